Context: an optimization exercise on an open-source flow, tuned for small area and a short achievable clock period. The choices shown serve that exercise and are no tape-out recipe.
Only simulation tests tie the RTL to the original design; equivalence was not proved.
Runs are listed by start time; runs that overlapped did not see each other's results, and the first one shown may already differ from the original design.
Some runs may be left out. An edit can pass the tests and still lose a function that they never use.

==> flow/design.v <==
`timescale 1ns / 1ps
module PC(
    input CLK,
    input Reset, 
    input PCWre, 
    input [31:0] PCData,
    output reg [31:0] Addr
);
    always@(posedge CLK or negedge Reset) begin
        if(Reset == 0)
            Addr <= 0;
        else begin 
            if (PCWre == 0)
                Addr <= Addr;
            else 
                Addr <= PCData;
        end
    end
endmodule
`timescale 1ns / 1ps
module Extend(
    input ExtSel,
    input [15:0] DataIn,
    output [31:0] DataOut
);
    wire [15:0] ext_bit;
    assign ext_bit =(DataIn[15] == 0)?16'b0000_0000_0000_0000:16'b1111_1111_1111_1111;
    assign DataOut = (ExtSel == 0)?{16'b0000_0000_0000_0000, DataIn}:{ext_bit, DataIn};
endmodule
`timescale 1ns / 1ps
module mux2to1_32(
    input sel,
    input [31:0] DataIn1,
    input [31:0] DataIn2,
    output reg [31:0] DataOut
);
    always@(*) begin
    case(sel)
        1'b0: DataOut = DataIn1;
        1'b1: DataOut = DataIn2;
    endcase
end 
endmodule
`timescale 1ns / 1ps
module mux2to1_5(
    input sel,
    input [4:0] DataIn1,
    input [4:0] DataIn2,
    output reg [4:0] DataOut
);
    always@(*) begin
    case(sel)
        1'b0: DataOut = DataIn1;
        1'b1: DataOut = DataIn2;
    endcase
end 
endmodule
`timescale 1ns / 1ps
module mux4to1(
    input [1:0] sel,
    input Reset,
    input [31:0] DataIn1,
    input [31:0] DataIn2,
    input [31:0] DataIn3,
    input [31:0] DataIn4,
    output reg [31:0] DataOut
    );
    always@(*) begin
        if (Reset == 0) begin
            DataOut = 0;
        end 
        else begin
            case(sel)
                2'b00: DataOut = DataIn1;
                2'b01: DataOut = DataIn2;
                2'b10: DataOut = DataIn3;
                2'b11: DataOut = DataIn4;
            endcase
        end
    end
endmodule
`timescale 1ns / 1ps
module ALU32(
        input [2:0] ALUopcode,
        input [31:0] rega,
        input [31:0] regb,
        output reg [31:0] result,
        output sign,
        output zero
        );
    assign zero = (result == 0) ? 1 : 0;
    assign sign = result[31];
    always @(ALUopcode or rega or regb) begin
        case (ALUopcode)
            3'b000 : result = rega + regb;
            3'b001 : result = rega - regb;
            3'b010 : result = regb << rega;
            3'b011 : result = rega | regb;
            3'b100 : result = rega & regb;
            3'b101 : result = (rega < regb) ? 1 : 0;  
            3'b110 : 
                begin                            
                    if (rega < regb && ((rega[31] == 0 && regb[31] == 0) ||
                             (rega[31] == 1 && regb[31] == 1))) result = 1;
                    else if (rega[31] == 0 && regb[31] == 1) result = 0;
                    else if (rega[31] == 1 && regb[31] == 0) result = 1;
                    else result = 0;
                end 
            3'b111:
                    result = rega ^ regb;
            default : result = 32'h00000000;
        endcase
    end
endmodule
`timescale 1ns / 1ps
module Control_unit(
    input [5:0] Opcode,
    input zero,
    input sign,
    output reg Reset,
    output reg ALUSrcA,
    output reg ALUSrcB,
    output reg DBDataSrc,
    output reg PCWre,
    output reg RegWre,
    output reg InsMemRW,
    output reg nRD,  
    output reg nWR,  
    output reg RegDst,  
    output reg ExtSel,
    output reg [1:0] PCSrc,  
    output reg [2:0] ALUOp  
);
    always@(*)
    begin
        Reset <= 1;
        InsMemRW <= 1;
        PCWre <= 0;
        RegDst <= 0;
        RegWre <= 0;
        ALUSrcA <= 0;
        ALUSrcB <= 0;
        ALUOp <= 3'b000;
        DBDataSrc <= 0;
        ExtSel <= 0;
        nRD <= 1;
        nWR <= 1;
        PCSrc <= 2'b00;
        case(Opcode)
            6'b000000: begin  
                PCWre <= 1;
                RegDst <= 1;
                RegWre <= 1;
                ALUSrcA <= 0;
                ALUSrcB <= 0;
                ALUOp <= 3'b000;
                DBDataSrc <= 0;
                PCSrc <= 0;
                nRD <= 1;
                nWR <= 1;
            end
            6'b000001: begin  
                PCWre <= 1;
                RegDst <= 0;
                RegWre <= 1;
                ALUSrcA <= 0;
                ALUSrcB <= 1;
                ALUOp <= 3'b000;
                DBDataSrc <= 0;
                ExtSel <= 1;  
                nRD <= 1;
                nWR <= 1;
                PCSrc <= 0;
            end
            6'b000010: begin  
                PCWre <= 1;
                RegDst <= 1;
                RegWre <= 1;
                ALUSrcA <= 0;
                ALUSrcB <= 0;
                ALUOp <= 3'b001;
                DBDataSrc <= 0;
                nRD <= 1;
                nWR <= 1;
                PCSrc <= 0;
            end
            6'b010000: begin  
                PCWre <= 1;
                RegDst <= 0;
                RegWre <= 1;
                ALUSrcA <= 0;
                ALUSrcB <= 1;
                ALUOp <= 3'b011;
                DBDataSrc <= 0;
                ExtSel <= 0;  
                nRD <= 1;
                nWR <= 1;
                PCSrc <= 0;
            end
            6'b010001: begin  
                PCWre <= 1;
                RegDst <= 1;
                RegWre <= 1;
                ALUSrcA <= 0;
                ALUSrcB <= 0;
                ALUOp <= 3'b100;
                DBDataSrc <= 0;
                nRD <= 1;
                nWR <= 1;
                PCSrc <= 0;
            end
            6'b010010: begin   
                PCWre <= 1;
                RegDst <= 1;
                RegWre <= 1;
                ALUSrcA <= 0;
                ALUSrcB <= 0;
                ALUOp <= 3'b011;
                DBDataSrc <= 0;
                nRD <= 1;
                nWR <= 1;
                PCSrc <= 0;
            end
            6'b011000: begin  
                PCWre <= 1;
                RegDst <= 1;
                RegWre <= 1;
                ALUSrcA <= 1; 
                ALUSrcB <= 0;
                ALUOp <= 3'b010;
                DBDataSrc <= 0;
                nRD <= 1;
                nWR <= 1;
                PCSrc <= 0;
            end
            6'b011100: begin  
                PCWre <= 1;
                RegDst <= 1;
                RegWre <= 1;
                ALUSrcA <= 0; 
                ALUSrcB <= 0;
                ALUOp <= 3'b110;
                DBDataSrc <= 0;
                nRD <= 1;
                nWR <= 1;
                PCSrc <= 0;
            end
            6'b100110: begin  
                PCWre <= 1;
                RegDst <= 0;
                RegWre <= 0;
                ALUSrcA <= 0;
                ALUSrcB <= 1;
                ALUOp <= 3'b000;
                ExtSel <= 1;
                nRD <= 1;
                nWR <= 0;
                PCSrc <= 0;
            end
            6'b100111: begin  
                PCWre <= 1;
                RegDst <= 0;
                RegWre <= 1;
                ALUSrcA <= 0;
                ALUSrcB <= 1;
                ALUOp <= 3'b000;
                DBDataSrc <= 1;
                ExtSel <= 1;
                nRD <= 0;
                nWR <= 1;
                PCSrc <= 0;
            end
            6'b110000: begin  
                PCWre <= 1;
                RegDst <= 0;
                RegWre <= 0;
                ALUSrcA <= 0;
                ALUSrcB <= 0;
                ALUOp <= 3'b111;
                DBDataSrc <= 1; 
                ExtSel <= 1;
                nRD <= 1;
                nWR <= 1;
                PCSrc <= {1'b0,zero};
            end    
            6'b110001: begin  
                PCWre <= 1;
                RegDst <= 0;
                RegWre <= 0;
                ALUSrcA <= 0;
                ALUSrcB <= 0;
                ALUOp <= 3'b111;
                DBDataSrc <= 1; 
                ExtSel <= 1;
                nRD <= 1;
                nWR <= 1;
                PCSrc <= {1'b0,~zero};
            end
            6'b110010: begin  
                PCWre <= 1;
                RegDst <= 0;
                RegWre <= 0;
                ALUSrcA <= 0;
                ALUSrcB <= 0;
                ALUOp <= 3'b001;
                DBDataSrc <= 1; 
                ExtSel <= 1;
                nRD <= 1;
                nWR <= 1;
                PCSrc <= {1'b0,~(sign|zero)};
            end
            6'b111000: begin  
                PCWre <= 1;
                PCSrc <= 2'b10;
            end   
            6'b111111: begin
                PCWre <= 0;
                PCSrc <= 0;
            end
            default: PCWre <= 0;
        endcase
    end
endmodule
`timescale 1ns / 1ps
module RegFile(
    input CLK, 
    input RegWre, 
    input [4:0] ReadReg1,
    input [4:0] ReadReg2,
    input [4:0] WriteReg,  
    input [31:0] WriteData,  
    output [31:0] ReadData1,
    output [31:0] ReadData2,
    input RST  
);
    reg [31:0] regFile[1:31]; 
    integer i;
    assign   ReadData1 = (ReadReg1 == 0) ? 0 : regFile[ReadReg1];  
    assign   ReadData2 = (ReadReg2 == 0) ? 0 : regFile[ReadReg2];  
    always @ (posedge CLK or negedge RST) begin    
        if (RST==0) begin
            for(i=1;i<32;i=i+1) regFile[i] <= 0;  
        end
        else if(RegWre == 1 && WriteReg != 0)    
            regFile[WriteReg] <= WriteData;   
    end
endmodule
`timescale 1ns / 1ps
module Data_Memory(
    input CLK,
    input [31:0] DAddr,
    input [31:0] DataIn, 
    output [31:0] Dataout,
    input nRD,  
    input nWR  
);
    reg [7:0] lane0 [0:31];
    reg [7:0] lane1 [0:31];
    reg [7:0] lane2 [0:31];
    reg [7:0] lane3 [0:31];
    wire [1:0] o = DAddr[1:0];
    wire [4:0] r = DAddr[6:2];
    wire [4:0] rn = DAddr[6:2] + 5'd1;
    wire [4:0] row0 = (o != 2'd0) ? rn : r;
    wire [4:0] row1 = (o >  2'd1) ? rn : r;
    wire [4:0] row2 = (o == 2'd3) ? rn : r;
    wire [4:0] row3 = r;
    wire [7:0] b0 = DataIn[31:24], b1 = DataIn[23:16], b2 = DataIn[15:8], b3 = DataIn[7:0];
    reg [7:0] w0, w1, w2, w3;
    always @(*) begin
        case (o)
            2'd0: begin w0 = b0; w1 = b1; w2 = b2; w3 = b3; end
            2'd1: begin w0 = b3; w1 = b0; w2 = b1; w3 = b2; end
            2'd2: begin w0 = b2; w1 = b3; w2 = b0; w3 = b1; end
            default: begin w0 = b1; w1 = b2; w2 = b3; w3 = b0; end
        endcase
    end
    always @(posedge CLK) begin
        if (nWR == 0) begin
            lane0[row0] <= w0;
            lane1[row1] <= w1;
            lane2[row2] <= w2;
            lane3[row3] <= w3;
        end
    end
    wire [7:0] q0 = lane0[row0], q1 = lane1[row1], q2 = lane2[row2], q3 = lane3[row3];
    reg [31:0] rd;
    always @(*) begin
        case (o)
            2'd0: rd = {q0, q1, q2, q3};
            2'd1: rd = {q1, q2, q3, q0};
            2'd2: rd = {q2, q3, q0, q1};
            default: rd = {q3, q0, q1, q2};
        endcase
    end
    assign Dataout = rd;
endmodule
`timescale 1ns / 1ps
module CPU_single_cycle(
    input CLK,
    input Reset,  
    output [31:0] iaddr,  
    input [31:0] idata,  
    output reg tr_rf_we,  
    output reg [4:0] tr_rf_waddr,
    output reg [31:0] tr_rf_wdata,
    output reg tr_dm_we,  
    output reg [6:0] tr_dm_addr,
    output reg [31:0] tr_dm_wdata
);
    wire PCWre;
    wire ALUSrcA;
    wire ALUSrcB;
    wire DBDataSrc;
    wire RegWre;
    wire nRD;
    wire nWR;
    wire RegDst;
    wire ExtSel;
    wire [1:0] PCSrc;
    wire [2:0] ALUOp;
    wire [31:0] PCData;
    wire [31:0] Addr;
    PC mypc(
        .CLK(CLK),
        .Reset(Reset),
        .PCWre(PCWre), 
        .PCData(PCData), 
        .Addr(Addr)
    );
    wire [5:0] Op_code;
    wire [4:0] Rs_reg;
    wire [4:0] Rt_reg;
    wire [4:0] Rd_reg;
    wire [4:0] Sa_number;
    wire [15:0] Imm_number;
    assign iaddr = Addr;
    assign Op_code = idata[31:26];
    assign Rs_reg = idata[25:21];
    assign Rt_reg = idata[20:16];
    assign Rd_reg = idata[15:11];
    assign Sa_number = idata[10:6];
    assign Imm_number = idata[15:0];
    wire [4:0] Wre_reg;
    mux2to1_5 mux2to1_1(
        .sel(RegDst),
        .DataIn1(Rt_reg),
        .DataIn2(Rd_reg),
        .DataOut(Wre_reg)
    );
    wire [31:0] Re_Data_1;
    wire [31:0] Re_Data_2;
    wire [31:0] Wre_back_data;
    RegFile myregfile(
        .CLK(CLK),
        .RegWre(RegWre), 
        .ReadReg1(Rs_reg),
        .ReadReg2(Rt_reg),
        .WriteReg(Wre_reg),
        .WriteData(Wre_back_data),
        .ReadData1(Re_Data_1),
        .ReadData2(Re_Data_2),
        .RST(Reset)
    );
    wire [31:0] Ext_Sa_number = {27'b000000000000000000000000000, Sa_number};
    wire [31:0] Ext_Imm_number;
    Extend MY_Extend(
        .ExtSel(ExtSel), 
        .DataIn(Imm_number),
        .DataOut(Ext_Imm_number)
    );
    wire [31:0] ALU_a;
    wire [31:0] ALU_b;
    mux2to1_32 Select_ALU_srcA(
        .sel(ALUSrcA), 
        .DataIn1(Re_Data_1),
        .DataIn2(Ext_Sa_number),
        .DataOut(ALU_a)
    );
    mux2to1_32 Select_ALU_srcB(
        .sel(ALUSrcB),  
        .DataIn1(Re_Data_2),
        .DataIn2(Ext_Imm_number),
        .DataOut(ALU_b)
    );
    wire [31:0] ALU_result;
    wire sign;
    wire zero;
    ALU32 My_ALU32(
        .ALUopcode(ALUOp),
        .rega(ALU_a),
        .regb(ALU_b),
        .result(ALU_result),
        .sign(sign),
        .zero(zero) 
    );
    wire [31:0] Re_Mem_Data;
    Data_Memory MY_Data_Memory(
        .CLK(CLK),
        .DAddr(ALU_result),
        .DataIn(Re_Data_2),
        .nRD(nRD),
        .nWR(nWR), 
        .Dataout(Re_Mem_Data)
    );
    mux2to1_32 Select_Wre_back_data(
        .sel(DBDataSrc), 
        .DataIn1(ALU_result),
        .DataIn2(Re_Mem_Data),
        .DataOut(Wre_back_data)
    );
    wire [31:0] PC4 = Addr+4;
    wire [31:0] PC4_move = PC4+(Ext_Imm_number << 2);
    wire [31:0] PC4_jump = {PC4[31:28], Ext_Imm_number,2'b00};
    mux4to1 My_mux4to1(
        .sel(PCSrc), 
        .Reset(Reset),
        .DataIn1(PC4),
        .DataIn2(PC4_move),
        .DataIn3(PC4_jump),
        .DataIn4(32'b0),
        .DataOut(PCData)
    );
    Control_unit my_control_unit(
        .Opcode(Op_code),
        .zero(zero),
        .sign(sign),
        .PCWre(PCWre),
        .RegDst(RegDst),
        .RegWre(RegWre),
        .ALUOp(ALUOp),
        .ALUSrcA(ALUSrcA),
        .ALUSrcB(ALUSrcB),
        .ExtSel(ExtSel),
        .PCSrc(PCSrc),
        .nRD(nRD),
        .nWR(nWR),
        .DBDataSrc(DBDataSrc)
    );
    always @(posedge CLK or negedge Reset) begin
        if (Reset == 0) begin
            tr_rf_we <= 0;
            tr_rf_waddr <= 0;
            tr_rf_wdata <= 0;
            tr_dm_we <= 0;
            tr_dm_addr <= 0;
            tr_dm_wdata <= 0;
        end else begin
            tr_rf_we <= RegWre && (Wre_reg != 0);
            tr_rf_waddr <= Wre_reg;
            tr_rf_wdata <= Wre_back_data;
            tr_dm_we <= ~nWR;
            tr_dm_addr <= ALU_result[6:0];
            tr_dm_wdata <= Re_Data_2;
        end
    end
endmodule
==> flow/run.sh <==
#!/bin/bash
# synth_recipe.tcl (not shown) runs the flow's synth.tcl, then flattens the netlist and writes it again
# the make line also repeats each setting of config.mk as NAME=value (left out here)
make -C /OpenROAD-flow-scripts/flow DESIGN_CONFIG=/design/flow/config.mk WORK_HOME=/design/flow/orfs CLKGATE_MAP_FILE= SYNTH_SCRIPT=/design/flow/synth_recipe.tcl finish
==> flow/config.mk <==
export PLATFORM = sky130hd
export DESIGN_NAME = CPU_single_cycle
export DESIGN_NICKNAME = CPU_single_cycle
export VERILOG_FILES = /design/flow/design.v
export SDC_FILE = /design/flow/constraint.sdc
export NUM_CORES = 4
export LEC_CHECK = 0
export CAP_MARGIN = 20
export CORE_MARGIN = 2
export CORE_UTILIZATION = 40
export PLACE_DENSITY = 0.6
export SLEW_MARGIN = 20
==> flow/constraint.sdc <==
create_clock -name core_clock -period 12.0 [get_ports {CLK}]
set_input_delay 2.4000 -clock core_clock [delete_from_list [all_inputs] [get_ports {CLK}]]
set_output_delay 2.4000 -clock core_clock [all_outputs]
set_load 0.01 [all_outputs]
==> reports/qor.txt, run 1 <==
status: finished clean
Least-Margin Pin Slew: 1.356 ns
post_cts resized: 0
Initial Utilization: 0.4021
Starting DRT DRC Count: 15802
Inserted Clock Buffers: 231
TritonRoute pass-1 iters: 8
Worst slew margin: 0.09511
TritonCTS clock tree: yes
synth cell count leaders: dfrtp_1 (1100), edfxtp_1 (1024), nand2_1 (930)
WL/cell: 39.66 um
crit path kind: input pin to flop
Yosys top cell area share: 0.2822
f_max: 0.09002 GHz
Crit path arrival time: 11.98 ns
setup TNS: 0 ns
CTS sink cnt: 2124
Clk pin slew, worst setup/hold paths: 0.07 ns
Via density: 6.930
IO Pins: 144
H-tree lvl count: 4
root buf cell: clkbuf_16
Die Y: 525.9 um
Detail Placement HPWL: 374500 um
Top FF cell, synth: dfrtp_1
Setup crit start kind: input pin
Yosys reg bits: 2124
Final Hold Vio Count: 0
fin crit share: 0.9258
largest cells by area after synthesis: edfxtp_1 (28%), dfrtp_1 (25%), mux2_2 (4.9%), nand2_1 (3.2%), a22oi_1 (2.6%)
clock buffer depth: 4
Post-Route WL: 554600 um
most frequent CP cell: buf_4
YS warnings: 10
number of distinct library cells after synthesis: 129
Crit. End Element: flop
Finish-stage setup viols: 0
Setup Skew: 0.08734 ns
Critical Path Fanout Max: 32
Final Net Count: 10346
Hold-fix buffers, CTS: 0
most frequent cell after synthesis: dfrtp_1
Sequential Area: 0.05828 mm2
Core Footprint: 0.2710 mm2
area grow syn2layout: 16.33%
critical path's largest stage delay: 0.93 ns
proportion of layout cells with a drive suffix above 1: 0.1826
initial antenna violation count: 42
Mapped Area: 0.1090 mm2
number of synthesized flops with an enable pin: 1024
post-synthesis sequential area ratio: 0.5348
number of port buffers: 141
Final min period: 11.11 ns
unrepaired setup endpoints after global routing: false
HP Class: flop to flop
GRT Total Usage: 0.3889
Clk Latency, worst-skew pair: 0.97 ns
# fillers: 24807
Critical Path RT: 12.87 ns
area of the multi-input gates: 0.04779 mm2
GRT overflow: 0
first-pass GRT wire length: 758300 um
min-delay src: myregfile.regFile[29][15]
DRC: 0
vias in the first global route: 91438
FFs w/ async S/R, synth: 0.5179
largest net degree at the start of global routing: 157
CP Launch Point: idata[17]
Antenna Nets Post-Route: 0
Avg Cell Area, Syn: 10.93 um2
critical path's slowest cell: nor2_2
Setup Buffers After CTS: 0
area leader, netlist: edfxtp_1
Horiz. Die Dim: 525.9 um
max-cap check violation count: 0
FP Rows: 191
vias: 96914
worst r2r src: myregfile.regFile[30][1]
RePlAce Congestion: 1.061
cell count after synthesis: 9974
Slew Limit Fails: 0
Die ar.: 0.2766 mm2
## state kept, by name, indices dropped and copies added, names as in the netlist, 30 cells and up
| signal | cells |
|---|---|
| MY_Data_Memory.lane0 | 256 |
| MY_Data_Memory.lane1 | 256 |
| MY_Data_Memory.lane2 | 256 |
| tr_rf_wdata | 32 |
| myregfile.regFile | 992 |
| tr_dm_wdata | 32 |
| MY_Data_Memory.lane3 | 256 |
| mypc.Addr | 30 |
## routing by layer
metal | routed length (um) | global-route usage | vias up
met1 | 201100 | 0.4793 | 48439
met4 | 51760 | 0.2908 | 28
met2 | 235100 | 0.5696 | 7533
met3 | 66290 | 0.1227 | 2327
li1 | - | - | 38587
met5 | 366 | 0.004675 | -
## cell type report
| type | count | share of cell area |
|---|---|---|
| flip-flops and latches | 2124 | 0.4597 |
| diodes | 40 | 0.0007896 |
| multi-input cells | 6844 | 0.3770 |
| repair buffers | 802 | 0.05879 |
| clock buffers | 307 | 0.05196 |
| inverters | 175 | 0.005300 |
| clock inverters | 122 | 0.01124 |
| well taps | 3570 | 0.03524 |
## critical path: cells and delay by family
family                   cells  cell delay, ns
buffers and inverters        9            2.16
adder cells (fa/ha/maj)      1            0.52
AO/OA/AOI/OAI               10            3.01
multiplexers                 1            0.20
AND/OR/NAND/NOR              9            3.56
## layout by cell type (no fill, tap or decap), types with 48 or more instances in the layout
cell type	Yosys	final
o21ai_1	60	60
o21ai_0	462	460
mux2i_1	218	186
clkbuf_16	0	240
a21o_1	65	62
o211ai_1	78	78
clkdlybuf4s50_1	0	130
buf_12	0	87
nand2_1	930	914
a22oi_1	372	370
nor2_4	3	61
a211oi_1	72	69
a22o_1	125	125
nor2_1	694	607
ha_1	131	131
mux2_2	479	479
a2111oi_0	109	109
buf_4	39	575
nand3_1	257	256
nor4_1	52	50
nand2b_1	87	87
o31ai_1	124	124
a21oi_1	506	502
mux4_2	65	65
nor3_1	110	102
inv_1	167	167
o21bai_1	85	85
dfrtp_1	1100	1100
o22ai_1	111	110
edfxtp_1	1024	1024
a31oi_1	51	48
and3_1	372	370
nand4_1	190	190
a221oi_1	132	132
## cell families (layout without fill, tap and decap cells)
group,Yosys count,count (layout),share of synthesized area
other,1,42,0.00003441
buffers and inverters,1007,1406,0.03973
AOI/OAI and AO/OA,2836,2836,0.1826
and+or+nand+nor,3033,3033,0.1378
DFF,2124,2124,0.5348
xor gates and xnor gates,72,72,0.005925
muxes,767,767,0.08348
adders and majority gates,134,134,0.01559
## final timing paths
check | depth (start not counted) | to | slack [ns]
max | 30 | myregfile.regFile[14][6] | 0.89
max in group asynchronous | 4 | myregfile.regFile[19][4] | 7.95
min | 2 | myregfile.regFile[29][15] | 0.49
min in group asynchronous | 1 | myregfile.regFile[8][22] | 1.39
min reg2reg | 2 | myregfile.regFile[29][15] | 0.49
max reg2reg | 28 | myregfile.regFile[24][0] | 3.30
## through the flow
step           setup WS [ns]  instances  utilization  cell area (um2)  hold slack (ns)
2_1_floorplan          1.217       9975            -           109000           0.4485
3_3_place_gp          0.1901      13511       0.4375           118600           0.4672
3_5_place_dp         0.08436      13512       0.4375           118600           0.4775
4_1_cts                1.038      13941       0.4671           126600           0.4920
5_1_grt               0.6816      13949       0.4674           126700           0.5134
6_report              0.8908      13984       0.4678           126800           0.4901
Power of run 1 is not shown: the default activity estimate is doubtful for this run.
==> run 2: changes to the inputs <==
==> flow/design.v (replaced) <==
`timescale 1ns / 1ps
`timescale 1ns / 1ps
`timescale 1ns / 1ps
`timescale 1ns / 1ps
`timescale 1ns / 1ps
`timescale 1ns / 1ps
`timescale 1ns / 1ps
`timescale 1ns / 1ps
`timescale 1ns / 1ps
`timescale 1ns / 1ps
module CPU_single_cycle(
    input CLK,
    input Reset,  
    output [31:0] iaddr,  
    input [31:0] idata,  
    output reg tr_rf_we,  
    output reg [4:0] tr_rf_waddr,
    output reg [31:0] tr_rf_wdata,
    output reg tr_dm_we,  
    output reg [6:0] tr_dm_addr,
    output reg [31:0] tr_dm_wdata
);
    genvar i, L;
    wire [5:0] op = idata[31:26];
    wire [4:0] rs = idata[25:21];
    wire [4:0] rt = idata[20:16];
    wire [4:0] rd = idata[15:11];
    wire [4:0] sa = idata[10:6];
    wire [15:0] imm = idata[15:0];
    wire op_add  = (op == 6'b000000);
    wire op_addi = (op == 6'b000001);
    wire op_sub  = (op == 6'b000010);
    wire op_ori  = (op == 6'b010000);
    wire op_and  = (op == 6'b010001);
    wire op_or   = (op == 6'b010010);
    wire op_sll  = (op == 6'b011000);
    wire op_slt  = (op == 6'b011100);
    wire op_sw   = (op == 6'b100110);
    wire op_lw   = (op == 6'b100111);
    wire op_beq  = (op == 6'b110000);
    wire op_bne  = (op == 6'b110001);
    wire op_bgtz = (op == 6'b110010);
    wire op_j    = (op == 6'b111000);
    wire wr_rd = op_add | op_sub | op_and | op_or | op_sll | op_slt;
    wire wr_rt = op_addi | op_ori | op_lw;
    wire pc_en = wr_rd | wr_rt | op_sw | op_beq | op_bne | op_bgtz | op_j;
    wire [4:0] wa = wr_rd ? rd : rt;
    wire rf_we = (wr_rd | wr_rt) & (wa != 5'd0);
    wire [31:0] wdata;
    wire [31:0] rfq [0:31];
    reg  [31:1] rv;
    wire [31:0] rvw = {rv, 1'b0};
    assign rfq[0] = 32'd0;
    generate
        for (i = 1; i < 32; i = i + 1) begin : R
            reg [31:0] q;
            always @(posedge CLK)
                if (rf_we && wa == i) q <= wdata;
            assign rfq[i] = q;
        end
    endgenerate
    always @(posedge CLK or negedge Reset) begin
        if (Reset == 1'b0)
            rv <= 31'd0;
        else if (rf_we)
            rv[wa] <= 1'b1;
    end
    wire [31:0] A = rvw[rs] ? rfq[rs] : 32'd0;
    wire [31:0] B = rvw[rt] ? rfq[rt] : 32'd0;
    wire use_imm = op_addi | op_lw | op_sw;
    wire do_sub = op_sub | op_slt | op_bgtz;
    wire [31:0] simm = {{16{imm[15]}}, imm};
    wire [31:0] Bop = use_imm ? simm : (do_sub ? ~B : B);
    wire [31:0] sum = A + Bop + {31'd0, do_sub};
    wire lt = (A[31] ^ B[31]) ? A[31] : sum[31];
    wire eq = (A == B);
    wire [31:0] shl = B << sa;
    wire [6:0] ea = A[6:0] + imm[6:0];
    wire [1:0] o = ea[1:0];
    wire [7:0] wb [0:3];
    assign wb[0] = B[31:24];
    assign wb[1] = B[23:16];
    assign wb[2] = B[15:8];
    assign wb[3] = B[7:0];
    wire [7:0] q [0:3];
    generate
        for (L = 0; L < 4; L = L + 1) begin : LANE
            wire [6:0] ip = imm[6:0] + (3 - L);
            wire [6:0] ra = A[6:0] + ip;
            wire [4:0] row = ra[6:2];
            wire [1:0] k = L - o;
            wire [7:0] wbyte = wb[k];
            wire [7:0] m [0:31];
            for (i = 0; i < 32; i = i + 1) begin : ROW
                reg [7:0] b;
                always @(posedge CLK)
                    if (op_sw && row == i) b <= wbyte;
                assign m[i] = b;
            end
            assign q[L] = m[row];
        end
    endgenerate
    wire [31:0] mdata = {q[o], q[o + 2'd1], q[o + 2'd2], q[o + 2'd3]};
    assign wdata = ({32{op_add | op_addi | op_sub}} & sum)
                 | ({32{op_ori}} & (A | {16'd0, imm}))
                 | ({32{op_and}} & (A & B))
                 | ({32{op_or}}  & (A | B))
                 | ({32{op_sll}} & shl)
                 | ({32{op_slt}} & {31'd0, lt})
                 | ({32{op_lw}}  & mdata);
    reg [31:2] pc;
    wire [31:2] pc4 = pc + 30'd1;
    wire [31:2] pct = pc4 + {{14{imm[15]}}, imm};
    wire take = (op_beq & eq) | (op_bne & ~eq) | (op_bgtz & ~eq & ~sum[31]);
    wire [31:2] npc = op_j ? {14'd0, imm} : (take ? pct : pc4);
    always @(posedge CLK or negedge Reset) begin
        if (Reset == 1'b0)
            pc <= 30'd0;
        else if (pc_en)
            pc <= npc;
    end
    assign iaddr = {pc, 2'b00};
    always @(posedge CLK or negedge Reset) begin
        if (Reset == 1'b0) begin
            tr_rf_we <= 1'b0;
            tr_dm_we <= 1'b0;
        end else begin
            tr_rf_we <= rf_we;
            tr_dm_we <= op_sw;
        end
    end
    always @(posedge CLK) begin
        tr_rf_waddr <= wa;
        tr_rf_wdata <= wdata;
        tr_dm_addr <= ea;
        tr_dm_wdata <= B;
    end
endmodule
==> run 2 against run 1 <==
Effect of this change:
- the layout now fails its checks (capacitance limit, slew limit)
- count of clock-buffer cells in the layout shrank 42
- flip-flop and latch count grew 31
- register-to-register slack lost 0.07 ns
- cell area shrank 10%
- sequential share of layout area grew 10 points
- non-clock buffer count shrank 199
==> reports/qor.txt, run 2 <==
post-synthesis sequential area ratio: 0.6549 (was 0.5348)
Least-Margin Pin Slew: 1.529 ns (was 1.356 ns)
f_max: 0.08975 GHz (was 0.09002 GHz)
YS warnings: 1 (was 10)
Min-Delay Endpoint: rv[21] (was myregfile.regFile[29][15])
min-delay src: rv[21] (was myregfile.regFile[29][15])
TritonCTS clock tree: yes (unchanged)
first-pass GRT wire length: 611200 um (was 758300 um)
FP Rows: 180 (was 191)
H-tree lvl count: 4 (unchanged)
FFs w/ async S/R, synth: 0.02923 (was 0.5179)
RePlAce Congestion: 1.047 (was 1.061)
initial antenna violation count: 36 (was 42)
Clk Latency, worst-skew pair: 0.97 ns (about the same)
Crit path arrival time: 11.74 ns (was 11.98 ns)
vias in the first global route: 73616 (was 91438)
Via density: 7.083 (was 6.930)
most frequent cell after synthesis: edfxtp_1 (was dfrtp_1)
Post-Route WL: 452800 um (was 554600 um)
worst r2r src: rv[15] (was myregfile.regFile[30][1])
most common cell after layout, fill and taps aside: edfxtp_1 (was dfrtp_1)
Finish-stage setup viols: 0 (unchanged)
pre-CTS setup slack: 0.3726 ns (was 0.08436 ns)
Yosys top cell area share: 0.6230 (was 0.2822)
max-cap check violation count: 1 (was 0)
unrepaired setup endpoints after global routing: false (unchanged)
max reg flops: 1024 (was 992)
Initial Utilization: 0.4032 (was 0.4021)
Layout Check Failures: capacitance limit, slew limit
crit path kind: input pin to flop (unchanged)
area leader, netlist: edfxtp_1 (unchanged)
synth cell count leaders: edfxtp_1 (2016), a22oi_1 (739), nor2_1 (481) (was dfrtp_1 (1100), edfxtp_1 (1024), nand2_1 (930))
R2R depth: 20 (was 28)
number of distinct library cells after synthesis: 101 (was 129)
number of synthesized flops with an enable pin: 2016 (was 1024)
largest net degree at the start of global routing: 64 (was 157)
TritonRoute pass-1 iters: 10 (was 8)
GRT overflow: 0 (unchanged)
Antenna Nets Post-Route: 0 (unchanged)
post_cts resized: 0 (unchanged)
reg2reg setup slack: 3.23 ns (was 3.30 ns)
Top reg by flops: LANE.ROW.b (was myregfile.regFile)
Yosys reg bits: 2155 (was 2124)
DRC: 0 (unchanged)
largest cells by area after synthesis: edfxtp_1 (62%), a22oi_1 (5.7%), mux2i_1 (2.1%), ha_1 (2.0%), nor2_1 (1.9%) (was edfxtp_1 (28%), dfrtp_1 (25%), mux2_2 (4.9%), nand2_1 (3.2%), a22oi_1 (2.6%))
Worst Slack Setup Final: 0.8582 ns (was 0.8908 ns)
largest registers: LANE.ROW.b x1024, R.q x992
Detail Placement HPWL: 289800 um (was 374500 um)
HP Class: flop to flop (unchanged)
vias: 78195 (was 96914)
# fillers: 21074 (was 24807)
number of port buffers: 141 (unchanged)
Die ar.: 0.2469 mm2 (was 0.2766 mm2)
GRT Total Usage: 0.3545 (was 0.3889)
Final min period: 11.14 ns (was 11.11 ns)
root buf cell: clkbuf_16 (unchanged)
WL/cell: 41.01 um (was 39.66 um)
Core Footprint: 0.2410 mm2 (was 0.2710 mm2)
WHS Path Cells: 1 (was 2)
CTS sink cnt: 2155 (was 2124)
Inserted Clock Buffers: 220 (was 231)
cell count after synthesis: 7283 (was 9974)
commonest cells after routing, fill and taps aside: edfxtp_1 (2016), a22oi_1 (739), buf_4 (425) (was dfrtp_1 (1100), edfxtp_1 (1024), nand2_1 (914))
area grow syn2layout: 16.99% (was 16.33%)
Horiz. Die Dim: 496.9 um (was 525.9 um)
status: complete, but fails checks (was finished clean)
Top FF cell, synth: edfxtp_1 (was dfrtp_1)
Worst slew margin: -0.02790 (was 0.09511)
Final Net Count: 7837 (was 10346)
Hold-fix buffers, CTS: 0 (unchanged)
Avg Cell Area, Syn: 13.34 um2 (was 10.93 um2)
fin crit share: 0.9285 (was 0.9258)
worst reg2reg endpoint: R[19].q[27] (was myregfile.regFile[24][0])
Die Y: 496.9 um (was 525.9 um)
proportion of layout cells with a drive suffix above 1: 0.1423 (was 0.1826)
Starting DRT DRC Count: 15288 (was 15802)
clock buffer depth: 3 (was 4)
setup TNS: 0 ns (unchanged)
Crit. End Element: flop (unchanged)
Mapped Area: 0.09717 mm2 (was 0.1090 mm2)
Setup Skew: 0.1113 ns (was 0.08734 ns)
Slew Limit Fails: 3 (was 0)
Critical Path RT: 12.60 ns (was 12.87 ns)
Final Hold Vio Count: 0 (unchanged)
Critical Path Fanout Max: 32 (unchanged)
Clk pin slew, worst setup/hold paths: 0.06 ns (was 0.07 ns)
IO Pins: 144 (unchanged)
Setup crit start kind: input pin (unchanged)
Setup Buffers After CTS: 0 (unchanged)
[run 2: cell types whose count changed in the layout (fill, tap and decap cells not counted), sizes merged, moves of 68 or more]
cell    change
and3      -194
edfxtp    +992
nand4      -68
nand2     -527
dfxtp      +76
nor2      -217
dfrtp    -1037
a21oi     -234
mux2      -466
a22oi     +366
buf       -204
o31ai     -112
o21ai     -359
[run 2: critical path: stages]
cell             delay [ns]
clkdlybuf4s50_1        0.98
nand2b_1               0.71
nor2_4                 0.75
a22o_1                 0.25
a221oi_1               0.04
and3_1                 0.21
a41o_1                 0.40
inv_1                  0.18
ha_1                   0.19
inv_1                  0.06
fa_1                   0.66
or4b_1                 0.63
nor2_1                 0.32
nor4_1                 0.19
nor2_4                 0.65
buf_4                  0.40
o41ai_1                0.13
a2111oi_0              0.68
a31oi_1                0.42
mux2i_1                0.50
o22ai_1                0.30
or3_1                  0.43
buf_12                 0.18
[run 2: layout make-up]
cell class                      count  area [um2]  share of cell area
Sequential cell                  2155       63640              0.5598
Antenna cell                       24       60.06           0.0005283
Timing Repair Buffer              603        5408             0.04757
Inverter                          127       476.7            0.004193
Clock inverter                    147        1723             0.01516
Tap cell                         3185        3985             0.03506
Multi-Input combinational cell   4534       32610              0.2868
Clock buffer                      265        5784             0.05088
[run 2: cell families after synthesis]
| logic type | synth area share |
|---|---|
| AOI/OAI and AO/OA | 0.1613 |
| xor gates and xnor gates | 0.01271 |
| adders and majority gates | 0.02155 |
| buffers and inverters | 0.02549 |
| DFF | 0.6549 |
| muxes | 0.03097 |
| other | 0.00003859 |
| and+or+nand+nor | 0.09307 |
[run 2: worst max-delay path by stage]
stage                    from          end  slack (ns)  cells after the start
floorplan           idata[21]  R[10].q[15]        1.28                     28
global placement    idata[21]  R[26].q[15]        0.10                     22
detailed placement  idata[21]  R[28].q[27]        0.37                     23
CTS                 idata[21]  R[31].q[27]        1.24                     23
global route        idata[21]  R[20].q[12]        0.66                     25
finish              idata[21]  R[19].q[27]        0.86                     23
[run 2: layer usage]
metal	up-vias	track usage	part of all wire	wire, um
met5	-	0	0.00049	223
met4	28	0.2220	0.079	35860
met3	1970	0.1099	0.14	63180
met2	7360	0.5309	0.43	195400
met1	38694	0.4476	0.35	158200
li1	30143	-	-	-
[run 2: per-stage QoR]
step	cell area (um2)	std cells	utilization	hold WS, ns
after floorplan	97180	7284	-	0.4487
after global placement	105500	10578	0.4377	0.4762
after detailed placement	105800	10590	0.4388	0.4856
after CTS	113300	11002	0.4700	0.5026
after global routing	113600	11018	0.4715	0.5205
final	113700	11040	0.4717	0.5053
Power of run 2 is not shown: the default activity estimate is doubtful for this run.
==> run 3: changes to the inputs <==
--- a/flow/config.mk
+++ b/flow/config.mk
@@ -11,2 +11,4 @@
 export PLACE_DENSITY = 0.6
+export SETUP_SLACK_MARGIN = 5
 export SLEW_MARGIN = 20
+export TNS_END_PERCENT = 10
==> run 3 against run 2 <==
Effect of this change:
- now clean on timing, DRC and antenna
- utilization up 3.4 points
- first-iteration DRC count up 4.9%
- critical endpoint is now R[11].q[27]
- cell area up 7.1%
- count of clock-buffer cells in the layout up 14
==> reports/qor.txt, run 3 <==
Via density: 7.055 (was 7.083)
M3 GR Usage: 0.1275 (was 0.1099)
critical path's largest stage delay: 0.52 ns (was 0.98 ns)
largest registers: LANE.ROW.b x1024, R.q x992 (unchanged)
Core Footprint: 0.2410 mm2 (unchanged)
Post-Route WL: 468300 um (was 452800 um)
largest family of logic cells by synthesized area: compound AO/OA/AOI/OAI gates (unchanged)
worst path buffer plus inverter count: 12 (was 5)
Crit path arrival time: 8.92 ns (was 11.74 ns)
GRT overflow: 0 (unchanged)
GRT busiest layer: met2 (unchanged)
setup TNS: 0 ns (unchanged)
clock buffer depth: 3 (unchanged)
commonest cells after routing, fill and taps aside: edfxtp_1 (2016), a22oi_1 (719), buf_4 (673) (was edfxtp_1 (2016), a22oi_1 (739), buf_4 (425))
post-synthesis sequential area ratio: 0.6549 (unchanged)
largest net degree at the start of global routing: 64 (unchanged)
max reg flops: 1024 (unchanged)
Clk pin slew, worst setup/hold paths: 0.06 ns (about the same)
min-delay src: rv[9] (was rv[21])
mux share of post-synthesis cell area: 0.03097 (unchanged)
YS warnings: 1 (unchanged)
root buf cell: clkbuf_16 (unchanged)
most frequent CP cell: buf_12
Mapped Area: 0.09717 mm2 (unchanged)
Final Hold Vio Count: 0 (unchanged)
Final Net Count: 8267 (was 7837)
XOR/XNOR share of the synthesized area: 0.01271 (unchanged)
number of distinct library cells after synthesis: 101 (unchanged)
IO Pins: 144 (unchanged)
unrepaired setup endpoints after global routing: true (was false)
met2 usage: 0.5420 (was 0.5309)
cell count after synthesis: 7283 (unchanged)
synth cell count leaders: edfxtp_1 (2016), a22oi_1 (739), nor2_1 (481) (unchanged)
FFs w/ async S/R, synth: 0.02923 (unchanged)
Worst slew margin: 0.1607 (was -0.02790)
Clk Latency, worst-skew pair: 0.93 ns (was 0.97 ns)
Antenna Nets Post-Route: 0 (unchanged)
Critical Path Fanout Max: 12 (was 32)
most frequent cell after synthesis: edfxtp_1 (unchanged)
Detail Placement HPWL: 285500 um (was 289800 um)
TritonCTS clock tree: yes (unchanged)
DRC: 0 (unchanged)
Starting DRT DRC Count: 16032 (was 15288)
CP top delay family: buffers and inverters (was simple AND/OR/NAND/NOR gates)
vias in the first global route: 76710 (was 73616)
Avg Cell Area, Syn: 13.34 um2 (unchanged)
CP Launch Point: idata[23] (was idata[21])
WL/cell: 40.77 um (was 41.01 um)
critical path's slowest cell: or3_4 (was clkdlybuf4s50_1)
FP Rows: 180 (unchanged)
compound-cell area share of the yosys netlist: 0.1613 (unchanged)
Top reg by flops: LANE.ROW.b (unchanged)
Crit. End Element: flop (unchanged)
max-cap check violation count: 0 (was 1)
Yosys reg bits: 2155 (unchanged)
Least-Margin Pin Slew: 1.249 ns (was 1.529 ns)
first-pass GRT wire length: 630700 um (was 611200 um)
fin crit share: 0.6897 (was 0.9285)
area leader, netlist: edfxtp_1 (unchanged)
vias: 81031 (was 78195)
most common cell after layout, fill and taps aside: edfxtp_1 (unchanged)
Top FF cell, synth: edfxtp_1 (unchanged)
area grow syn2layout: 25.33% (was 16.99%)
Final min period: 8.276 ns (was 11.14 ns)
Finish-stage setup viols: 0 (unchanged)
# fillers: 20283 (was 21074)
GRT Total Usage: 0.3641 (was 0.3545)
Initial Utilization: 0.4032 (unchanged)
Yosys top cell area share: 0.6230 (unchanged)
Inserted Clock Buffers: 224 (was 220)
H-tree lvl count: 4 (unchanged)
Setup crit start kind: input pin (unchanged)
Die ar.: 0.2469 mm2 (unchanged)
Setup Skew: 0.06828 ns (was 0.1113 ns)
number of port buffers: 141 (unchanged)
largest cells by area after synthesis: edfxtp_1 (62%), a22oi_1 (5.7%), mux2i_1 (2.1%), ha_1 (2.0%), nor2_1 (1.9%) (unchanged)
Slew Limit Fails: 0 (was 3)
Sequential Area: 0.06364 mm2 (unchanged)
proportion of layout cells with a drive suffix above 1: 0.2357 (was 0.1423)
f_max: 0.1208 GHz (was 0.08975 GHz)
initial antenna violation count: 25 (was 36)
RePlAce Congestion: 1.047 (about the same)
Die Y: 496.9 um (unchanged)
CTS sink cnt: 2155 (unchanged)
TritonRoute pass-1 iters: 13 (was 10)
Hold-fix buffers, CTS: 0 (unchanged)
Horiz. Die Dim: 496.9 um (unchanged)
crit path kind: input pin to flop (unchanged)
M1 GR Usage: 0.4513 (was 0.4476)
area of the multi-input gates: 0.03564 mm2 (was 0.03261 mm2)
number of synthesized flops with an enable pin: 2016 (unchanged)
status: finished clean (was complete, but fails checks)
Critical Path RT: 12.64 ns (was 12.60 ns)
Synth Area in Adders: 0.02155 (unchanged)
Synth Area in Simple Gates: 0.09307 (unchanged)
worst r2r src: rv[31] (was rv[15])
HP Class: flop to flop (unchanged)
-- run 3: cell counts after synthesis --
No cell type changed its count.
-- run 3: final cells by class --
cell class | instances | share of cell area
sequential | 2155 | 0.5225
multi-input combinational | 4540 | 0.2927
timing repair buffer | 1023 | 0.08456
clock buffer | 279 | 0.04913
tap | 3185 | 0.03272
clock inverter | 148 | 0.01371
inverter | 127 | 0.004069
antenna | 29 | 0.0005959
-- run 3: path summary, 6_finish.rpt --
path                            slack [ns]          end  cells after the start
worst max-delay path                  3.72  R[11].q[27]                     30
worst min-delay path                  0.50        rv[9]                      1
worst max register to register        5.11  R[11].q[27]                     24
worst min register to register        0.50        rv[9]                      1
max in group asynchronous             9.71        pc[3]                      1
min in group asynchronous             1.62        rv[3]                      1
-- run 3: worst reg2reg max path, delay by kind of cell, from the launching register on --
kind                       cells  cell delay (ns)
and+or+nand+nor                5             1.79
muxes                          4             1.42
AOI/OAI and AO/OA              5             1.30
buffers and inverters          8             1.09
adders and majority gates      2             0.64
DFF                            1             0.41
-- run 3: timing repair --
action                     4_1_cts  5_1_grt
cloned                          26        8
pin swaps                      149       75
setup buffers                  320       70
resized for setup              542      256
setup endpoints to repair     3135     1817
-- run 3: through the flow --
stage	setup slack [ns]	hold slack (ns)	cells	cell area [um2]	util
2_1_floorplan	3.309	0.4487	7284	98420	-
3_3_place_gp	0.2441	0.4737	10588	105800	0.4389
3_5_place_dp	0.1896	0.4823	10596	106000	0.4398
4_1_cts	3.948	0.4998	11369	119500	0.4958
5_1_grt	3.809	0.5169	11461	121700	0.5051
6_report	3.724	0.4965	11486	121800	0.5054
-- run 3: layer usage --
layer	routed length, um	up-vias
met5	454	-
li1	-	31101
met1	161800	40005
met3	67430	2305
met4	39530	30
met2	199100	7590
-- run 3: cell families after synthesis --
group,count (synthesis)
AOI/OAI and AO/OA,2113
xor gates and xnor gates,141
adders and majority gates,162
buffers and inverters,595
DFF,2155
muxes,258
other,1
and+or+nand+nor,1858
Power of run 3 is not shown: the default activity estimate is doubtful for this run.
==> run 4: changes to the inputs <==
--- a/flow/design.v
+++ b/flow/design.v
@@ -5,6 +5,169 @@
 `timescale 1ns / 1ps
-`timescale 1ns / 1ps
-`timescale 1ns / 1ps
-`timescale 1ns / 1ps
-`timescale 1ns / 1ps
+module c_aoi22(input a, input b, input c, input d, output y);
+    assign y = ~((a & b) | (c & d));
+endmodule
+module c_nand4(input a, input b, input c, input d, output y);
+    assign y = ~(a & b & c & d);
+endmodule
+module c_nor2(input a, input b, output y);
+    assign y = ~(a | b);
+endmodule
+module c_nand2(input a, input b, output y);
+    assign y = ~(a & b);
+endmodule
+module aor8(input [7:0] s, input [7:0] d, output y);
+    assign y = |(s & d);
+endmodule
+module aor32(input [31:0] s, input [31:0] d, output y);
+    wire [3:0] o;
+    wire [1:0] n;
+    genvar i;
+    generate
+        for (i = 0; i < 4; i = i + 1) begin : P
+            aor8 u(.s(s[8*i+7:8*i]), .d(d[8*i+7:8*i]), .y(o[i]));
+        end
+    endgenerate
+    c_nor2 u0(.a(o[0]), .b(o[1]), .y(n[0]));
+    c_nor2 u1(.a(o[2]), .b(o[3]), .y(n[1]));
+    c_nand2 u2(.a(n[0]), .b(n[1]), .y(y));
+endmodule
+module aor4(input [3:0] s, input [3:0] d, output y);
+    assign y = |(s & d);
+endmodule
+module c_xor2(input a, input b, output y);
+    assign y = a ^ b;
+endmodule
+module c_and2(input a, input b, output y);
+    assign y = a & b;
+endmodule
+module c_inv(input a, output y);
+    assign y = ~a;
+endmodule
+module c_aoi21(input a1, input a2, input b1, output y);
+    assign y = ~((a1 & a2) | b1);
+endmodule
+module c_oai21(input a1, input a2, input b1, output y);
+    assign y = ~((a1 | a2) & b1);
+endmodule
+`timescale 1ns / 1ps
+module ALU32(
+    input [31:0] a,
+    input [31:0] b,
+    input cin,
+    output [31:0] s
+);
+    wire [31:0] p;
+    wire [32:0] G [0:6];
+    wire [32:0] P [0:6];
+    genvar l, k;
+    generate
+        for (k = 0; k < 32; k = k + 1) begin : PG
+            c_xor2 ux(.a(a[k]), .b(b[k]), .y(p[k]));
+            c_and2 ug(.a(a[k]), .b(b[k]), .y(G[0][k+1]));
+            assign P[0][k+1] = p[k];
+        end
+        assign G[0][0] = cin;
+        assign P[0][0] = 1'b0;
+        for (l = 0; l < 6; l = l + 1) begin : LV
+            for (k = 0; k < 33; k = k + 1) begin : B
+                if (k >= (1 << l)) begin : C
+                    if (l % 2 == 0) begin : ODD
+                        c_aoi21 ug(.a1(P[l][k]), .a2(G[l][k - (1 << l)]), .b1(G[l][k]), .y(G[l+1][k]));
+                        if (k - (1 << l) >= 1) begin : PP
+                            c_nand2 up(.a(P[l][k]), .b(P[l][k - (1 << l)]), .y(P[l+1][k]));
+                        end else begin : PZ
+                            assign P[l+1][k] = 1'b1;
+                        end
+                    end else begin : EVEN
+                        c_oai21 ug(.a1(P[l][k]), .a2(G[l][k - (1 << l)]), .b1(G[l][k]), .y(G[l+1][k]));
+                        if (k - (1 << l) >= 1) begin : PP
+                            c_nor2 up(.a(P[l][k]), .b(P[l][k - (1 << l)]), .y(P[l+1][k]));
+                        end else begin : PZ
+                            assign P[l+1][k] = 1'b0;
+                        end
+                    end
+                end else begin : N
+                    c_inv ug(.a(G[l][k]), .y(G[l+1][k]));
+                    assign P[l+1][k] = (l % 2 == 0) ? 1'b1 : 1'b0;
+                end
+            end
+        end
+        for (k = 0; k < 32; k = k + 1) begin : S
+            c_xor2 us(.a(p[k]), .b(G[6][k]), .y(s[k]));
+        end
+    endgenerate
+endmodule
+`timescale 1ns / 1ps
+`timescale 1ns / 1ps
+module RegFile(
+    input [31:0] s,
+    input [1023:0] d,
+    output [31:0] y
+);
+    genvar b, j;
+    generate
+        for (b = 0; b < 32; b = b + 1) begin : BIT
+            wire [31:0] col;
+            for (j = 0; j < 32; j = j + 1) begin : C
+                assign col[j] = d[32*j + b];
+            end
+            aor32 m(.s(s), .d(col), .y(y[b]));
+        end
+    endgenerate
+endmodule
+`timescale 1ns / 1ps
+module Data_Memory(
+    input [6:0] A,
+    input [6:0] ip,
+    output [31:0] line
+);
+    wire [6:0] x = A ^ ip;
+    wire [6:0] g = A & ip;
+    wire c2 = g[1] | (x[1] & g[0]);
+    genvar i;
+    generate
+        for (i = 0; i < 32; i = i + 1) begin : ROW
+            wire [4:0] K = i;
+            wire t2 = ~(x[2] ^ K[0] ^ c2);
+            wire t3 = ~(x[3] ^ K[1] ^ (g[2] | (x[2] & ~K[0])));
+            wire t4 = ~(x[4] ^ K[2] ^ (g[3] | (x[3] & ~K[1])));
+            wire t5 = ~(x[5] ^ K[3] ^ (g[4] | (x[4] & ~K[2])));
+            wire t6 = ~(x[6] ^ K[4] ^ (g[5] | (x[5] & ~K[3])));
+            assign line[i] = t2 & t3 & t4 & t5 & t6;
+        end
+    endgenerate
+endmodule
+module dm_read(
+    input [31:0] line,
+    input [255:0] d,  
+    output [7:0] y
+);
+    genvar b, j;
+    generate
+        for (b = 0; b < 8; b = b + 1) begin : BIT
+            wire [31:0] col;
+            for (j = 0; j < 32; j = j + 1) begin : C
+                assign col[j] = d[8*j + b];
+            end
+            aor32 m(.s(line), .d(col), .y(y[b]));
+        end
+    endgenerate
+endmodule
+module dm_rot(
+    input [3:0] oh,
+    input [31:0] q,  
+    output [31:0] y  
+);
+    genvar k, b;
+    generate
+        for (k = 0; k < 4; k = k + 1) begin : BY
+            for (b = 0; b < 8; b = b + 1) begin : BI
+                aor4 m(.s(oh),
+                       .d({q[8*((3 + k) % 4) + b], q[8*((2 + k) % 4) + b],
+                           q[8*((1 + k) % 4) + b], q[8*((0 + k) % 4) + b]}),
+                       .y(y[8*(3 - k) + b]));
+            end
+        end
+    endgenerate
+endmodule
 `timescale 1ns / 1ps
@@ -49,6 +212,6 @@
     wire [31:0] wdata;
-    wire [31:0] rfq [0:31];
+    wire [1023:0] rfd;
     reg  [31:1] rv;
     wire [31:0] rvw = {rv, 1'b0};
-    assign rfq[0] = 32'd0;
+    assign rfd[31:0] = 32'd0;
     generate
@@ -58,3 +221,3 @@
                 if (rf_we && wa == i) q <= wdata;
-            assign rfq[i] = q;
+            assign rfd[32*i+31:32*i] = q;
         end
@@ -67,4 +230,12 @@
     end
-    wire [31:0] A = rvw[rs] ? rfq[rs] : 32'd0;
-    wire [31:0] B = rvw[rt] ? rfq[rt] : 32'd0;
+    wire [31:0] selA, selB;
+    generate
+        for (i = 0; i < 32; i = i + 1) begin : SEL
+            assign selA[i] = rvw[i] & (rs == i);
+            assign selB[i] = rvw[i] & (rt == i);
+        end
+    endgenerate
+    wire [31:0] A, B;
+    RegFile rdA(.s(selA), .d(rfd), .y(A));
+    RegFile rdB(.s(selB), .d(rfd), .y(B));
     wire use_imm = op_addi | op_lw | op_sw;
@@ -73,3 +244,4 @@
     wire [31:0] Bop = use_imm ? simm : (do_sub ? ~B : B);
-    wire [31:0] sum = A + Bop + {31'd0, do_sub};
+    wire [31:0] sum;
+    ALU32 alu(.a(A), .b(Bop), .cin(do_sub), .s(sum));
     wire lt = (A[31] ^ B[31]) ? A[31] : sum[31];
@@ -78,3 +250,4 @@
     wire [6:0] ea = A[6:0] + imm[6:0];
-    wire [1:0] o = ea[1:0];
+    wire [1:0] o = A[1:0] + imm[1:0];
+    wire [3:0] oh = {o == 2'd3, o == 2'd2, o == 2'd1, o == 2'd0};
     wire [7:0] wb [0:3];
@@ -84,3 +257,3 @@
     assign wb[3] = B[7:0];
-    wire [7:0] q [0:3];
+    wire [31:0] q;
     generate
@@ -88,7 +261,7 @@
             wire [6:0] ip = imm[6:0] + (3 - L);
-            wire [6:0] ra = A[6:0] + ip;
-            wire [4:0] row = ra[6:2];
+            wire [31:0] line;
+            Data_Memory dec(.A(A[6:0]), .ip(ip), .line(line));
             wire [1:0] k = L - o;
             wire [7:0] wbyte = wb[k];
-            wire [7:0] m [0:31];
+            wire [255:0] md;
             for (i = 0; i < 32; i = i + 1) begin : ROW
@@ -96,9 +269,10 @@
                 always @(posedge CLK)
-                    if (op_sw && row == i) b <= wbyte;
-                assign m[i] = b;
-            end
-            assign q[L] = m[row];
-        end
-    endgenerate
-    wire [31:0] mdata = {q[o], q[o + 2'd1], q[o + 2'd2], q[o + 2'd3]};
+                    if (op_sw && line[i]) b <= wbyte;
+                assign md[8*i+7:8*i] = b;
+            end
+            dm_read rd(.line(line), .d(md), .y(q[8*L+7:8*L]));
+        end
+    endgenerate
+    wire [31:0] mdata;
+    dm_rot rot(.oh(oh & {4{op_lw}}), .q(q), .y(mdata));
     assign wdata = ({32{op_add | op_addi | op_sub}} & sum)
@@ -109,3 +283,3 @@
                  | ({32{op_slt}} & {31'd0, lt})
-                 | ({32{op_lw}}  & mdata);
+                 | mdata;  
     reg [31:2] pc;
--- a/flow/config.mk
+++ b/flow/config.mk
@@ -7,8 +7,11 @@
 export LEC_CHECK = 0
-export CAP_MARGIN = 20
+export CAP_MARGIN = 30
 export CORE_MARGIN = 2
 export CORE_UTILIZATION = 40
+export CTS_BUF_LIST = sky130_fd_sc_hd__clkbuf_8
+export CTS_CLUSTER_SIZE = 20
 export PLACE_DENSITY = 0.6
 export SETUP_SLACK_MARGIN = 5
-export SLEW_MARGIN = 20
+export SLEW_MARGIN = 30
+export SYNTH_HIERARCHICAL = 1
 export TNS_END_PERCENT = 10
==> run 4 against run 3 <==
Effect of this change:
- largest cell class unchanged
- highest routed layer unchanged
- utilization shrank 1.7 points
- clock skew grew 0.041 ns
- final cell count shrank 2.0%
- first-iteration DRC count shrank 36%
- via count shrank 10%
- sequential share of layout area grew 2.6 points
- maximum frequency grew 14%
==> reports/qor.txt, run 4 <==
area leader, netlist: edfxtp_1 (unchanged)
Finish-stage setup viols: 0 (unchanged)
WL/cell: 32.34 um (was 40.77 um)
status: finished clean (unchanged)
Via density: 6.474 (was 7.055)
largest net degree at the start of global routing: 69 (was 64)
top sig layer: met5 (unchanged)
GRT Total Usage: 0.2901 (was 0.3641)
TritonCTS clock tree: yes (unchanged)
max-cap check violation count: 0 (unchanged)
Final min period: 7.233 ns (was 8.276 ns)
CP endpoint: R[17].q[5] (was R[11].q[27])
most frequent cell after synthesis: edfxtp_1 (unchanged)
Horiz. Die Dim: 491.9 um (was 496.9 um)
Starting DRT DRC Count: 10303 (was 16032)
worst r2r src: rv[18] (was rv[31])
initial antenna violation count: 19 (was 25)
number of port buffers: 141 (unchanged)
WL met3: 45140 um (was 67430 um)
Inserted Clock Buffers: 366 (was 224)
fin crit share: 0.6028 (was 0.6897)
Crit. End Element: flop (unchanged)
most common cell after layout, fill and taps aside: edfxtp_1 (unchanged)
Critical Path RT: 12.76 ns (was 12.64 ns)
worst reg2reg endpoint: R[17].q[5] (was R[11].q[27])
setup TNS: 0 ns (unchanged)
YS warnings: 8 (was 1)
HP Class: flop to flop (unchanged)
proportion of layout cells with a drive suffix above 1: 0.2062 (was 0.2357)
# fillers: 20273 (was 20283)
FP Rows: 179 (was 180)
Critical Path Fanout Max: 33 (was 12)
Crit path arrival time: 7.99 ns (was 8.92 ns)
Die ar.: 0.2420 mm2 (was 0.2469 mm2)
GRT overflow: 0 (unchanged)
max reg flops: 1024 (unchanged)
Antenna Nets Post-Route: 0 (unchanged)
Slew Limit Fails: 0 (unchanged)
Setup crit start kind: input pin (unchanged)
Least-Margin Pin Slew: 1.051 ns (was 1.249 ns)
IO Pins: 144 (unchanged)
Final Hold Vio Count: 0 (unchanged)
post-synthesis sequential area ratio: 0.6684 (was 0.6549)
Post-Route WL: 364000 um (was 468300 um)
Initial Utilization: 0.4014 (was 0.4032)
Avg Cell Area, Syn: 14.03 um2 (was 13.34 um2)
CTS sink cnt: 2155 (unchanged)
f_max: 0.1383 GHz (was 0.1208 GHz)
vias in the first global route: 69723 (was 76710)
Clk Latency, worst-skew pair: 1.11 ns (was 0.93 ns)
Met1 Wirelength: 132600 um (was 161800 um)
Setup Skew: 0.1097 ns (was 0.06828 ns)
Die Y: 491.9 um (was 496.9 um)
RePlAce Congestion: 0.9875 (was 1.047)
Core Footprint: 0.2372 mm2 (was 0.2410 mm2)
vias: 72861 (was 81031)
clock buffer depth: 4 (was 3)
R2R depth: 22 (was 24)
met2 WL: 158200 um (was 199100 um)
Top FF cell, synth: edfxtp_1 (unchanged)
commonest cells after routing, fill and taps aside: edfxtp_1 (2016), a22oi_1 (1595), nand4_1 (405) (was edfxtp_1 (2016), a22oi_1 (719), buf_4 (673))
cell count after synthesis: 6785 (was 7283)
H-tree lvl count: 5 (was 4)
Mapped Area: 0.09521 mm2 (was 0.09717 mm2)
FFs w/ async S/R, synth: 0.02923 (unchanged)
TritonRoute pass-1 iters: 7 (was 13)
Top reg by flops: LANE.ROW.b (unchanged)
Clk pin slew, worst setup/hold paths: 0.06 ns (about the same)
number of synthesized flops with an enable pin: 2016 (unchanged)
synth cell count leaders: edfxtp_1 (2016), a22oi_1 (1601), nand4_1 (405) (was edfxtp_1 (2016), a22oi_1 (739), nor2_1 (481))
area grow syn2layout: 21.74% (was 25.33%)
number of distinct library cells after synthesis: 93 (was 101)
unrepaired setup endpoints after global routing: true (unchanged)
Final Net Count: 7986 (was 8267)
root buf cell: clkbuf_8 (was clkbuf_16)
crit path kind: input pin to flop (unchanged)
largest cells by area after synthesis: edfxtp_1 (64%), a22oi_1 (13%), nand4_1 (2.7%), ha_1 (2.1%), dfrtp_1 (1.7%) (was edfxtp_1 (62%), a22oi_1 (5.7%), mux2i_1 (2.1%), ha_1 (2.0%), nor2_1 (1.9%))
Detail Placement HPWL: 227300 um (was 285500 um)
largest registers: LANE.ROW.b x1024, R.q x992 (unchanged)
Worst slew margin: 0.2993 (was 0.1607)
reg2reg setup slack: 5.98 ns (was 5.11 ns)
Yosys reg bits: 2155 (unchanged)
CP Launch Point: idata[22] (was idata[23])
first-pass GRT wire length: 506200 um (was 630700 um)
DRC: 0 (unchanged)
Hold-fix buffers, CTS: 0 (unchanged)
Yosys top cell area share: 0.6358 (was 0.6230)
==> run 4: cell types whose count changed after synthesis, moves of 152 or more <==
| cell | delta |
|---|---|
| clkbuf_1 | -245 |
| a221oi_1 | -176 |
| nand4_1 | +282 |
| mux2i_1 | -178 |
| a22oi_1 | +862 |
| nand3_1 | -152 |
| a21oi_1 | -168 |
==> run 4: cell families (layout without fill, tap and decap cells) <==
kind of cell,count (synthesis),in the layout,share of synthesized area
adder cells (fa/ha/maj),161,161,0.02131
flip-flops,2155,2155,0.6684
other,1,148,0.00003939
XOR/XNOR,243,243,0.02577
AND/OR/NAND/NOR,1691,1707,0.09035
buffers and inverters,329,1458,0.01384
multiplexers,84,84,0.01586
AO/OA/AOI/OAI,2121,2132,0.1645
==> run 4: modules after synthesis, one instance, submodules excluded, a selection <==
module            cells inside  times used  cell area, um2  flip-flops and latches
CPU_single_cycle          3748           1           74670                    2155
Data_Memory                 87           4           659.4                       0
aor4                         3          32           18.77                       0
aor8                         5         384           36.28                       0
c_and2                       1          31           6.256                       0
c_aoi21                      1          75           8.758                       0
c_inv                        1          63           3.754                       0
c_nand2                      1         150           3.754                       0
c_nor2                       1         236           3.754                       0
c_oai21                      1          54           5.005                       0
c_xor2                       1          64           8.758                       0
==> run 4: critical path: stages <==
cell	delay, ns
buf_2	0.32
nand2_1	0.15
nor2_4	0.31
and3_4	0.40
a22oi_1	0.12
nand4_1	0.20
nor2_4	0.11
nand2_4	0.25
buf_12	0.17
inv_1	0.07
ha_4	0.38
xor2_4	0.42
nor3_2	0.21
a22oi_1	0.26
nand4_1	0.21
nor2_1	0.36
nand2_2	0.24
a22oi_1	0.23
nand2_1	0.12
a221o_1	0.28
nor2_1	0.31
o21ai_2	0.10
buf_6	0.27
==> run 4: final cells by class <==
type                            count  area, um2  share of cell area
Sequential cell                  2155      63640              0.5490
Timing Repair Buffer              610       5846             0.05043
Multi-Input combinational cell   4457      34850              0.3007
Antenna cell                       18      45.04           0.0003886
Inverter                          201      759.5            0.006552
Clock inverter                    259       1469             0.01267
Tap cell                         3167       3963             0.03419
Clock buffer                      388       5340             0.04607
==> run 4: per-layer routing <==
layer  vias up  GRT usage
li1      29999          -
met1     36275     0.3685
met2      5256     0.4296
met3      1315    0.09014
met4        16     0.1856
met5         -          0
==> run 4: worst min-delay path by stage <==
| stage | slack [ns] | to | startpoint | cells past startpoint |
|---|---|---|---|---|
| global route | 0.53 | rv[5] | rv[5] | 1 |
| CTS | 0.50 | rv[5] | rv[5] | 1 |
| detailed placement | 0.47 | rv[5] | rv[5] | 1 |
| finish | 0.52 | rv[10] | rv[10] | 1 |
| floorplan | 0.44 | rv[1] | rv[1] | 1 |
| global placement | 0.46 | rv[10] | rv[10] | 1 |
==> run 4: timing repair <==
action,4_1_cts,5_1_grt
hold endpoints to repair,0,0
cloned,24,3
setup endpoints to repair,3107,1084
buffers inserted,176,80
pin swaps,86,72
resized for setup,416,261
==> run 4: stage by stage <==
step	setup WS (ns)	hold WS (ns)	instances	utilization	instance area (um2)
2_1_floorplan	4.779	0.4416	6914	-	96020
3_3_place_gp	1.466	0.4591	10300	0.4331	102700
3_5_place_dp	1.563	0.4699	10303	0.4349	103100
4_1_cts	4.927	0.5022	11150	0.4802	113900
5_1_grt	4.837	0.5294	11242	0.4886	115900
6_report	4.767	0.5176	11255	0.4887	115900
Power of run 4 is not shown: the default activity estimate is doubtful for this run.
==> run 5: changes to the inputs <==
--- a/flow/design.v
+++ b/flow/design.v
@@ -20,2 +20,19 @@
 endmodule
+module aor7(input [6:0] s, input [6:0] d, output y);
+    assign y = |(s & d);
+endmodule
+module aor31(input [30:0] s, input [30:0] d, output y);
+    wire [3:0] o;
+    wire [1:0] n;
+    aor7 u7(.s(s[6:0]), .d(d[6:0]), .y(o[0]));
+    genvar i;
+    generate
+        for (i = 1; i < 4; i = i + 1) begin : P
+            aor8 u(.s(s[8*i+6:8*i-1]), .d(d[8*i+6:8*i-1]), .y(o[i]));
+        end
+    endgenerate
+    c_nor2 u0(.a(o[0]), .b(o[1]), .y(n[0]));
+    c_nor2 u1(.a(o[2]), .b(o[3]), .y(n[1]));
+    c_nand2 u2(.a(n[0]), .b(n[1]), .y(y));
+endmodule
 module aor32(input [31:0] s, input [31:0] d, output y);
@@ -51,2 +68,8 @@
 endmodule
+module c_nand3(input a, input b, input c, output y);
+    assign y = ~(a & b & c);
+endmodule
+module c_ao22(input a, input b, input c, input d, output y);
+    assign y = (a & b) | (c & d);
+endmodule
 `timescale 1ns / 1ps
@@ -75,3 +98,3 @@
                         c_aoi21 ug(.a1(P[l][k]), .a2(G[l][k - (1 << l)]), .b1(G[l][k]), .y(G[l+1][k]));
-                        if (k - (1 << l) >= 1) begin : PP
+                        if (k >= (2 << l)) begin : PP
                             c_nand2 up(.a(P[l][k]), .b(P[l][k - (1 << l)]), .y(P[l+1][k]));
@@ -82,3 +105,3 @@
                         c_oai21 ug(.a1(P[l][k]), .a2(G[l][k - (1 << l)]), .b1(G[l][k]), .y(G[l+1][k]));
-                        if (k - (1 << l) >= 1) begin : PP
+                        if (k >= (2 << l)) begin : PP
                             c_nor2 up(.a(P[l][k]), .b(P[l][k - (1 << l)]), .y(P[l+1][k]));
@@ -102,4 +125,4 @@
 module RegFile(
-    input [31:0] s,
-    input [1023:0] d,
+    input [30:0] s,
+    input [991:0] d,
     output [31:0] y
@@ -109,7 +132,7 @@
         for (b = 0; b < 32; b = b + 1) begin : BIT
-            wire [31:0] col;
-            for (j = 0; j < 32; j = j + 1) begin : C
+            wire [30:0] col;
+            for (j = 0; j < 31; j = j + 1) begin : C
                 assign col[j] = d[32*j + b];
             end
-            aor32 m(.s(s), .d(col), .y(y[b]));
+            aor31 m(.s(s), .d(col), .y(y[b]));
         end
@@ -123,4 +146,10 @@
 );
-    wire [6:0] x = A ^ ip;
+    wire [6:0] x;
     wire [6:0] g = A & ip;
+    genvar n;
+    generate
+        for (n = 0; n < 7; n = n + 1) begin : X
+            c_xor2 ux(.a(A[n]), .b(ip[n]), .y(x[n]));
+        end
+    endgenerate
     wire c2 = g[1] | (x[1] & g[0]);
@@ -158,2 +187,3 @@
     input [31:0] q,  
+    input [31:0] other_n,
     output [31:0] y  
@@ -164,6 +194,6 @@
             for (b = 0; b < 8; b = b + 1) begin : BI
-                aor4 m(.s(oh),
-                       .d({q[8*((3 + k) % 4) + b], q[8*((2 + k) % 4) + b],
-                           q[8*((1 + k) % 4) + b], q[8*((0 + k) % 4) + b]}),
-                       .y(y[8*(3 - k) + b]));
+                wire n0, n1;
+                c_aoi22 u0(.a(oh[0]), .b(q[8*((0 + k) % 4) + b]), .c(oh[1]), .d(q[8*((1 + k) % 4) + b]), .y(n0));
+                c_aoi22 u1(.a(oh[2]), .b(q[8*((2 + k) % 4) + b]), .c(oh[3]), .d(q[8*((3 + k) % 4) + b]), .y(n1));
+                c_nand3 u2(.a(n0), .b(n1), .c(other_n[8*(3 - k) + b]), .y(y[8*(3 - k) + b]));
             end
@@ -219,4 +249,11 @@
             reg [31:0] q;
+            wire we = rf_we && wa == i;
+            wire hold = ~we;
+            wire [31:0] dn;
+            genvar b2;
+            for (b2 = 0; b2 < 32; b2 = b2 + 1) begin : H
+                c_ao22 h(.a(we), .b(wdata[b2]), .c(hold), .d(q[b2]), .y(dn[b2]));
+            end
             always @(posedge CLK)
-                if (rf_we && wa == i) q <= wdata;
+                q <= dn;
             assign rfd[32*i+31:32*i] = q;
@@ -238,4 +275,4 @@
     wire [31:0] A, B;
-    RegFile rdA(.s(selA), .d(rfd), .y(A));
-    RegFile rdB(.s(selB), .d(rfd), .y(B));
+    RegFile rdA(.s(selA[31:1]), .d(rfd[1023:32]), .y(A));
+    RegFile rdB(.s(selB[31:1]), .d(rfd[1023:32]), .y(B));
     wire use_imm = op_addi | op_lw | op_sw;
@@ -268,4 +305,11 @@
                 reg [7:0] b;
+                wire we = op_sw & line[i];
+                wire hold = ~we;
+                wire [7:0] dn;
+                genvar b2;
+                for (b2 = 0; b2 < 8; b2 = b2 + 1) begin : H
+                    c_ao22 h(.a(we), .b(wbyte[b2]), .c(hold), .d(b[b2]), .y(dn[b2]));
+                end
                 always @(posedge CLK)
-                    if (op_sw && line[i]) b <= wbyte;
+                    b <= dn;
                 assign md[8*i+7:8*i] = b;
@@ -275,11 +319,9 @@
     endgenerate
-    wire [31:0] mdata;
-    dm_rot rot(.oh(oh & {4{op_lw}}), .q(q), .y(mdata));
-    assign wdata = ({32{op_add | op_addi | op_sub}} & sum)
-                 | ({32{op_ori}} & (A | {16'd0, imm}))
-                 | ({32{op_and}} & (A & B))
-                 | ({32{op_or}}  & (A | B))
-                 | ({32{op_sll}} & shl)
-                 | ({32{op_slt}} & {31'd0, lt})
-                 | mdata;  
+    wire [31:0] other = ({32{op_add | op_addi | op_sub}} & sum)
+                      | ({32{op_ori}} & (A | {16'd0, imm}))
+                      | ({32{op_and}} & (A & B))
+                      | ({32{op_or}}  & (A | B))
+                      | ({32{op_sll}} & shl)
+                      | ({32{op_slt}} & {31'd0, lt});
+    dm_rot rot(.oh(oh & {4{op_lw}}), .q(q), .other_n(~other), .y(wdata));
     reg [31:2] pc;
==> run 5 against run 4 <==
Effect of this change:
- still clean
- worst hold slack worse by 0.047 ns
- maximum frequency rose by 0.16%
- synthesized cell count is 30% higher
==> reports/qor.txt, run 5 <==
status: finished clean (unchanged)
Top reg by flops: LANE.ROW.b (unchanged)
Yosys reg bits: 2155 (unchanged)
area leader, netlist: dfxtp_1 (was edfxtp_1)
fin crit share: 0.6018 (was 0.6028)
f_max: 0.1385 GHz (was 0.1383 GHz)
HP Class: flop to flop (unchanged)
unrepaired setup endpoints after global routing: true (unchanged)
Horiz. Die Dim: 484.4 um (was 491.9 um)
Inserted Clock Buffers: 373 (was 366)
Initial Utilization: 0.4019 (was 0.4014)
Die Y: 484.4 um (was 491.9 um)
number of synthesized flops with an enable pin: 0 (was 2016)
Final Hold Vio Count: 0 (unchanged)
Setup Skew: 0.09169 ns (was 0.1097 ns)
FFs w/ async S/R, synth: 0.02923 (unchanged)
proportion of layout cells with a drive suffix above 1: 0.1929 (was 0.2062)
Least-Margin Pin Slew: 1.046 ns (was 1.051 ns)
Antenna Nets Post-Route: 0 (unchanged)
Yosys top cell area share: 0.4537 (was 0.6358)
GRT overflow: 0 (unchanged)
largest registers: LANE.ROW.b x1024, R.q x992 (unchanged)
Final min period: 7.221 ns (was 7.233 ns)
vias in the first global route: 85404 (was 69723)
DRC: 0 (unchanged)
post-route cell area: 0.1137 mm2 (was 0.1159 mm2)
number of distinct library cells after synthesis: 89 (was 93)
area grow syn2layout: 23.18% (was 21.74%)
Core Footprint: 0.2297 mm2 (was 0.2372 mm2)
Final Net Count: 9934 (was 7986)
mux share of post-synthesis cell area: 0.01908 (was 0.01586)
compound-cell area share of the yosys netlist: 0.3622 (was 0.1645)
Top FF cell, synth: dfxtp_1 (was edfxtp_1)
Critical Path Fanout Max: 16 (was 33)
Detail Placement HPWL: 254500 um (was 227300 um)
Synth Area in Adders: 0.01643 (was 0.02131)
root buf cell: clkbuf_8 (unchanged)
GRT Total Usage: 0.3516 (was 0.2901)
H-tree lvl count: 5 (unchanged)
most frequent cell after synthesis: dfxtp_1 (was edfxtp_1)
setup TNS: 0 ns (unchanged)
TritonCTS clock tree: yes (unchanged)
Post-Route WL: 436900 um (was 364000 um)
initial antenna violation count: 30 (was 19)
Crit. End Element: flop (unchanged)
Worst slew margin: 0.3027 (was 0.2993)
CP Launch Point: idata[22] (unchanged)
max reg flops: 1024 (unchanged)
clock buffer depth: 4 (unchanged)
CTS sink cnt: 2155 (unchanged)
post-synthesis sequential area ratio: 0.4708 (was 0.6684)
Setup crit start kind: input pin (unchanged)
largest cells by area after synthesis: dfxtp_1 (45%), a22o_1 (19%), a22oi_1 (12%), nand4_1 (2.2%), nand2_1 (1.9%) (was edfxtp_1 (64%), a22oi_1 (13%), nand4_1 (2.7%), ha_1 (2.1%), dfrtp_1 (1.7%))
FP Rows: 176 (was 179)
Starting DRT DRC Count: 13505 (was 10303)
crit path kind: input pin to flop (unchanged)
TritonRoute pass-1 iters: 13 (was 7)
Slew Limit Fails: 0 (unchanged)
first-pass GRT wire length: 614800 um (was 506200 um)
largest net degree at the start of global routing: 130 (was 69)
max-cap check violation count: 0 (unchanged)
YS warnings: 8 (unchanged)
number of port buffers: 141 (unchanged)
Clk pin slew, worst setup/hold paths: 0.06 ns (about the same)
hold slack: 0.4707 ns (was 0.5176 ns)
XOR/XNOR share of the synthesized area: 0.02472 (was 0.02577)
placed instance area: 0.09908 mm2 (was 0.1031 mm2)
commonest cells after routing, fill and taps aside: dfxtp_1 (2092), a22o_1 (2016), a22oi_1 (1433) (was edfxtp_1 (2016), a22oi_1 (1595), nand4_1 (405))
IO Pins: 144 (unchanged)
Die ar.: 0.2346 mm2 (was 0.2420 mm2)
most common cell after layout, fill and taps aside: dfxtp_1 (was edfxtp_1)
synth cell count leaders: dfxtp_1 (2092), a22o_1 (2016), a22oi_1 (1434) (was edfxtp_1 (2016), a22oi_1 (1601), nand4_1 (405))
Critical Path RT: 13.02 ns (was 12.76 ns)
largest family of logic cells by synthesized area: compound AO/OA/AOI/OAI gates (unchanged)
cell count after synthesis: 8843 (was 6785)
vias: 91055 (was 72861)
Via density: 6.946 (was 6.474)
RePlAce Congestion: 0.9882 (was 0.9875)
Synth Area in Simple Gates: 0.08733 (was 0.09035)
Finish-stage setup viols: 0 (unchanged)
Crit path arrival time: 8.24 ns (was 7.99 ns)
WL/cell: 33.33 um (was 32.34 um)
Clk Latency, worst-skew pair: 1.16 ns (was 1.11 ns)
Mapped Area: 0.09231 mm2 (was 0.09521 mm2)
Avg Cell Area, Syn: 10.44 um2 (was 14.03 um2)
min-delay src: LANE[3].ROW[6].b[4] (was rv[10])
# fillers: 20780 (was 20273)
worst r2r src: rv[4] (was rv[18])
run 5: cell types whose count changed in the layout (fill, tap and decap cells not counted), sizes merged, moves of 128 or more:
cell / previous run / this run
a22o: 0 / 2016
and2: 173 / 37
conb: 130 / 2
dfxtp: 76 / 2092
edfxtp: 2016 / 0
nand2: 322 / 473
run 5: per-stage QoR:
stage               cells  utilization  setup slack (ns)
floorplan            8844            -             5.000
global placement    12071       0.4309             1.708
detailed placement  12071       0.4314             1.715
CTS                 13009       0.4872             4.878
global route        13097       0.4949             4.904
finish              13109       0.4951             4.779
run 5: repair_timing:
action                                  4_1_cts  5_1_grt
gates resized for setup                     493      239
setup buffers                               234       70
pin swaps                                   164      100
hold buffers                                  0        0
endpoints found under the setup margin     2078     1054
cloned                                       45        8
run 5: cells by family after synthesis:
kind of cell,Yosys count
DFF,2155
muxes,102
and+or+nand+nor,1667
xor gates and xnor gates,246
adders and majority gates,120
buffers and inverters,452
AOI/OAI and AO/OA,4100
other,1
run 5: final cells by class:
type | instances | area [um2] | share of cell area
Tap cell | 3026 | 3786 | 0.03330
Inverter | 328 | 1235 | 0.01086
Timing Repair Buffer | 632 | 6312 | 0.05551
Clock buffer | 484 | 6661 | 0.05858
Clock inverter | 175 | 998.5 | 0.008781
Sequential cell | 2155 | 43460 | 0.3822
Antenna cell | 19 | 47.55 | 0.0004181
Multi-Input combinational cell | 6290 | 51210 | 0.4504
run 5: critical path, stage by stage:
cell and delay [ns]:
clkbuf_4 0.27, and3b_2 0.33, buf_12 0.15, and3_2 0.42, a22oi_1 0.29, nand4_1 0.25
nor2_1 0.45, nand2_1 0.38, xor2_1 0.26, buf_4 0.17, buf_4 0.13, a21oi_2 0.18
o21ai_1 0.15, a21oi_2 0.17, o21ai_1 0.09, a21oi_2 0.19, inv_1 0.08, xor2_1 0.20
a22oi_1 0.22, o211ai_1 0.34, a221oi_4 0.42, buf_12 0.18, nand3_4 0.09, buf_4 0.19
a22o_1 0.20
run 5: modules after synthesis, one instance, submodules excluded, excerpt:
module	area, um2	cells inside	times used
c_oai21	5.005	1	54
c_aoi21	8.758	1	75
c_ao22	8.758	1	2016
aor7	30.03	4	64
CPU_single_cycle	54680	3882	1
c_inv	3.754	1	63
Data_Memory	474.2	74	4
c_nor2	3.754	1	236
c_and2	6.256	1	31
c_xor2	8.758	1	88
c_aoi22	12.51	1	64
c_nand2	3.754	1	150
c_nand3	5.005	1	32
aor8	36.28	5	320
run 5: routing by layer:
| layer | routed length (um) | track usage |
|---|---|---|
| met1 | 164600 | 0.4375 |
| met2 | 175900 | 0.4920 |
| met3 | 61370 | 0.1472 |
| met4 | 34640 | 0.2328 |
| met5 | 414 | 0.01388 |
run 5: worst paths after layout:
check                                      end  slack, ns  cells after the start
hold reg to reg            LANE[3].ROW[6].b[4]       0.47                      1
max in group asynchronous               rv[14]      10.10                      1
setup reg to reg                   R[10].q[28]       6.03                     22
setup / recovery                    R[8].q[16]       4.78                     25
hold / removal             LANE[3].ROW[6].b[4]       0.47                      1
min in group asynchronous               rv[17]       1.33                      1
Power of run 5 is not shown: the default activity estimate is doubtful for this run.

==> what the ideal ports hide <==
In the flow no input, the clock included, has a driving cell. The finished layouts below were timed again as built, in two steps. Step 1 (the two cells are an assumption about what drives the block):
set clk [get_ports {CLK}]
set_driving_cell -lib_cell sky130_fd_sc_hd__clkbuf_16 $clk
set_driving_cell -lib_cell sky130_fd_sc_hd__buf_2 [delete_from_list [all_inputs] $clk]
Step 2 adds t to the input delays and takes it off the output delays; t is the mean of the earliest and latest rising clock arrival at the registers after step 1. Input paths then give back, and output paths get back, about the clock's delay inside the block. Slacks: ideal / step 1 / step 2; pairs: ideal / step 1.
| run | t (ns) | setup WS [ns] | pins driven straight from the clock port |
|---|---|---|---|
| run 1 | 1.038 | 0.891 / 0.908 / -0.130 | 1 |
| run 2 | 1.004 | 0.858 / 0.926 / -0.078 | 1 |
| run 3 | 0.986 | 3.724 / 3.729 / 2.744 | 1 |
| run 4 | 1.150 | 4.767 / 4.797 / 3.647 | 1 |
| run 5 | 1.212 | 4.779 / 4.823 / 3.611 | 1 |
The setup slack of run 5, which loses most, moves by +0.044 ns with the drivers and by -1.168 ns with both steps.
